What follows belongs to an exercise in optimizing a design on an open flow for small area; a production flow would make more cautious choices.
In this exercise RTL edits were held to simulation tests only and were not proved equivalent to the original.
Order is by start time. A run may have started before the one above it ended, and the first run may already hold edits.
Not every run is shown, and edits may drop behaviour that the tests do not exercise.
In runs 7 and 8 the design's own scripts or RTL, not TritonCTS, make the clock network.
The clock port is modelled as an ideal driver, which makes a skipped or thinned clock tree look cheaper than it is; a real chip needs a root buffer or a tree.
Power and IR drop assume default switching activity.

$ cat design.v
module stepper_zatvaranje(clk, rst, ir_zatvaranje, motor_zatvaranje1, motor_zatvaranje2);
	input clk;
	input rst;
	input ir_zatvaranje;
	output[3:0] motor_zatvaranje1; 
	output[3:0] motor_zatvaranje2;
	reg[3:0] motor_zatvaranje1;
	reg[3:0] motor_zatvaranje2;
	reg[1:0] step1, step2; 
	reg[31:0] StepCounter;
	parameter	[31:0] step_delay = 32'd200000;	 
	parameter	[31:0] vrijeme_cekanja = 32'd300_000_000;  
	parameter	input_angle = 850; 
	integer angle;
	always @(posedge clk) 
	begin
		if (rst)
		begin 
			step1 <= 3'b0;
			step2 <= 3'b0;
			StepCounter <= 32'b0;
			angle <= 0;
			motor_zatvaranje1 <= 4'b0000;
			motor_zatvaranje2 <= 4'b0000;
		end
		else if ((ir_zatvaranje == 1'b0) && (angle < (2*input_angle)))
		begin
			StepCounter <= StepCounter + 31'b1; 
			if (StepCounter >= step_delay)
			begin
				StepCounter <=32'b0;
				if (angle < input_angle) 
				begin
					step1 <= step1 - 1;
					step2 <= step2 + 1;
					angle <= angle + 1;
					case (step1) 
					0: motor_zatvaranje1 <= 4'b1100;
					1: motor_zatvaranje1 <= 4'b0110;
					2: motor_zatvaranje1 <= 4'b0011;
					3: motor_zatvaranje1 <= 4'b1001;						
					endcase
					case (step2) 
					0: motor_zatvaranje2 <= 4'b1100;
					1: motor_zatvaranje2 <= 4'b0110;
					2: motor_zatvaranje2 <= 4'b0011;
					3: motor_zatvaranje2 <= 4'b1001;						
					endcase 
				end
				else if (angle == input_angle)
				begin
					step1 <= 0;
					step2 <= 0;
					angle <= angle + 1;
				end
				else if ((angle > input_angle) && (angle < (2 * input_angle)))
				begin
					step1 <= step1 + 1;
					step2 <= step2 - 1;
					angle <= angle + 1;
					case (step1) 
					0: motor_zatvaranje1 <= 4'b1100;
					1: motor_zatvaranje1 <= 4'b0110;
					2: motor_zatvaranje1 <= 4'b0011;
					3: motor_zatvaranje1 <= 4'b1001;		
					endcase 
					case (step2) 
					0: motor_zatvaranje2 <= 4'b1100;
					1: motor_zatvaranje2 <= 4'b0110;
					2: motor_zatvaranje2 <= 4'b0011;
					3: motor_zatvaranje2 <= 4'b1001;						
					endcase 
				end
			end
		end
		else if ( angle >= (2 * input_angle))
		begin
			motor_zatvaranje1 <= 4'b0000;
			motor_zatvaranje2 <= 4'b0000;
			StepCounter <= StepCounter + 31'b1;
			if (StepCounter == vrijeme_cekanja)
			begin
				angle <= 0;
				StepCounter <=32'b0;
			end	
		end
	end 
 endmodule
module stepper_traka (clk, rst, ir_zatvaranje, ir_pumpa, motor_traka1, motor_traka2);
	input clk;
	input rst;
	input ir_zatvaranje;
	input ir_pumpa;
	output[3:0] motor_traka1; 
	output[3:0] motor_traka2;
	reg[3:0] motor_traka1; 
	reg[3:0] motor_traka2;
	reg[1:0] step1, step2;
	reg[31:0] StepCounter;
	parameter[31:0] step_delay = 32'd200000;	 
	parameter[31:0] vrijeme_zatvaranja = 32'd227_600_000;  
	parameter[31:0] vrijeme_punjenja = 32'd750_000_000;  
	parameter input_angle = 3000; 
	integer angle;
	integer blokiranje_zatvaranje;
	integer blokiranje_pumpa;
	always @(posedge clk) 
	begin
		if (rst)
		begin 
			step1 <= 3'b0;
			step2 <= 3'b0;
			StepCounter <= 32'b0;
			motor_traka1 <= 4'b0000;
			motor_traka2 <= 4'b0000;
			angle = 0;
			blokiranje_zatvaranje = 0;
			blokiranje_pumpa = 0;
		end
		else if ((ir_zatvaranje == 1'b1) && (ir_pumpa == 1'b1) && (blokiranje_zatvaranje == 0) && (blokiranje_pumpa == 0))
		begin
			StepCounter <= StepCounter + 31'b1; 
			if (StepCounter >= step_delay)
			begin
				StepCounter <= 31'b0;
				step1 <= step1 - 1;
				step2 <= step2 - 1;
				case (step1) 
				0: motor_traka1 <= 4'b1100;
				1: motor_traka1 <= 4'b0110;
				2: motor_traka1 <= 4'b0011;
				3: motor_traka1 <= 4'b1001;						
				endcase 
				case (step2) 
				0: motor_traka2 <= 4'b1100;
				1: motor_traka2 <= 4'b0110;
				2: motor_traka2 <= 4'b0011;
				3: motor_traka2 <= 4'b1001;						
				endcase 
			end
		end
		else if((ir_pumpa == 1'b0) && (StepCounter < vrijeme_punjenja) && (blokiranje_pumpa == 0))
		begin
			StepCounter <= StepCounter + 1'b1;
			motor_traka1 <= 4'b0000;
			motor_traka2 <= 4'b0000;
		end
		else if ((ir_pumpa == 1'b0) && (StepCounter == vrijeme_punjenja) && (blokiranje_pumpa == 0))
		begin
			blokiranje_pumpa = 1;
			StepCounter <= 31'b0;					
		end
		else if(blokiranje_pumpa == 1)
		begin
			StepCounter <= StepCounter + 31'b10;
			if (StepCounter >= step_delay)
			begin
				StepCounter <= 31'b0;
				if (angle < input_angle) 
				begin
					step1 <= step1 - 1;
					step2 <= step2 - 1;
					angle <= angle + 1;
					case (step1) 
					0: motor_traka1 <= 4'b1100;
					1: motor_traka1 <= 4'b0110;
					2: motor_traka1 <= 4'b0011;
					3: motor_traka1 <= 4'b1001;						
					endcase 
					case (step2) 
					0: motor_traka2 <= 4'b1100;
					1: motor_traka2 <= 4'b0110;
					2: motor_traka2 <= 4'b0011;
					3: motor_traka2 <= 4'b1001;						
					endcase 
				end
				else if(angle == input_angle)
				begin
					angle = 0;
					blokiranje_pumpa = 0;
				end
			end
		end
		else if ((ir_zatvaranje == 1'b0) && (StepCounter < vrijeme_zatvaranja) && (blokiranje_zatvaranje == 0))
		begin
			StepCounter <= StepCounter + 31'b1;
			motor_traka1 <= 4'b0000;
			motor_traka2 <= 4'b0000;
		end
		else if ((ir_zatvaranje == 1'b0) && (StepCounter == vrijeme_zatvaranja) && (blokiranje_zatvaranje == 0))
		begin
			blokiranje_zatvaranje = 1;
			StepCounter <= 31'b0;
		end
		else if (blokiranje_zatvaranje == 1)
		begin
			StepCounter <= StepCounter + 31'b10;
			if (StepCounter >= step_delay)
			begin
				StepCounter <= 31'b0;
				if (angle < input_angle) 
				begin
					step1 <= step1 - 1;
					step2 <= step2 - 1;
					angle <= angle + 1;
					case (step1) 
					0: motor_traka1 <= 4'b1100;
					1: motor_traka1 <= 4'b0110;
					2: motor_traka1 <= 4'b0011;
					3: motor_traka1 <= 4'b1001;						
					endcase 
					case (step2) 
					0: motor_traka2 <= 4'b1100;
					1: motor_traka2 <= 4'b0110;
					2: motor_traka2 <= 4'b0011;
					3: motor_traka2 <= 4'b1001;						
					endcase 
				end
				else if(angle == input_angle)
				begin
					angle = 0;
					blokiranje_zatvaranje = 0;
				end
			end
		end
	end
endmodule 
module pumpa (clk, rst, ir_pumpa, pumpa_switch, dioda_punjenje);
	input clk;
	input rst;
	input ir_pumpa;
	output pumpa_switch;
	output dioda_punjenje;
	reg pumpa_switch;
	reg dioda_punjenje;
	reg[35:0] StepCounter;
	parameter[35:0] vrijeme_punjenja = 32'd700_000_000;  
	parameter[35:0] vrijeme_cekanja = 32'd400_000_000;  
	always @(posedge clk) 
	begin
		if (rst)
		begin
			StepCounter <= 32'b0;
			pumpa_switch <= 1'b1;  
			dioda_punjenje <= 1'b1;  
		end
		else if ((ir_pumpa == 1'b0) && (StepCounter < vrijeme_punjenja))
		begin
			pumpa_switch <= 1'b0;  
			dioda_punjenje <= 1'b0;  
			StepCounter <= StepCounter + 1'b1;
		end
		else if((ir_pumpa == 1'b0) && (StepCounter >= vrijeme_punjenja) && (StepCounter < (vrijeme_punjenja + vrijeme_cekanja)))
		begin
			pumpa_switch <= 1'b1;  
			dioda_punjenje <= 1'b1;  
			StepCounter <= StepCounter + 31'b1; 
			if (StepCounter == (vrijeme_cekanja + vrijeme_punjenja - 1))
			begin
				pumpa_switch <= 1'b1;  
				dioda_punjenje <= 1'b1;  
				StepCounter <=32'b0;
			end	
		end
	end
endmodule 
module top(clk,
				rst,
				ir_zatvaranje, 
				ir_pumpa,
				motor_zatvaranje1, 
				motor_zatvaranje2, 
				motor_traka1, 
				motor_traka2,
				pumpa_switch,
				dioda_punjenje
				);
	input clk;
	input rst;
	input ir_zatvaranje;
	input ir_pumpa;
	output [3:0] motor_zatvaranje1; 
	output [3:0] motor_zatvaranje2;
	output [3:0] motor_traka1;
	output [3:0] motor_traka2;
	output pumpa_switch;
	output dioda_punjenje;
	stepper_zatvaranje #(
		.step_delay (32'd20),
		.vrijeme_cekanja (32'd30_000)
		) step_motor_zatvaranje (
		.clk (clk),
		.rst (rst),
		.ir_zatvaranje (ir_zatvaranje),
		.motor_zatvaranje1 (motor_zatvaranje1),
		.motor_zatvaranje2 (motor_zatvaranje2)
		);
	stepper_traka #(
		.step_delay (32'd20),
		.vrijeme_zatvaranja (32'd22_760),
		.vrijeme_punjenja (32'd75_000)
		) step_motor_traka (
		.clk (clk),
		.rst (rst),
		.ir_zatvaranje (ir_zatvaranje),
		.ir_pumpa(ir_pumpa),
		.motor_traka1 (motor_traka1),
		.motor_traka2 (motor_traka2)
		);
	pumpa #(
		.vrijeme_punjenja (36'd70_000),
		.vrijeme_cekanja (36'd40_000)
		) pumpa (
		.clk(clk),
		.rst(rst),
		.ir_pumpa(ir_pumpa),
		.pumpa_switch(pumpa_switch),
		.dioda_punjenje(dioda_punjenje)
		);
endmodule 
$ cat run.sh
#!/bin/bash
# synth_recipe.tcl (not shown) runs the flow's synth.tcl, then flattens the netlist and writes it again
# the make line also repeats each setting of config.mk as NAME=value (left out here)
make -C /OpenROAD-flow-scripts/flow DESIGN_CONFIG=/design/flow/config.mk WORK_HOME=/design/flow/orfs CLKGATE_MAP_FILE= SYNTH_SCRIPT=/design/flow/synth_recipe.tcl finish
$ cat config.mk
export PLATFORM = sky130hd
export DESIGN_NAME = top
export DESIGN_NICKNAME = top
export VERILOG_FILES = /design/flow/design.v
export SDC_FILE = /design/flow/constraint.sdc
export NUM_CORES = 4
export LEC_CHECK = 0
export CAP_MARGIN = 20
export CORE_MARGIN = 2
export CORE_UTILIZATION = 40
export SLEW_MARGIN = 20
$ cat constraint.sdc
create_clock -name core_clock -period 10.0 [get_ports {clk}]
set_input_delay 2.0000 -clock core_clock [delete_from_list [all_inputs] [get_ports {clk}]]
set_output_delay 2.0000 -clock core_clock [all_outputs]
set_load 0.01 [all_outputs]
==> summary.txt, run 1 <==
Timing
  – Period utilization: between 40 and 50%
  – Max Slew Vio Count: 0
  – Final WS setup: roughly 5.5 ns
  – Post-route minimum period: approximately 4.5 ns
  – Least-Margin Pin Slew: between 1 and 1.5 ns
  – TNS Setup: 0 ns
  – Fmax: 0.2240 GHz
  – WHS: between 0.4 and 0.5 ns
  – # setup viols final: 0
  – Clock Skew: 0.01393 ns
  – Headroom to the max-slew limit: between 30% and 40%
  – RSZ-0062 raised after global routing: no
  – Final hold viol count: 0

Critical path
  – Kind of start point of the critical path: primary input
  – WS Path Type: in -> reg
  – Reg2reg start: step_motor_zatvaranje.angle[26]
  – Flop2flop setup slack: 6.65 ns
  – Critical Path Source: ir_zatvaranje
  – CP Capture Type: flip-flop
  – Crit-path max FO: 14
  – Setup crit end: step_motor_traka.motor_traka2[1]
  – WP data arrival: 4.85 ns
  – Reg2Reg Capture Point: step_motor_zatvaranje.motor_zatvaranje2[0]
  – Required @ worst endpoint: 10.38 ns
  – R2R depth: 7

Cells and area
  – P&R area growth vs syn: 10.98%
  – # fillers: ~2300
  – N_diodes: 0
  – Layout Nets: roughly 1200
  – Layout cells sized above 1: a little under 5%
  – Layout Utilization: around 45%

Route
  – Detailed Routing Iterations Pass 1: 5
  – Wire per inst: ~14 um
  – Initial drt markers: between 400 and 500
  – # DRC: 0
  – DR vias: approximately 7900
  – Vias per cell: around 5.4
  – Final WL: between 20000 and 25000 um
  – Detail Route Antenna Nets: 0

Power and ir drop
  – Pleak: 3.614 nW
  – P_sw: between 0.3 and 0.4 mW
  – Clock share of power: 45.5%
  – Internal: roughly 1.1 mW
  – VDD IR max: around 0.11 mV
  – Tot Pwr: ~1.5 mW
  – Pwr/cell area: approximately 140 mW/mm^2
  – Net switching share of the total power: 25.65%
  – Sequential share of power: between 50% and 60%
  – Comb power frac: 3.6%

Floorplan
  – Die Area: between 0.02 and 0.025 mm^2
  – # rows: 56
  – Io pins: 22
  – Core area: roughly 0.023 mm^2
  – Die Height: between 150 and 200 um
  – Horiz. Die Dim: 157.7 um
  – Starting Density: between 40% and 50%

Clocking
  – CTS tree: yes
  – Post-CTS Hold Fix Bufs: 0
  – Worst-skew pair later-pin latency: roughly 0.45 ns
  – CTS Buf Count: 17
  – Post-CTS setup buffers: 0
  – Longest Clk Path Bufs: 2
  – # resized after CTS: 0
  – Sink Count: 191
  – Clock-pin slew on the worst setup and hold paths: 0.07 ns
  – H-tree depth: 4
  – Clk root buf: clkbuf_16

Synthesis
  – Synth warn: 3
  – Average footprint of a synthesized cell: 8.347 um^2
  – Top FF cell, synth: dfxtp_1
  – Post-synthesis sequential element count: ~190
  – Post-synth EDFFs: 0
  – Register area share after synthesis: roughly two fifths
  – Cell variety after synth: 65
  – Async set-or-reset flop fraction in the synthesized netlist: 0%
  – Syn Std Cell Area: ~0.0094 mm^2
  – Syn Inst Count: 1132
  – Syn_nets: roughly 1200

Run
  – Max Cap Violations: 0

Global route
  – Pin count of the biggest net entering global routing: 54
  – Vias in the first global route: approximately 7300
  – First-pass GRT wire length: 36170 um
  – Gr usage total: 17.68%
  – Grt ovf: 0
  – Initial antenna violation count: 0

Status
  – Status: finished clean

Hold path
  – Hold Path Class: reg -> reg

Placed design
  – Detailed-placement wirelength estimate: approximately 14000 um
  – DP Worst Slack: roughly 5.1 ns
  – GPL Wtd Cong: roughly 0.8
  – Number of port buffers: 21
==> through the flow <==
stage          std cells  instance area (um^2)
2_1_floorplan       1132                  9449
3_3_place_gp        1427                  9881
3_5_place_dp        1427                  9881
4_1_cts             1459                 10480
5_1_grt             1459                 10490
6_report            1459                 10490
==> flip-flops by register name (all words and copies together) (netlist names), 2 cells and up <==
name	flops
step_motor_traka.step1	2
step_motor_traka.step2	2
step_motor_traka.motor_traka1	4
step_motor_zatvaranje.motor_zatvaranje1	4
step_motor_traka.StepCounter	32
pumpa.StepCounter	36
step_motor_zatvaranje.step2	2
step_motor_zatvaranje.angle	32
step_motor_zatvaranje.StepCounter	32
step_motor_zatvaranje.step1	2
step_motor_traka.motor_traka2	4
step_motor_traka.angle	32
step_motor_zatvaranje.motor_zatvaranje2	4
==> kinds of logic (layout without fill, tap and decap cells) <==
family	Yosys count	in the layout	share of synthesized area [%]
DFF	191	191	40.47
buffers and inverters	76	84	3.257
muxes	12	12	1.271
AOI/OAI and AO/OA	179	179	12.38
xor gates and xnor gates	74	74	6.859
adders and majority gates	28	28	3.708
and+or+nand+nor	572	572	32.06
==> cell type report <==
| class | instances | area [um^2] | area share, % |
|---|---|---|---|
| inverter | 27 | 101.3 | 0.9665 |
| timing repair buffer | 25 | 235.2 | 2.243 |
| sequential | 191 | 3824 | 36.46 |
| clock inverter | 14 | 155.1 | 1.480 |
| clock buffer | 18 | 439.2 | 4.188 |
| tap | 319 | 399.1 | 3.806 |
| multi-input combinational | 865 | 5333 | 50.85 |
==> placed cells by master (no fill, tap or decap), types with 9 or more instances in the layout <==
cell,n
and3_1,27
clkdlybuf4s50_1,20
nor4_1,48
xnor2_1,49
nor3_1,41
and2_1,45
clkbuf_16,17
or4_1,10
or3_1,17
dfxtp_1,191
o21ai_0,30
ha_1,28
xor2_1,25
nand2_1,99
nor2_1,140
a211oi_1,9
inv_1,27
nand3_1,52
mux2i_1,11
nand4_1,40
a21oi_1,62
o21ai_1,9
==> critical path: stages <==
cell and delay [ns]:
clkdlybuf4s50_1 0.71, nor2_1 0.10, nand2_1 0.10, nor4_1 0.09
nor2_1 0.79, o211ai_1 0.18, a31oi_1 0.67, a32o_1 0.21
==> synthesized netlist by cell type (4+ instances only) <==
cell type / number / area (um^2)
o31ai_1: 7 / 52.55
nand4_1: 40 / 250.2
a21oi_1: 63 / 315.3
and4_1: 7 / 61.31
and3_1: 27 / 168.9
o2bb2ai_1: 6 / 52.55
nor3b_1: 5 / 37.54
nor4_1: 48 / 300.3
xor2_1: 25 / 219.0
inv_1: 27 / 101.4
xnor2_1: 49 / 429.2
or3_1: 17 / 106.4
nor2_1: 140 / 525.5
a311oi_1: 7 / 61.31
dfxtp_1: 191 / 3824
nand3b_1: 7 / 52.55
a21o_1: 5 / 37.54
or4_1: 10 / 75.07
and2_1: 45 / 281.5
o21ai_1: 9 / 45.04
nand3_1: 52 / 260.3
o21ai_0: 30 / 150.1
o2111ai_1: 4 / 35.03
clkbuf_1: 32 / 120.1
nand2b_1: 8 / 50.05
a211oi_1: 9 / 67.56
mux2i_1: 12 / 120.1
o211ai_1: 6 / 45.04
nor4b_1: 7 / 61.31
nor3_1: 42 / 210.2
nor4_4: 4 / 85.08
buf_2: 12 / 60.06
a31oi_1: 7 / 43.79
nand2_1: 100 / 375.4
ha_1: 28 / 350.3
==> per-layer routing <==
| metal | vias up | routed length, um | part of all wire [%] | GRT usage (%) |
|---|---|---|---|---|
| li1 | 4079 | - | - | - |
| met1 | 3682 | 10740 | 51 | 25.07 |
| met2 | 109 | 9212 | 44 | 27.06 |
| met3 | 24 | 669 | 3.2 | 3.449 |
| met4 | 0 | 319 | 1.5 | 5.455 |
| met5 | - | 0 | 0 | 0 |
==> how the worst min path moves through the flow <==
| stage | from | end | slack (ns) | cells past startpoint |
|---|---|---|---|---|
| 2_1_floorplan | pumpa.StepCounter[20] | pumpa.StepCounter[20] | 0.43 | 1 |
| 3_3_place_gp | step_motor_traka.StepCounter[28] | step_motor_traka.StepCounter[28] | 0.44 | 1 |
| 3_5_place_dp | step_motor_traka.motor_traka2[2] | step_motor_traka.motor_traka2[2] | 0.45 | 1 |
| 4_1_cts | step_motor_zatvaranje.motor_zatvaranje2[1] | step_motor_zatvaranje.motor_zatvaranje2[1] | 0.47 | 2 |
| 5_1_grt | pumpa.StepCounter[35] | pumpa.StepCounter[35] | 0.48 | 1 |
| 6_report | step_motor_zatvaranje.motor_zatvaranje2[1] | step_motor_zatvaranje.motor_zatvaranje2[1] | 0.46 | 2 |
==> power by group through the flow <==
stage	combinational, mW	sequential, mW	clock [mW]
global route	0.0616	0.770	0.741
CTS	0.0546	0.769	0.707
floorplan	0.0411	0.785	0
finish	0.0544	0.769	0.688
global placement	0.0540	0.787	0
detailed placement	0.0543	0.787	0
==> run 2: changes to the inputs <==
==> design.v (replaced) <==
module stepper_zatvaranje(clk, rst, ir_zatvaranje, motor_zatvaranje1, motor_zatvaranje2);
	input clk;
	input rst;
	input ir_zatvaranje;
	output [3:0] motor_zatvaranje1;
	output [3:0] motor_zatvaranje2;
	localparam [11:0] H0 = 12'd348;
	localparam [11:0] HREST = H0 + 12'd1700;           
	localparam [11:0] HEND = HREST + 12'd1428;         
	localparam [4:0]  LEND = 5'd12;
	reg [11:0] hi;
	reg [4:0] lo;
	reg f;           
	wire rest = hi[11];
	wire en = rest | ~ir_zatvaranje;
	wire lo_end = lo[4] & lo[2];                                  
	wire rest_end = ((hi & HEND) == HEND) & lo[3] & lo[2];        
	always @(posedge clk)
	begin
		if (rst | rest_end)
		begin
			hi <= H0;
			lo <= 5'd0;
		end
		else if (en)
		begin
			if (lo_end)
			begin
				lo <= 5'd0;
				hi <= hi + 1'b1;
			end
			else
				lo <= lo + 1'b1;
		end
	end
	always @(posedge clk)
		f <= ~rst & (f | rest);
	wire a0 = (hi == H0);
	wire down = (hi > H0) & (hi <= H0 + 12'd850);
	wire a851 = (hi == H0 + 12'd851);
	wire up = (hi >= H0 + 12'd852) & ((hi < HREST) | ((hi == HREST) & (lo == 5'd0)));
	reg [1:0] idx;
	always @(*)
	begin
		if (up)
			idx = hi[1:0] - H0[1:0];
		else if (a851)
			idx = {1'b0, f} + 2'd1 - 2'd2;    
		else
			idx = {1'b0, f} + 2'd1 - (hi[1:0] - H0[1:0]);
	end
	wire on = down | a851 | up;
	wire [3:0] pat = {~(idx[1] ^ idx[0]), ~idx[1], idx[1] ^ idx[0], idx[1]};
	assign motor_zatvaranje1 = on ? pat : 4'b0000;
	assign motor_zatvaranje2 = {motor_zatvaranje1[2], motor_zatvaranje1[3], motor_zatvaranje1[0], motor_zatvaranje1[1]};
endmodule
module stepper_traka (clk, rst, ir_zatvaranje, ir_pumpa, motor_traka1, motor_traka2);
	input clk;
	input rst;
	input ir_zatvaranje;
	input ir_pumpa;
	output [3:0] motor_traka1;
	output [3:0] motor_traka2;
	parameter [16:0] step_delay = 17'd20;
	parameter [16:0] vrijeme_zatvaranja = 17'd22760;
	parameter [16:0] vrijeme_punjenja = 17'd75000;
	parameter [11:0] input_angle = 12'd3000;
	reg [16:0] StepCounter;    
	reg [11:0] angle;          
	reg blok_z, blok_p, on;
	reg [1:0] m;
	wire sc_ge = StepCounter >= step_delay;
	wire sc_fill_end = ((StepCounter & vrijeme_punjenja) == vrijeme_punjenja);
	wire angle_end = ((angle & input_angle) == input_angle);
	wire move = blok_p | (ir_pumpa & blok_z);
	wire [3:0] pat = {~(m[1] ^ m[0]), ~m[1], m[1] ^ m[0], m[1]};
	assign motor_traka1 = on ? pat : 4'b0000;
	assign motor_traka2 = motor_traka1;
	always @(posedge clk)
	begin
		if (rst)
		begin
			StepCounter <= 17'd0;
			angle <= 12'd0;
			blok_z <= 1'b0;
			blok_p <= 1'b0;
			on <= 1'b0;
			m <= 2'd1;
		end
		else if (move)
		begin
			if (sc_ge)
			begin
				StepCounter <= 17'd0;
				if (angle_end)
				begin
					angle <= 12'd0;
					if (blok_p)
						blok_p <= 1'b0;
					else
						blok_z <= 1'b0;
				end
				else
				begin
					angle <= angle + 1'b1;
					m <= m - 1'b1;
					on <= 1'b1;
				end
			end
			else
				StepCounter <= StepCounter + 2'd2;
		end
		else if (!ir_pumpa)
		begin
			if (sc_fill_end)
			begin
				blok_p <= 1'b1;
				StepCounter <= 17'd0;
			end
			else
			begin
				StepCounter <= StepCounter + 1'b1;
				on <= 1'b0;
			end
		end
		else if (ir_zatvaranje)
		begin
			if (sc_ge)
			begin
				StepCounter <= 17'd0;
				m <= m - 1'b1;
				on <= 1'b1;
			end
			else
				StepCounter <= StepCounter + 1'b1;
		end
		else if (StepCounter < vrijeme_zatvaranja)
		begin
			StepCounter <= StepCounter + 1'b1;
			on <= 1'b0;
		end
		else if (StepCounter == vrijeme_zatvaranja)
		begin
			blok_z <= 1'b1;
			StepCounter <= 17'd0;
		end
	end
endmodule
module pumpa (clk, rst, ir_pumpa, pumpa_switch, dioda_punjenje);
	input clk;
	input rst;
	input ir_pumpa;
	output pumpa_switch;
	output dioda_punjenje;
	reg [16:0] D;
	wire last = ((D & 17'd121919) == 17'd121919);
	wire off = D[16] & (D[15] | D[14]);
	assign pumpa_switch = off;
	assign dioda_punjenje = off;
	always @(posedge clk)
	begin
		if (rst)
			D <= 17'd121919;
		else if (!ir_pumpa)
		begin
			if (last)
				D <= 17'd11920;
			else
				D <= D + 1'b1;
		end
	end
endmodule
module top(clk,
				rst,
				ir_zatvaranje,
				ir_pumpa,
				motor_zatvaranje1,
				motor_zatvaranje2,
				motor_traka1,
				motor_traka2,
				pumpa_switch,
				dioda_punjenje
				);
	input clk;
	input rst;
	input ir_zatvaranje;
	input ir_pumpa;
	output [3:0] motor_zatvaranje1;
	output [3:0] motor_zatvaranje2;
	output [3:0] motor_traka1;
	output [3:0] motor_traka2;
	output pumpa_switch;
	output dioda_punjenje;
	stepper_zatvaranje step_motor_zatvaranje (
		.clk (clk),
		.rst (rst),
		.ir_zatvaranje (ir_zatvaranje),
		.motor_zatvaranje1 (motor_zatvaranje1),
		.motor_zatvaranje2 (motor_zatvaranje2)
		);
	stepper_traka step_motor_traka (
		.clk (clk),
		.rst (rst),
		.ir_zatvaranje (ir_zatvaranje),
		.ir_pumpa (ir_pumpa),
		.motor_traka1 (motor_traka1),
		.motor_traka2 (motor_traka2)
		);
	pumpa pumpa (
		.clk (clk),
		.rst (rst),
		.ir_pumpa (ir_pumpa),
		.pumpa_switch (pumpa_switch),
		.dioda_punjenje (dioda_punjenje)
		);
endmodule
==> summary.txt, run 2 <==
Global route
  – Met1 Track Usage GR: 20.75% (-4.3 points)
  – Gr usage total: 17.13% (-0.55 points)
  – Grt ovf: 0 (unchanged)
  – Grt met2 use: 28.99% (+1.9 points)
  – Vias in the first global route: 3335 (-55%)
  – Pin count of the biggest net entering global routing: 25 (-54%)
  – Initial antenna violation count: 0 (unchanged)
  – First-pass GRT wire length: 15550 um (-57%)
  – GR peak layer: met2
  – M3 GR Usage: 4.082% (+0.63 points)

Critical path
  – CP Capture Type: primary output
  – WP data arrival: 2.81 ns (-2.04 ns)
  – R2R depth: 5 (-2)
  – Kind of start point of the critical path: flip-flop
  – WS Path Type: reg -> out
  – Crit-path max FO: 9 (-5)
  – Required @ worst endpoint: 8.00 ns (-2.38 ns)

Synthesis
  – Synth top cells by count: dfxtp_1, nand2_1, nor2_1
  – Leading area contributor after synthesis: dfxtp_1
  – Top FF cell, synth: dfxtp_1
  – Register area share after synthesis: 33.34% (-7.1 points)
  – Top-area cell type share of the netlist area: 33.34% (-7.1 points)
  – Syn Std Cell Area: 0.004143 mm^2 (-56%)
  – Synth top area cells: dfxtp_1, nand2_1, nor2_1
  – Post-synth EDFFs: 0 (unchanged)
  – Syn Inst Count: 513 (-55%)
  – Async set-or-reset flop fraction in the synthesized netlist: 0% (unchanged)
  – Average footprint of a synthesized cell: 8.075 um^2 (-3.3%)
  – Cell variety after synth: 75 (+15%)
  – Post-synthesis sequential element count: 69 (-64%)
  – Syn_nets: 527 (-55%)
  – Most common cell in the netlist: dfxtp_1
  – Synth warn: 3 (unchanged)

Cells and area
  – P&R area growth vs syn: 8.638%
  – Commonest non-fill, non-tap cell in the layout: dfxtp_1
  – Layout Utilization: 44.19% (-0.75 points)
  – Layout cells sized above 1: 7.678% (+2.9 points)
  – Final cell count without fillers: 657 (-55%)
  – Most frequent cells in the layout: dfxtp_1, nand2_1, nor2_1, a21oi_1
  – N_diodes: 0 (unchanged)
  – Largest regs: pumpa.D x17, step_motor_traka.StepCounter x17
  – Layout Nets: 530 (-54%)

Timing
  – TNS Setup: 0 ns (unchanged)
  – Max Slew Vio Count: 0 (unchanged)
  – WHS: 0.5192 ns (+0.06006 ns)
  – Post-route minimum period: 4.805 ns (+0.3406 ns)
  – Fmax: 0.2081 GHz (-7.1%)
  – Clock Skew: 0.01063 ns (-0.003299 ns)
  – Least-Margin Pin Slew: 0.7472 ns (-0.2753 ns)
  – Period utilization: 48.05% (+3.4 points)
  – Final hold viol count: 0 (unchanged)
  – # setup viols final: 0 (unchanged)
  – Headroom to the max-slew limit: 49.89% (+18 points)
  – RSZ-0062 raised after global routing: no

Route
  – Vias per cell: 5.516 (+1.9%)
  – Detailed Routing Iterations Pass 1: 4 (-1)
  – Final WL: 9163 um (-56%)
  – # DRC: 0 (unchanged)
  – Initial drt markers: 245 (-47%)
  – DR vias: 3624 (-54%)
  – Detail Route Antenna Nets: 0 (unchanged)
  – Wire per inst: 13.95 um (-2.8%)

Power and ir drop
  – Pleak: 1.580 nW (-56%)
  – Pwr/cell area: 128.2 mW/mm^2 (-11%)
  – VDD IR max: 0.1204 mV (+6.1%)

Run
  – Max Cap Violations: 0 (unchanged)

Placed design
  – Number of port buffers: 21 (unchanged)
  – Detailed-placement wirelength estimate: 6561 um (-53%)
  – GPL Wtd Cong: 0.8747 (+9.8%)
  – Cell count after placement: 641 (-55%)

Floorplan
  – Core area: 0.01018 mm^2 (-56%)
  – Io pins: 22 (unchanged)
  – # rows: 37 (-34%)
  – Horiz. Die Dim: 105.8 um (-33%)
  – Die Height: 105.8 um (-33%)
  – Starting Density: 40.68% (+0.18 points)
  – Die Area: 0.01119 mm^2 (-55%)

Status
  – Status: finished clean

Clocking
  – CTS tree: yes
  – Clk root buf: clkbuf_8
  – H-tree depth: 3 (-1)
  – Post-CTS Hold Fix Bufs: 0 (unchanged)
  – Worst-skew pair later-pin latency: 0.36 ns (-0.09 ns)
  – Longest Clk Path Bufs: 2 (unchanged)
  – # resized after CTS: 0 (unchanged)
  – Sink Count: 69 (-64%)
  – Clock-pin slew on the worst setup and hold paths: 0.08 ns (about the same)
  – Post-CTS setup buffers: 0 (unchanged)
  – CTS Buf Count: 9 (-8)

Hold path
  – Worst Hold Depth: 2 (unchanged)
  – Hold Path Class: reg -> reg
==> run 2: cell type report <==
cell class	count	area, um^2
clock buffers	10	137.6
well taps	136	170.2
multi-input cells	395	2472
flip-flops and latches	69	1381
fillers	1051	5684
inverters	18	67.56
repair buffers	23	225.2
clock inverters	6	46.29
==> run 2: report_power, final <==
group	leakage (nW)	internal, mW	switching, mW
sequential	0.560	0.288	0.0133
clock	0.0893	0.0983	0.113
combinational	0.931	0.0276	0.0367
==> run 2: logic make-up (layout without fill, tap and decap cells) <==
family	count (synthesis)	after routing	synth area share, %
AO/OA/AOI/OAI	116	116	18.70
XOR/XNOR	36	36	7.611
adder cells (fa/ha/maj)	10	10	3.020
buffers and inverters	49	57	6.977
flip-flops	69	69	33.34
multiplexers	5	5	1.238
AND/OR/NAND/NOR	228	228	29.12
==> run 2: path summary, 6_finish.rpt <==
check	slack [ns]	start	to
worst max-delay path	5.19	step_motor_zatvaranje.hi[4]	motor_zatvaranje2[3]
worst min-delay path	0.52	step_motor_traka.angle[9]	step_motor_traka.angle[9]
worst max register to register	7.81	step_motor_traka.StepCounter[4]	step_motor_traka.on
worst min register to register	0.52	step_motor_traka.angle[9]	step_motor_traka.angle[9]
==> run 2: layer usage <==
layer / wire, um / part of all wire, %
met2: 4362 / 48
met1: 4245 / 46
met3: 340 / 3.7
met4: 214 / 2.3
met5: 0 / 0
==> run 2: worst max-delay path, cell delays in order (launching register included) <==
cell and delay (ns):
dfxtp_1 0.40, nor4_1 0.53, and4b_1 0.28, a32oi_2 0.18, a21oi_1 0.18, a21o_1 0.12
nor2b_1 0.18, clkdlybuf4s50_1 0.57
==> run 2: metrics by stage <==
step	power (mW)	setup slack [ns]	instance area [um^2]
2_1_floorplan	0.3537	6.079	4143
3_3_place_gp	0.3701	5.609	4317
3_5_place_dp	0.3722	5.540	4317
4_1_cts	0.5883	5.226	4501
5_1_grt	0.6114	5.052	4501
6_report	0.5770	5.195	4501
==> run 3: changes to the inputs <==
==> design.v (replaced) <==
module stepper_zatvaranje(clk, rst, ir_zatvaranje, motor_zatvaranje1, motor_zatvaranje2);
	input clk;
	input rst;
	input ir_zatvaranje;
	output [3:0] motor_zatvaranje1;
	output [3:0] motor_zatvaranje2;
	localparam [11:0] H0 = 12'd348;
	localparam [11:0] HEND = H0 + 12'd1700 + 12'd1428;    
	reg [11:0] hi;
	reg [4:0] lo;
	reg f;           
	reg on;          
	function ge12;
		input [11:0] q;
		input [11:0] k;
		integer j;
		begin
			ge12 = 1'b1;
			for (j = 0; j < 12; j = j + 1)
				ge12 = k[j] ? (q[j] & ge12) : (q[j] | ge12);
		end
	endfunction
	wire rest = hi[11];
	wire en = rest | ~ir_zatvaranje;
	wire lo_end = lo[4] & lo[2];                                  
	wire rest_end = ((hi & HEND) == HEND) & lo[3] & lo[2];
	wire clr = rst | rest_end;
	wire hi_inc = en & lo_end;
	wire [5:0] cl;
	wire [12:0] ch;
	assign cl[0] = en;
	assign ch[0] = hi_inc;
	genvar i;
	generate
		for (i = 0; i < 5; i = i + 1)
		begin : lo_c
			assign cl[i + 1] = cl[i] & lo[i];
		end
		for (i = 0; i < 12; i = i + 1)
		begin : hi_c
			assign ch[i + 1] = ch[i] & hi[i];
		end
	endgenerate
	always @(posedge clk)
	begin
		lo <= (clr | hi_inc) ? 5'd0 : lo ^ cl[4:0];
		hi <= clr ? H0 : hi ^ ch[11:0];
		f <= ~rst & (f | rest);
		on <= ~rst & ~rest & (on | (~ir_zatvaranje & lo_end));
	end
	wire up = ge12(hi, H0 + 12'd852);
	wire a851 = ge12(hi, H0 + 12'd851) & ~up;
	wire [1:0] idx = up ? hi[1:0] : a851 ? {1'b0, f} + 2'd3 : {1'b0, f} + 2'd1 - hi[1:0];
	wire [3:0] pat = {~(idx[1] ^ idx[0]), ~idx[1], idx[1] ^ idx[0], idx[1]};
	assign motor_zatvaranje1 = on ? pat : 4'b0000;
	assign motor_zatvaranje2 = {motor_zatvaranje1[2], motor_zatvaranje1[3], motor_zatvaranje1[0], motor_zatvaranje1[1]};
endmodule
module stepper_traka (clk, rst, ir_zatvaranje, ir_pumpa, motor_traka1, motor_traka2);
	input clk;
	input rst;
	input ir_zatvaranje;
	input ir_pumpa;
	output [3:0] motor_traka1;
	output [3:0] motor_traka2;
	localparam [16:0] STEP_DELAY = 17'd20;
	localparam [16:0] T_CAP = 17'd22760;
	localparam [16:0] T_FILL = 17'd75000;
	localparam [11:0] ANGLE = 12'd3000;
	reg [16:0] sc;        
	reg [11:0] angle;     
	reg blok_z, blok_p, on;
	reg [1:0] g;
	function ge17;
		input [16:0] q;
		input [16:0] k;
		integer j;
		begin
			ge17 = 1'b1;
			for (j = 0; j < 17; j = j + 1)
				ge17 = k[j] ? (q[j] & ge17) : (q[j] | ge17);
		end
	endfunction
	wire ge20 = ge17(sc, STEP_DELAY);
	wire fill_end = ((sc & T_FILL) == T_FILL);
	wire angle_end = ((angle & ANGLE) == ANGLE);
	wire le_cap = ~ge17(sc, T_CAP + 17'd1);
	wire eq_cap = le_cap & ((sc & T_CAP) == T_CAP);
	wire lt_cap = le_cap & ~eq_cap;
	wire b_move = blok_p | (ir_pumpa & blok_z);        
	wire b_fill = ~b_move & ~ir_pumpa;                 
	wire b_run = ~b_move & ir_pumpa & ir_zatvaranje;   
	wire b_cap = ~b_move & ir_pumpa & ~ir_zatvaranje;  
	wire move_step = b_move & ge20;
	wire step = (move_step & ~angle_end) | (b_run & ge20);
	wire stop = (b_fill & ~fill_end) | (b_cap & lt_cap);
	wire sc_clr = rst | ((b_move | b_run) & ge20) | (b_fill & fill_end) | (b_cap & eq_cap);
	wire inc2 = b_move;
	wire inc1 = ~b_move & ~(b_cap & ~lt_cap);
	wire [17:0] c;
	assign c[0] = 1'b0;
	assign c[1] = (sc[0] & inc1) | inc2;
	genvar i;
	generate
		for (i = 1; i < 17; i = i + 1)
		begin : sc_inc
			assign c[i + 1] = c[i] & sc[i];
		end
	endgenerate
	wire [16:0] sc_sum = sc ^ {c[16:1], inc1};
	wire [12:0] ca;
	assign ca[0] = move_step;
	generate
		for (i = 0; i < 12; i = i + 1)
		begin : angle_inc
			assign ca[i + 1] = ca[i] & angle[i];
		end
	endgenerate
	wire [3:0] pat = {~g[0], ~g[1], g[0], g[1]};
	assign motor_traka1 = on ? pat : 4'b0000;
	assign motor_traka2 = motor_traka1;
	always @(posedge clk)
	begin
		sc <= sc_clr ? 17'd0 : sc_sum;
		angle <= (rst | (move_step & angle_end)) ? 12'd0 : angle ^ ca[11:0];
		if (rst)
		begin
			blok_z <= 1'b0;
			blok_p <= 1'b0;
			on <= 1'b0;
			g <= 2'b01;
		end
		else
		begin
			if (b_fill & fill_end)
				blok_p <= 1'b1;
			else if (move_step & angle_end & blok_p)
				blok_p <= 1'b0;
			if (b_cap & eq_cap)
				blok_z <= 1'b1;
			else if (move_step & angle_end & ~blok_p)
				blok_z <= 1'b0;
			if (step)
			begin
				g <= {~g[0], g[1]};
				on <= 1'b1;
			end
			else if (stop)
				on <= 1'b0;
		end
	end
endmodule
module pumpa (clk, rst, ir_pumpa, pumpa_switch, dioda_punjenje);
	input clk;
	input rst;
	input ir_pumpa;
	output pumpa_switch;
	output dioda_punjenje;
	localparam [16:0] D_IDLE = 17'd121919;
	localparam [16:0] D_FILL = 17'd11920;
	reg [16:0] D;
	wire last = ((D & D_IDLE) == D_IDLE);
	wire en = ~ir_pumpa;
	wire [17:0] c;
	assign c[0] = en;
	genvar i;
	generate
		for (i = 0; i < 17; i = i + 1)
		begin : inc
			assign c[i + 1] = c[i] & D[i];
		end
	endgenerate
	wire off = D[16] & (D[15] | D[14]);
	assign pumpa_switch = off;
	assign dioda_punjenje = off;
	always @(posedge clk)
	begin
		if (rst)
			D <= D_IDLE;
		else if (en & last)
			D <= D_FILL;
		else
			D <= D ^ c[16:0];
	end
endmodule
module top(clk,
				rst,
				ir_zatvaranje,
				ir_pumpa,
				motor_zatvaranje1,
				motor_zatvaranje2,
				motor_traka1,
				motor_traka2,
				pumpa_switch,
				dioda_punjenje
				);
	input clk;
	input rst;
	input ir_zatvaranje;
	input ir_pumpa;
	output [3:0] motor_zatvaranje1;
	output [3:0] motor_zatvaranje2;
	output [3:0] motor_traka1;
	output [3:0] motor_traka2;
	output pumpa_switch;
	output dioda_punjenje;
	stepper_zatvaranje step_motor_zatvaranje (
		.clk (clk),
		.rst (rst),
		.ir_zatvaranje (ir_zatvaranje),
		.motor_zatvaranje1 (motor_zatvaranje1),
		.motor_zatvaranje2 (motor_zatvaranje2)
		);
	stepper_traka step_motor_traka (
		.clk (clk),
		.rst (rst),
		.ir_zatvaranje (ir_zatvaranje),
		.ir_pumpa (ir_pumpa),
		.motor_traka1 (motor_traka1),
		.motor_traka2 (motor_traka2)
		);
	pumpa pumpa (
		.clk (clk),
		.rst (rst),
		.ir_pumpa (ir_pumpa),
		.pumpa_switch (pumpa_switch),
		.dioda_punjenje (dioda_punjenje)
		);
endmodule
==> summary.txt, run 3 <==
Floorplan
  – Horiz. Die Dim: 95.49 um (-9.7%)
  – # rows: 33 (-11%)
  – Core area: 0.008175 mm^2 (-20%)
  – Io pins: 22 (unchanged)
  – Starting Density: 40.96% (+0.28 points)
  – Die Height: 95.49 um (-9.7%)
  – Die Area: 0.009118 mm^2 (-18%)

Power and ir drop
  – Comb power frac: 11.5% (+0.3 points)
  – Pleak: 1.804 nW (+14%)
  – Clock share of power: 41.9% (+5.2 points)
  – Sequential share of power: 46.6% (-5.6 points)
  – Pwr/cell area: 176.3 mW/mm^2 (+37%)
  – Net switching share of the total power: 22.90% (-5.4 points)
  – VDD IR max: 0.09114 mV (-24%)
  – P_sw: 0.1554 mW (-4.9%)
  – Internal: 0.5232 mW (+27%)

Timing
  – Post-route minimum period: 6.870 ns (+2.065 ns)
  – Fmax: 0.1456 GHz (-30%)
  – RSZ-0062 raised after global routing: no
  – Headroom to the max-slew limit: 32.84% (-17 points)
  – Clock Skew: 0.01258 ns (+0.001952 ns)
  – Final WS setup: 3.130 ns (-2.065 ns)
  – Least-Margin Pin Slew: 0.9944 ns (+0.2472 ns)
  – Final hold viol count: 0 (unchanged)
  – # setup viols final: 0 (unchanged)
  – Period utilization: 68.70% (+21 points)
  – Max Slew Vio Count: 0 (unchanged)
  – TNS Setup: 0 ns (unchanged)

Hold path
  – Hold endpoint: step_motor_traka.g[0]
  – Hold Path Class: reg -> reg
  – Worst Hold Depth: 1 (-1)
  – HP Start: step_motor_traka.g[1]

Synthesis
  – Main combinational cell family by area after synthesis: adder cells
  – Synth warn: 3 (unchanged)
  – Syn Std Cell Area: 0.003348 mm^2 (-19%)
  – Top-area cell type share of the netlist area: 41.85% (+8.5 points)
  – Top FF cell, synth: dfxtp_1
  – Syn_nets: 378 (-28%)
  – Simple-Gate Fraction of Synth Area: 19.62% (-9.5 points)
  – Syn Inst Count: 315 (-39%)
  – Synth Area in Adders: 22.05% (+19 points)
  – Synth top cells by count: dfxtp_1, ha_1, and2_1
  – Synth top area cells: dfxtp_1, ha_1, and2_1
  – Average footprint of a synthesized cell: 10.63 um^2 (+32%)
  – Post-synthesis compound-gate area fraction: 9.454% (-9.2 points)
  – Most common cell in the netlist: dfxtp_1
  – Register area share after synthesis: 41.85% (+8.5 points)
  – Post-synth EDFFs: 0 (unchanged)
  – Mux contribution to synthesized area: 1.196% (-0.042 points)
  – Async set-or-reset flop fraction in the synthesized netlist: 0% (unchanged)
  – Synth Area in XOR/XNOR: 1.308% (-6.3 points)
  – Leading area contributor after synthesis: dfxtp_1
  – Cell variety after synth: 48 (-36%)
  – Post-synthesis sequential element count: 70 (+1.4%)

Cells and area
  – Footprint of the multi-input gates: 0.001795 mm^2 (-27%)
  – # fillers: 795 (-24%)
  – Commonest non-fill, non-tap cell in the layout: dfxtp_1
  – Seq. cell area: 0.001401 mm^2 (+1.4%)
  – P&R area growth vs syn: 14.98%
  – N_diodes: 0 (unchanged)
  – Largest regs: pumpa.D x17, step_motor_traka.sc x17
  – Layout Nets: 395 (-25%)
  – Most frequent cells in the layout: dfxtp_1, ha_1, and2_1, clkdlybuf4s50_1, nor2_1
  – Layout cells sized above 1: 8.012% (+0.33 points)

Placed design
  – Detailed-placement wirelength estimate: 4087 um (-38%)
  – DP Worst Slack: 2.762 ns (-2.778 ns)
  – GPL Wtd Cong: 0.7636 (-13%)
  – Number of port buffers: 21 (unchanged)

Route
  – Wire per inst: 12.14 um (-13%)
  – DR vias: 2205 (-39%)
  – Vias per cell: 4.989 (-9.6%)
  – Initial drt markers: 69 (-72%)
  – Final WL: 5366 um (-41%)
  – Detail Route Antenna Nets: 0 (unchanged)
  – Detailed Routing Iterations Pass 1: 4 (unchanged)
  – # DRC: 0 (unchanged)

Global route
  – Initial antenna violation count: 0 (unchanged)
  – First-pass GRT wire length: 9397 um (-40%)
  – Vias in the first global route: 2066 (-38%)
  – Gr usage total: 13.34% (-3.8 points)
  – Pin count of the biggest net entering global routing: 24 (-4.0%)
  – Grt ovf: 0 (unchanged)

Critical path
  – WP data arrival: 7.10 ns (+4.29 ns)
  – Reg2Reg Capture Point: step_motor_traka.sc[16]
  – Reg2reg start: step_motor_traka.sc[5]
  – R2R depth: 24 (+19)
  – WS Path Type: in -> reg
  – Flop2flop setup slack: 4.94 ns (-2.87 ns)
  – Crit-path max FO: 5 (-4)
  – Required @ worst endpoint: 10.23 ns (+2.23 ns)
  – CP Capture Type: flip-flop
  – Kind of start point of the critical path: primary input

Clocking
  – # resized after CTS: 0 (unchanged)
  – CTS tree: yes
  – Clk root buf: clkbuf_8
  – Longest Clk Path Bufs: 2 (unchanged)
  – Worst-skew pair later-pin latency: 0.34 ns (-0.02 ns)
  – CTS Buf Count: 9 (unchanged)
  – Post-CTS Hold Fix Bufs: 0 (unchanged)
  – Sink Count: 70 (+1.4%)
  – Post-CTS setup buffers: 0 (unchanged)
  – H-tree depth: 3 (unchanged)
  – Clock-pin slew on the worst setup and hold paths: 0.07 ns (about the same)

Status
  – Status: finished clean

Run
  – Max Cap Violations: 0 (unchanged)
run 3: cell count changes after synthesis, moves of 11 or more:
cell / delta
nand2_1: -58
and2_1: +43
nand3_1: -21
ha_1: +49
xnor2_1: -16
o21ai_0: -22
a21oi_1: -28
nor2_1: -34
and3_1: -11
xor2_1: -15
run 3: worst max-delay path: stages:
cell and delay (ns):
clkdlybuf4s50_1 0.55, inv_2 0.09, or4_4 0.50, o21a_1 0.21
ha_1 0.18, or3_1 0.35, ha_1 0.21, ha_1 0.20
ha_1 0.19, ha_1 0.20, ha_1 0.20, ha_1 0.19
ha_1 0.20, ha_1 0.19, ha_1 0.20, ha_1 0.20
ha_1 0.19, ha_1 0.19, ha_1 0.19, ha_1 0.19
ha_1 0.20, xor2_1 0.13, and2_1 0.15
run 3: area by class of cell:
cell class                 instances  area share (%)
clock buffer                      11           3.932
clock inverter                     5           2.697
inverter                          13           1.267
multi-input combinational        216           46.64
sequential                        70           36.40
tap                              105           3.412
timing repair buffer              22           5.655
run 3: metal layers:
layer  global-route usage [%]  routed length [um]  vias to the layer above
li1                         -                   -                     1133
met5                        0                   0                        -
met1                    17.75                2659                     1033
met4                    3.929                  55                        0
met2                    20.36                2431                       34
met3                    4.743                 220                        5
run 3: worst max path at each step:
stage | startpoint | end | slack [ns] | cells past startpoint
2_1_floorplan | ir_pumpa | step_motor_traka.sc[16] | 3.55 | 22
3_3_place_gp | ir_pumpa | step_motor_traka.sc[16] | 2.84 | 23
5_1_grt | ir_pumpa | step_motor_traka.sc[16] | 2.92 | 23
4_1_cts | ir_pumpa | step_motor_traka.sc[16] | 3.14 | 23
6_report | ir_pumpa | step_motor_traka.sc[16] | 3.13 | 23
3_5_place_dp | ir_pumpa | step_motor_traka.sc[16] | 2.76 | 23
run 3: cell families after synthesis:
kind of cell             Yosys count
AND/OR/NAND/NOR                  107
flip-flops                        70
adder cells (fa/ha/maj)           59
AO/OA/AOI/OAI                     41
buffers and inverters             29
XOR/XNOR                           5
multiplexers                       4
run 3: power groups by stage:
stage	Clock (mW)	Combinational, mW	Sequential, mW
after global placement	0	0.0785	0.322
after floorplan	0	0.0603	0.319
after global routing	0.303	0.0940	0.319
final	0.285	0.0779	0.316
after detailed placement	0	0.0792	0.323
after CTS	0.294	0.0801	0.316
run 3: metrics by stage:
| step | hold WS, ns | utilization (%) | instance area [um^2] | total power, mW | cells |
|---|---|---|---|---|---|
| after floorplan | 0.4724 | - | 3348 | 0.3792 | 315 |
| after global placement | 0.4907 | 43.97 | 3595 | 0.4009 | 426 |
| after detailed placement | 0.4965 | 43.97 | 3595 | 0.4020 | 426 |
| after CTS | 0.5126 | 47.09 | 3850 | 0.6902 | 442 |
| after global routing | 0.5373 | 47.09 | 3850 | 0.7160 | 442 |
| final | 0.5114 | 47.09 | 3850 | 0.6786 | 442 |
==> run 4: changes to the inputs <==
==> flow/run.sh (new file) <==
#!/bin/bash
# Standard layout, unchanged.
set -e
bash standard.sh finish > standard.log 2>&1
==> standard.sh (new file) <==
#!/bin/bash
# synth_recipe.tcl (not shown) runs the flow's synth.tcl, then flattens the netlist and writes it again
# the make line also repeats each setting of config.mk as NAME=value (left out here)
make -C /OpenROAD-flow-scripts/flow DESIGN_CONFIG=/design/flow/config.mk WORK_HOME=/design/flow/orfs CLKGATE_MAP_FILE= SYNTH_SCRIPT=/design/flow/synth_recipe.tcl "${@:-finish}"
removed: run.sh
==> summary.txt, run 4 <==
Placed design
  – Area after DPL: 0.003595 mm^2 (unchanged)
  – Number of port buffers: 21 (unchanged)
  – Detailed-placement wirelength estimate: 4087 um (unchanged)
  – GPL Wtd Cong: 0.7636 (unchanged)

Cells and area
  – Layout Nets: 395 (unchanged)
  – N_diodes: 0 (unchanged)
  – Most frequent cells in the layout: dfxtp_1, ha_1, and2_1, clkdlybuf4s50_1, nor2_1
  – Final Instance Area: 0.003850 mm^2 (unchanged)
  – Largest regs: pumpa.D x17, step_motor_traka.sc x17
  – Layout cells sized above 1: 8.012% (unchanged)
  – # fillers: 795 (unchanged)
  – P&R area growth vs syn: 14.98% (unchanged)
  – Commonest non-fill, non-tap cell in the layout: dfxtp_1

Global route
  – Pin count of the biggest net entering global routing: 24 (unchanged)
  – First-pass GRT wire length: 9397 um (unchanged)
  – Grt ovf: 0 (unchanged)
  – Vias in the first global route: 2066 (unchanged)
  – Initial antenna violation count: 0 (unchanged)
  – Gr usage total: 13.34% (unchanged)

Synthesis
  – Synth top cells by count: dfxtp_1, ha_1, and2_1
  – Register area share after synthesis: 41.85% (unchanged)
  – Top-area cell type share of the netlist area: 41.85% (unchanged)
  – Synth Area in Adders: 22.05% (unchanged)
  – Cell variety after synth: 48 (unchanged)
  – Post-synthesis sequential element count: 70 (unchanged)
  – Synth Area in XOR/XNOR: 1.308% (unchanged)
  – Most common cell in the netlist: dfxtp_1
  – Async set-or-reset flop fraction in the synthesized netlist: 0% (unchanged)
  – Syn_nets: 378 (unchanged)
  – Mux contribution to synthesized area: 1.196% (unchanged)
  – Post-synth EDFFs: 0 (unchanged)
  – Leading area contributor after synthesis: dfxtp_1
  – Top FF cell, synth: dfxtp_1
  – Syn Std Cell Area: 0.003348 mm^2 (unchanged)
  – Simple-Gate Fraction of Synth Area: 19.62% (unchanged)
  – Average footprint of a synthesized cell: 10.63 um^2 (unchanged)
  – Synth warn: 3 (unchanged)
  – Post-synthesis compound-gate area fraction: 9.454% (unchanged)
  – Syn Inst Count: 315 (unchanged)
  – Synth top area cells: dfxtp_1, ha_1, and2_1
  – Main combinational cell family by area after synthesis: adder cells

Timing
  – TNS Setup: 0 ns (unchanged)
  – Headroom to the max-slew limit: 32.84% (unchanged)
  – Max Slew Vio Count: 0 (unchanged)
  – # setup viols final: 0 (unchanged)
  – Least-Margin Pin Slew: 0.9944 ns (unchanged)
  – Post-route minimum period: 6.870 ns (unchanged)
  – Fmax: 0.1456 GHz (unchanged)
  – Clock Skew: 0.01258 ns (unchanged)
  – RSZ-0062 raised after global routing: no
  – Final hold viol count: 0 (unchanged)
  – Period utilization: 68.70% (unchanged)

Route
  – Final WL: 5366 um (unchanged)
  – # DRC: 0 (unchanged)
  – Wire per inst: 12.14 um (unchanged)
  – DR vias: 2205 (unchanged)
  – Vias per cell: 4.989 (unchanged)
  – Detailed Routing Iterations Pass 1: 4 (unchanged)
  – Initial drt markers: 69 (unchanged)
  – Detail Route Antenna Nets: 0 (unchanged)

Critical path
  – Kind of start point of the critical path: primary input
  – WS Path Type: in -> reg
  – CP Capture Type: flip-flop
  – Flop2flop setup slack: 4.94 ns (about the same)
  – Required @ worst endpoint: 10.23 ns (about the same)
  – WP data arrival: 7.10 ns (about the same)
  – Crit-path max FO: 5 (unchanged)

Floorplan
  – Die Height: 95.49 um (unchanged)
  – # rows: 33 (unchanged)
  – Core area: 0.008175 mm^2 (unchanged)
  – Io pins: 22 (unchanged)
  – Die Area: 0.009118 mm^2 (unchanged)
  – Starting Density: 40.96% (unchanged)
  – Horiz. Die Dim: 95.49 um (unchanged)

Clocking
  – Post-CTS setup buffers: 0 (unchanged)
  – # resized after CTS: 0 (unchanged)
  – Worst-skew pair later-pin latency: 0.34 ns (about the same)
  – Clock-pin slew on the worst setup and hold paths: 0.07 ns (about the same)
  – H-tree depth: 3 (unchanged)
  – Clk root buf: clkbuf_8
  – Longest Clk Path Bufs: 2 (unchanged)
  – Sink Count: 70 (unchanged)
  – Post-CTS Hold Fix Bufs: 0 (unchanged)
  – CTS tree: yes
  – CTS Buf Count: 9 (unchanged)

Power and ir drop
  – Pwr/cell area: 176.3 mW/mm^2 (unchanged)
  – Pleak: 1.804 nW (unchanged)
  – VDD IR max: 0.09114 mV (unchanged)

Hold path
  – Hold Path Class: reg -> reg

Status
  – Status: finished clean

Run
  – Max Cap Violations: 0 (unchanged)
-- run 4: layout make-up --
class	count	area [um^2]	area share, %
tap	105	131.4	3.412
clock inverter	5	103.9	2.697
multi-input combinational	216	1795	46.64
timing repair buffer	22	217.7	5.655
clock buffer	11	151.4	3.932
sequential	70	1401	36.40
inverter	13	48.80	1.267
-- run 4: path summary, 6_finish.rpt --
kind / cells past startpoint / to / startpoint
worst max register to register: 24 / step_motor_traka.sc[16] / step_motor_traka.sc[5]
worst max-delay path: 23 / step_motor_traka.sc[16] / ir_pumpa
worst min register to register: 1 / step_motor_traka.g[0] / step_motor_traka.g[1]
worst min-delay path: 1 / step_motor_traka.g[0] / step_motor_traka.g[1]
-- run 4: where the power goes --
part           internal, mW  switching (mW)
Sequential            0.303          0.0126
Combinational        0.0399          0.0380
Clock                 0.180           0.105
-- run 4: kinds of logic after synthesis --
family,count (synthesis)
AO/OA/AOI/OAI,41
adder cells (fa/ha/maj),59
AND/OR/NAND/NOR,107
XOR/XNOR,5
flip-flops,70
buffers and inverters,29
multiplexers,4
-- run 4: per-stage QoR --
step	hold slack, ns	power [mW]	std cells	setup slack, ns	utilization, %
5_1_grt	0.5373	0.7160	442	2.923	47.09
6_report	0.5114	0.6786	442	3.130	47.09
2_1_floorplan	0.4724	0.3792	315	3.555	-
3_5_place_dp	0.4965	0.4020	426	2.762	43.97
4_1_cts	0.5126	0.6902	442	3.136	47.09
3_3_place_gp	0.4907	0.4009	426	2.835	43.97
-- run 4: routing by layer --
layer	up-vias	track usage [%]	wire, um
li1	1133	-	-
met1	1033	17.75	2659
met2	34	20.36	2431
met3	5	4.743	220
met4	0	3.929	55
met5	-	0	0
-- run 4: worst max-delay path, cell delays in order --
cell and delay (ns):
clkdlybuf4s50_1 0.55, inv_2 0.09, or4_4 0.50, o21a_1 0.21
ha_1 0.18, or3_1 0.35, ha_1 0.21, ha_1 0.20
ha_1 0.19, ha_1 0.20, ha_1 0.20, ha_1 0.19
ha_1 0.20, ha_1 0.19, ha_1 0.20, ha_1 0.20
ha_1 0.19, ha_1 0.19, ha_1 0.19, ha_1 0.19
ha_1 0.20, xor2_1 0.13, and2_1 0.15
==> run 5: changes to the inputs <==
==> flow/run.sh (replaced) <==
#!/bin/bash
# Standard layout with single-drive-strength port buffers and a small clock tree.
set -e
bash standard.sh BUFFER_PORTS_ARGS="-buffer_cell sky130_fd_sc_hd__buf_1" \
  CTS_ARGS="-sink_clustering_enable -repair_clock_nets -dont_use_dummy_load -buf_list sky130_fd_sc_hd__clkbuf_8 -root_buf sky130_fd_sc_hd__clkbuf_8 -sink_clustering_size 70" \
  finish > standard.log 2>&1
==> summary.txt, run 5 <==
Status
  – Status: finished clean

Timing
  – Fmax: 0.1545 GHz (+6.1%)
  – Least-Margin Pin Slew: 0.8977 ns (-0.09670 ns)
  – TNS Setup: 0 ns (unchanged)
  – Clock Skew: 0.02369 ns (+0.01111 ns)
  – Final WS setup: 3.527 ns (+0.3969 ns)
  – # setup viols final: 0 (unchanged)
  – Final hold viol count: 0 (unchanged)
  – Max Slew Vio Count: 0 (unchanged)
  – RSZ-0062 raised after global routing: no
  – Period utilization: 64.73% (-4.0 points)
  – Post-route minimum period: 6.473 ns (-0.3968 ns)
  – Headroom to the max-slew limit: 39.37% (+6.5 points)

Floorplan
  – Horiz. Die Dim: 95.49 um (unchanged)
  – Die Height: 95.49 um (unchanged)
  – # rows: 33 (unchanged)
  – Io pins: 22 (unchanged)
  – Starting Density: 40.96% (unchanged)
  – Core area: 0.008175 mm^2 (unchanged)
  – Die Area: 0.009118 mm^2 (unchanged)

Critical path
  – R2R depth: 24 (unchanged)
  – Critical-path cell list: buf_1 -> inv_2 -> or4_4 -> o21a_1 -> ha_1 -> or3_1 -> ha_1 -> ha_1 -> ha_1 -> ha_1 -> ha_1 -> ha_1 -> ha_1 -> ha_1 -> ha_1 -> ha_1 -> ha_1 -> ha_1 -> ha_1 -> ha_1 -> ha_1 -> xor2_1 -> and2_1
  – Number of buffers and inverters on the critical path: 2 (unchanged)
  – Kind of start point of the critical path: primary input
  – Most used cell, CP: ha_1
  – CP Depth: 23 (unchanged)
  – WS Path Type: in -> reg
  – Reg2reg start: step_motor_traka.sc[7]
  – WP data arrival: 6.71 ns (-0.39 ns)
  – CP Capture Type: flip-flop
  – Required @ worst endpoint: 10.23 ns (about the same)
  – Reg2Reg Capture Point: step_motor_traka.sc[16]
  – Crit-path max FO: 5 (unchanged)
  – Slowest stage delay, CP: 0.50 ns (-0.05 ns)
  – CP delay by family, top: adder cells
  – CP max-delay cell: or4_4
  – Flop2flop setup slack: 4.96 ns (+0.02 ns)

Power and ir drop
  – Tot Pwr: 0.5610 mW (-17%)
  – VDD IR max: 0.1004 mV (+10%)
  – Pwr/cell area: 156.4 mW/mm^2 (-11%)
  – Pleak: 1.689 nW (-6.4%)

Cells and area
  – Layout cells sized above 1: 6.061% (-2.0 points)
  – P&R area growth vs syn: 7.138%
  – N_diodes: 0 (unchanged)
  – Seq. cell area: 0.001401 mm^2 (unchanged)
  – Layout Nets: 395 (unchanged)
  – # fillers: 815 (+2.5%)
  – Commonest non-fill, non-tap cell in the layout: dfxtp_1
  – Final cell count without fillers: 435 (-1.6%)
  – Footprint of the multi-input gates: 0.001795 mm^2 (unchanged)
  – Most frequent cells in the layout: dfxtp_1, ha_1, and2_1, buf_1, nor2_1
  – Largest regs: pumpa.D x17, step_motor_traka.sc x17

Synthesis
  – Post-synthesis sequential element count: 70 (unchanged)
  – Mux contribution to synthesized area: 1.196% (unchanged)
  – Leading area contributor after synthesis: dfxtp_1
  – Synth Area in Adders: 22.05% (unchanged)
  – Syn Std Cell Area: 0.003348 mm^2 (unchanged)
  – Synth warn: 3 (unchanged)
  – Most common cell in the netlist: dfxtp_1
  – Cell variety after synth: 48 (unchanged)
  – Average footprint of a synthesized cell: 10.63 um^2 (unchanged)
  – Top-area cell type share of the netlist area: 41.85% (unchanged)
  – Post-synth EDFFs: 0 (unchanged)
  – Synth top cells by count: dfxtp_1, ha_1, and2_1
  – Syn_nets: 378 (unchanged)
  – Synth top area cells: dfxtp_1, ha_1, and2_1
  – Syn Inst Count: 315 (unchanged)
  – Top FF cell, synth: dfxtp_1
  – Async set-or-reset flop fraction in the synthesized netlist: 0% (unchanged)
  – Synth Area in XOR/XNOR: 1.308% (unchanged)
  – Post-synthesis compound-gate area fraction: 9.454% (unchanged)
  – Register area share after synthesis: 41.85% (unchanged)
  – Simple-Gate Fraction of Synth Area: 19.62% (unchanged)
  – Main combinational cell family by area after synthesis: adder cells

Clocking
  – Post-CTS setup buffers: 0 (unchanged)
  – Longest Clk Path Bufs: 2 (unchanged)
  – Worst-skew pair later-pin latency: 0.34 ns (about the same)
  – Sink Count: 70 (unchanged)
  – CTS Buf Count: 9 (unchanged)
  – Post-CTS Hold Fix Bufs: 0 (unchanged)
  – CTS tree: yes
  – Clock-pin slew on the worst setup and hold paths: 0.06 ns (about the same)
  – # resized after CTS: 0 (unchanged)
  – Clk root buf: clkbuf_8
  – H-tree depth: 3 (unchanged)

Placed design
  – Cell count after placement: 426 (unchanged)
  – Detailed-placement wirelength estimate: 3989 um (-2.4%)
  – DP Worst Slack: 3.145 ns (+0.3834 ns)
  – Number of port buffers: 21 (unchanged)
  – GPL Wtd Cong: 0.7700 (+0.84%)

Route
  – DR vias: 2164 (-1.9%)
  – Wire per inst: 12.22 um (+0.64%)
  – Final WL: 5315 um (-0.95%)
  – Initial drt markers: 58 (-16%)
  – Vias per cell: 4.975 (-0.28%)
  – Detail Route Antenna Nets: 0 (unchanged)
  – # DRC: 0 (unchanged)
  – Detailed Routing Iterations Pass 1: 4 (unchanged)

Global route
  – Vias in the first global route: 2033 (-1.6%)
  – Pin count of the biggest net entering global routing: 24 (unchanged)
  – First-pass GRT wire length: 9246 um (-1.6%)
  – Grt ovf: 0 (unchanged)
  – Gr usage total: 13.39% (+0.051 points)
  – Initial antenna violation count: 0 (unchanged)

Run
  – Max Cap Violations: 0 (unchanged)

Hold path
  – Hold endpoint: step_motor_zatvaranje.f
  – Worst Hold Depth: 2 (+1)
  – HP Start: step_motor_zatvaranje.f
  – Hold Path Class: reg -> reg
-- run 5: final cells by class --
class / count / area share [%]
inverters: 13 / 1.360
well taps: 105 / 3.662
flip-flops and latches: 70 / 39.07
multi-input cells: 216 / 50.05
repair buffers: 22 / 2.407
clock buffers: 9 / 3.453
-- run 5: logic make-up after synthesis --
group           count (synthesis)
xor+xnor                        5
simple gates                  107
mux                             4
flops                          70
compound gates                 41
buf+inv                        29
fa+ha+maj                      59
-- run 5: worst max-delay path by stage --
stage | startpoint | endpoint | slack [ns]
floorplan | ir_pumpa | step_motor_traka.sc[16] | 3.55
global placement | ir_pumpa | step_motor_traka.sc[16] | 3.21
detailed placement | ir_pumpa | step_motor_traka.sc[16] | 3.15
CTS | ir_pumpa | step_motor_traka.sc[16] | 3.51
global route | ir_pumpa | step_motor_traka.sc[16] | 3.23
finish | ir_pumpa | step_motor_traka.sc[16] | 3.53
-- run 5: worst min-delay path, delay by kind of cell, from the launching register on --
kind | cells | cell delay (ns)
flops | 1 | 0.33
simple gates | 2 | 0.13
-- run 5: where the power goes --
part | leakage [nW] | total, mW | switching [mW] | internal (mW)
clock | 0.0647 | 0.172 | 0.0917 | 0.0802
combinational | 1.06 | 0.0730 | 0.0381 | 0.0349
sequential | 0.568 | 0.316 | 0.0125 | 0.304
total | 1.69 | 0.561 | 0.142 | 0.419
-- run 5: per-layer routing --
layer  global-route usage [%]  share of wire [%]  up-vias
met1                    17.48                 51      996
met3                    5.138                4.3        9
met5                        0                  0        -
met4                    5.357                1.5        0
met2                    19.89                 43       32
li1                         -                  -     1127
-- run 5: stage by stage --
stage	instance area [um^2]	hold slack (ns)	utilization, %
after floorplan	3348	0.4724	-
after CTS	3587	0.5046	43.88
after global routing	3587	0.5377	43.88
final	3587	0.5001	43.88
after detailed placement	3463	0.4939	42.36
after global placement	3463	0.4904	42.36
==> run 6: changes to the inputs <==
==> flow/run.sh (replaced) <==
#!/bin/bash
# Standard layout with single-drive-strength port buffers and a small clock tree.
set -e
bash standard.sh BUFFER_PORTS_ARGS="-buffer_cell sky130_fd_sc_hd__buf_1" \
  CTS_ARGS="-sink_clustering_enable -repair_clock_nets -dont_use_dummy_load -buf_list sky130_fd_sc_hd__clkbuf_4 -root_buf sky130_fd_sc_hd__clkbuf_4 -sink_clustering_size 35" \
  finish > standard.log 2>&1
==> summary.txt, run 6 <==
Critical path
  – Flop2flop setup slack: 4.95 ns (about the same)
  – Number of buffers and inverters on the critical path: 2 (unchanged)
  – WS Path Type: in -> reg
  – Crit-path max FO: 5 (unchanged)
  – CP Capture Type: flip-flop
  – Most used cell, CP: ha_1
  – CP max-delay cell: or4_4
  – Kind of start point of the critical path: primary input
  – WP data arrival: 6.70 ns (about the same)
  – Slowest stage delay, CP: 0.50 ns (about the same)
  – CP delay by family, top: adder cells
  – Required @ worst endpoint: 10.30 ns (+0.07 ns)
  – Critical-path cell list: buf_1 -> inv_2 -> or4_4 -> o21a_1 -> ha_1 -> or3_1 -> ha_1 -> ha_1 -> ha_1 -> ha_1 -> ha_1 -> ha_1 -> ha_1 -> ha_1 -> ha_1 -> ha_1 -> ha_1 -> ha_1 -> ha_1 -> ha_1 -> ha_1 -> xor2_1 -> and2_1

Global route
  – Grt ovf: 0 (unchanged)
  – Pin count of the biggest net entering global routing: 24 (unchanged)
  – Vias in the first global route: 2031 (-0.098%)
  – Initial antenna violation count: 0 (unchanged)
  – Gr usage total: 13.26% (-0.13 points)
  – First-pass GRT wire length: 9197 um (-0.53%)

Clocking
  – Post-CTS setup buffers: 0 (unchanged)
  – CTS tree: yes
  – # resized after CTS: 0 (unchanged)
  – CTS Buf Count: 9 (unchanged)
  – Longest Clk Path Bufs: 2 (unchanged)
  – Clk root buf: clkbuf_4
  – Clock-pin slew on the worst setup and hold paths: 0.09 ns (+0.03 ns)
  – H-tree depth: 3 (unchanged)
  – Sink Count: 70 (unchanged)
  – Post-CTS Hold Fix Bufs: 0 (unchanged)
  – Worst-skew pair later-pin latency: 0.41 ns (+0.07 ns)

Placed design
  – GPL Wtd Cong: 0.7700 (unchanged)
  – Number of port buffers: 21 (unchanged)
  – Detailed-placement wirelength estimate: 3989 um (unchanged)

Synthesis
  – Register area share after synthesis: 41.85% (unchanged)
  – Top-area cell type share of the netlist area: 41.85% (unchanged)
  – Leading area contributor after synthesis: dfxtp_1
  – Most common cell in the netlist: dfxtp_1
  – Post-synthesis sequential element count: 70 (unchanged)
  – Async set-or-reset flop fraction in the synthesized netlist: 0% (unchanged)
  – Synth top area cells: dfxtp_1, ha_1, and2_1
  – Syn_nets: 378 (unchanged)
  – Average footprint of a synthesized cell: 10.63 um^2 (unchanged)
  – Post-synth EDFFs: 0 (unchanged)
  – Synth top cells by count: dfxtp_1, ha_1, and2_1
  – Synth warn: 3 (unchanged)
  – Syn Std Cell Area: 0.003348 mm^2 (unchanged)
  – Top FF cell, synth: dfxtp_1
  – Syn Inst Count: 315 (unchanged)
  – Cell variety after synth: 48 (unchanged)

Timing
  – Max Slew Vio Count: 0 (unchanged)
  – Final hold viol count: 0 (unchanged)
  – TNS Setup: 0 ns (unchanged)
  – RSZ-0062 raised after global routing: no
  – Headroom to the max-slew limit: 38.64% (-0.73 points)
  – Fmax: 0.1562 GHz (+1.1%)
  – Clock Skew: 0.03677 ns (+0.01308 ns)
  – # setup viols final: 0 (unchanged)
  – Least-Margin Pin Slew: 0.9085 ns (+0.01084 ns)
  – Post-route minimum period: 6.401 ns (-0.07292 ns)
  – WHS: 0.5072 ns (+0.007090 ns)
  – Period utilization: 64.01% (-0.73 points)

Floorplan
  – Io pins: 22 (unchanged)
  – Starting Density: 40.96% (unchanged)
  – # rows: 33 (unchanged)
  – Core area: 0.008175 mm^2 (unchanged)
  – Die Height: 95.49 um (unchanged)
  – Die Area: 0.009118 mm^2 (unchanged)
  – Horiz. Die Dim: 95.49 um (unchanged)

Power and ir drop
  – Comb power frac: 14.1% (+1.1 points)
  – Net switching share of the total power: 26.53% (+1.2 points)
  – Pleak: 1.666 nW (-1.4%)
  – Pwr/cell area: 146.5 mW/mm^2 (-6.3%)
  – P_sw: 0.1372 mW (-3.5%)
  – Clock share of power: 24.8% (-5.8 points)
  – VDD IR max: 0.1008 mV (+0.43%)
  – Sequential share of power: 61.1% (+4.7 points)
  – Internal: 0.3801 mW (-9.2%)

Cells and area
  – P&R area growth vs syn: 5.456%
  – Most frequent cells in the layout: dfxtp_1, ha_1, and2_1, buf_1, nor2_1
  – Commonest non-fill, non-tap cell in the layout: dfxtp_1
  – Footprint of the multi-input gates: 0.001795 mm^2 (unchanged)
  – Layout Nets: 395 (unchanged)
  – Layout cells sized above 1: 6.061% (unchanged)
  – Largest regs: pumpa.D x17, step_motor_traka.sc x17
  – Seq. cell area: 0.001401 mm^2 (unchanged)
  – # fillers: 827 (+1.5%)
  – N_diodes: 0 (unchanged)

Route
  – Final WL: 5255 um (-1.1%)
  – Top Metal Used: met4
  – Routed wl met3: 227 um (-0.87%)
  – Detailed Routing Iterations Pass 1: 4 (unchanged)
  – Detail Route Antenna Nets: 0 (unchanged)
  – Vias per cell: 4.982 (+0.14%)
  – M1 wire length: 2666 um (-2.1%)
  – Wire per inst: 12.08 um (-1.1%)
  – # DRC: 0 (unchanged)
  – DR vias: 2167 (+0.14%)
  – Initial drt markers: 60 (+3.4%)
  – Met2 wire length: 2258 um (-0.96%)

Status
  – Status: finished clean

Hold path
  – Hold Path Class: reg -> reg

Run
  – Max Cap Violations: 0 (unchanged)
run 6: cell counts after synthesis:
Identical to the previous run, type by type.
run 6: path summary, 6_finish.rpt:
path                             endpoint  cells after the start               startpoint
setup reg to reg  step_motor_traka.sc[16]                     24   step_motor_traka.sc[7]
setup / recovery  step_motor_traka.sc[16]                     23                 ir_pumpa
hold / removal    step_motor_zatvaranje.f                      2  step_motor_zatvaranje.f
hold reg to reg   step_motor_zatvaranje.f                      2  step_motor_zatvaranje.f
run 6: final cells by class:
type                       count  area share (%)
sequential                    70           39.69
inverter                      13           1.382
multi-input combinational    216           50.85
clock buffer                   9           1.914
tap                          105           3.721
timing repair buffer          22           2.445
run 6: power by group through the flow:
stage          Clock [mW]  Sequential [mW]  Combinational (mW)
2_1_floorplan           0            0.319              0.0603
3_3_place_gp            0            0.322              0.0733
3_5_place_dp            0            0.322              0.0747
4_1_cts             0.136            0.316              0.0750
5_1_grt             0.148            0.319              0.0878
6_report            0.128            0.316              0.0732
run 6: worst register-to-register path, cell delays in order, from the launching register on:
cell and delay, ns:
dfxtp_1 0.39, nand4_1 0.17, or2_2 0.34, nand2_1 0.09, nor2_1 0.04, o21a_1 0.17
ha_1 0.18, or3_1 0.34, ha_1 0.21, ha_1 0.19, ha_1 0.19, ha_1 0.19
ha_1 0.19, ha_1 0.19, ha_1 0.20, ha_1 0.19, ha_1 0.20, ha_1 0.19
ha_1 0.20, ha_1 0.20, ha_1 0.20, ha_1 0.20, ha_1 0.20, xor2_1 0.13
and2_1 0.15
run 6: logic make-up after synthesis:
family / count (synthesis) / share of synthesized area [%]
xor+xnor: 5 / 1.308
buf+inv: 29 / 4.521
fa+ha+maj: 59 / 22.05
mux: 4 / 1.196
simple gates: 107 / 19.62
flops: 70 / 41.85
compound gates: 41 / 9.455
run 6: stage by stage:
stage               power, mW  area, um^2  setup WS (ns)  cells  utilization (%)
floorplan              0.3792        3348          3.555    315                -
detailed placement     0.3969        3463          3.145    426            42.36
finish                 0.5174        3531          3.600    435            43.19
global route           0.5548        3531          3.330    435            43.19
CTS                    0.5265        3531          3.582    435            43.19
global placement       0.3955        3463          3.205    426            42.36
run 6: per-layer routing:
metal  up-vias  global-route usage (%)
li1       1130                       -
met1       987                   17.29
met2        41                   19.78
met3         9                   4.743
met4         0                   5.714
met5         -                       0
==> run 7: changes to the inputs <==
==> flow/run.sh (replaced) <==
#!/bin/bash
# Standard layout, except: single-strength port buffers and a hand-built
# one-level clock tree (flow/cts_manual.tcl) in place of TritonCTS.
set -e
here=$(pwd)
args=(BUFFER_PORTS_ARGS="-buffer_cell sky130_fd_sc_hd__buf_1")
bash standard.sh "${args[@]}" place > place.log 2>&1
MY_CLKBUF=sky130_fd_sc_hd__clkbuf_8 MY_CLKBUF_N=4 \
  bash standard.sh "${args[@]}" run RUN_SCRIPT=$here/flow/cts_manual.tcl RUN_LOG_NAME_STEM=4_1_cts > cts.log 2>&1
bash standard.sh "${args[@]}" finish > finish.log 2>&1
==> flow/cts_manual.tcl (new file) <==
# Clock tree step in place of ORFS's cts.tcl: the design is small, so the
# clock port drives a few clock buffers directly and each buffer drives a
# group of registers (split by x position).  The rest follows cts.tcl.
utl::set_metrics_stage "cts__{}"
source $::env(SCRIPTS_DIR)/load.tcl
erase_non_stage_variables cts
load_design 3_place.odb 3_place.sdc

set buf_cell $::env(MY_CLKBUF)
set nbuf $::env(MY_CLKBUF_N)

set db [ord::get_db]
set block [ord::get_db_block]
set clk_net [$block findNet clk]
set master [$db findMaster $buf_cell]

set sinks {}
foreach it [$clk_net getITerms] {
  set inst [$it getInst]
  set bb [$inst getBBox]
  set x [expr {([$bb xMin] + [$bb xMax]) / 2}]
  set y [expr {([$bb yMin] + [$bb yMax]) / 2}]
  lappend sinks [list $x $y $it]
}
# split the sinks into nbuf groups: halves by x, then each half by y
proc split_sinks {sinks parts axis} {
  if {$parts <= 1} { return [list $sinks] }
  set sinks [lsort -integer -index $axis $sinks]
  set n [llength $sinks]
  set h [expr {$n / 2}]
  set p [expr {$parts / 2}]
  set next [expr {1 - $axis}]
  return [concat [split_sinks [lrange $sinks 0 [expr {$h - 1}]] $p $next] \
                 [split_sinks [lrange $sinks $h end] [expr {$parts - $p}] $next]]
}
set groups [split_sinks $sinks $nbuf 0]
puts "manual cts: [llength $sinks] sinks, $nbuf x $buf_cell"

set b 0
foreach group $groups {
  set net [odb::dbNet_create $block clknet_${b}_clk]
  $net setSigType CLOCK
  set inst [odb::dbInst_create $block $master clkbuf_${b}_clk]
  set sx 0
  set sy 0
  foreach s $group {
    set it [lindex $s 2]
    $it disconnect
    $it connect $net
    set sx [expr {$sx + [lindex $s 0]}]
    set sy [expr {$sy + [lindex $s 1]}]
  }
  set cnt [llength $group]
  [$inst findITerm A] connect $clk_net
  [$inst findITerm X] connect $net
  $inst setLocation [expr {$sx / $cnt}] [expr {$sy / $cnt}]
  $inst setPlacementStatus PLACED
  puts "manual cts: buffer $b drives $cnt sinks"
  incr b
}

set_propagated_clock [all_clocks]
estimate_parasitics -placement

set_placement_padding -global \
  -left $::env(CELL_PAD_IN_SITES_DETAIL_PLACEMENT) \
  -right $::env(CELL_PAD_IN_SITES_DETAIL_PLACEMENT)
detailed_placement
estimate_parasitics -placement
repair_timing_helper
detailed_placement
check_placement -verbose

report_metrics 4 "cts final"
orfs_write_db $::env(RESULTS_DIR)/4_1_cts.odb
orfs_write_sdc $::env(RESULTS_DIR)/4_cts.sdc
--- a/config.mk
+++ b/config.mk
@@ -7,5 +7,5 @@
 export LEC_CHECK = 0
 export CAP_MARGIN = 20
 export CORE_MARGIN = 2
-export CORE_UTILIZATION = 40
+export CORE_UTILIZATION = 65
 export SLEW_MARGIN = 20
==> summary.txt, run 7 <==
Power and ir drop
  – Sequential share of power: 64.0% (+2.9 points)
  – Pleak: 1.653 nW (-0.76%)
  – Pwr/cell area: 142.3 mW/mm^2 (-2.9%)
  – P_sw: 0.1188 mW (-13%)
  – VDD IR max: 0.1199 mV (+19%)
  – Comb power frac: 14.6% (+0.5 points)
  – Internal: 0.3755 mW (-1.2%)
  – Clock share of power: 21.4% (-3.4 points)
  – Net switching share of the total power: 24.03% (-2.5 points)

Synthesis
  – Synth warn: 3 (unchanged)
  – Most common cell in the netlist: dfxtp_1
  – Syn_nets: 378 (unchanged)
  – Post-synthesis sequential element count: 70 (unchanged)
  – Post-synth EDFFs: 0 (unchanged)
  – Register area share after synthesis: 41.85% (unchanged)
  – Top FF cell, synth: dfxtp_1
  – Synth top area cells: dfxtp_1, ha_1, and2_1
  – Leading area contributor after synthesis: dfxtp_1
  – Synth top cells by count: dfxtp_1, ha_1, and2_1
  – Average footprint of a synthesized cell: 10.63 um^2 (unchanged)
  – Async set-or-reset flop fraction in the synthesized netlist: 0% (unchanged)
  – Cell variety after synth: 48 (unchanged)
  – Top-area cell type share of the netlist area: 41.85% (unchanged)
  – Syn Std Cell Area: 0.003348 mm^2 (unchanged)
  – Syn Inst Count: 315 (unchanged)

Global route
  – Vias in the first global route: 2066 (+1.7%)
  – First-pass GRT wire length: 8790 um (-4.4%)
  – GR peak layer: met2
  – Grt met2 use: 34.20% (+14 points)
  – Pin count of the biggest net entering global routing: 24 (unchanged)
  – Met1 Track Usage GR: 25.27% (+8.0 points)
  – Initial antenna violation count: 0 (unchanged)
  – Gr usage total: 18.78% (+5.5 points)
  – Grt ovf: 0 (unchanged)
  – M3 GR Usage: 1.058% (-3.7 points)

Floorplan
  – Io pins: 22 (unchanged)
  – Horiz. Die Dim: 75.77 um (-21%)
  – Die Area: 0.005741 mm^2 (-37%)
  – Starting Density: 66.40% (+25 points)
  – Core area: 0.005042 mm^2 (-38%)
  – # rows: 26 (-21%)
  – Die Height: 75.77 um (-21%)

Timing
  – Clock Skew: 0.01035 ns (-0.02642 ns)
  – Max Slew Vio Count: 0 (unchanged)
  – Period utilization: 66.78% (+2.8 points)
  – Least-Margin Pin Slew: 0.9168 ns (+0.008267 ns)
  – Fmax: 0.1497 GHz (-4.2%)
  – RSZ-0062 raised after global routing: no
  – Final hold viol count: 0 (unchanged)
  – Post-route minimum period: 6.678 ns (+0.2779 ns)
  – Headroom to the max-slew limit: 38.08% (-0.56 points)
  – TNS Setup: 0 ns (unchanged)
  – # setup viols final: 0 (unchanged)

Cells and area
  – Most frequent cells in the layout: dfxtp_1, ha_1, and2_1, buf_1, nor2_1
  – Commonest non-fill, non-tap cell in the layout: dfxtp_1
  – P&R area growth vs syn: 3.774%
  – Layout Nets: 390 (-1.3%)
  – Largest regs: pumpa.D x17, step_motor_traka.sc x17
  – N_diodes: 0 (unchanged)
  – Layout cells sized above 1: 4.615% (-1.4 points)
  – Final Instance Area: 0.003475 mm^2 (-1.6%)

Route
  – Detailed Routing Iterations Pass 1: 5 (+1)
  – Vias per cell: 5.387 (+8.1%)
  – Initial drt markers: 71 (+18%)
  – Wire per inst: 12.75 um (+5.6%)
  – Detail Route Antenna Nets: 0 (unchanged)
  – DR vias: 2128 (-1.8%)
  – # DRC: 0 (unchanged)
  – Final WL: 5037 um (-4.1%)

Critical path
  – WP data arrival: 6.74 ns (+0.04 ns)
  – Kind of start point of the critical path: primary input
  – Crit-path max FO: 5 (unchanged)
  – WS Path Type: in -> reg
  – CP Capture Type: flip-flop
  – Flop2flop setup slack: 4.93 ns (-0.02 ns)
  – Required @ worst endpoint: 10.06 ns (-0.24 ns)

Clocking
  – Clock-pin slew on the worst setup and hold paths: 0.11 ns (+0.02 ns)
  – Worst-skew pair later-pin latency: 0.16 ns (-0.25 ns)
  – Post-CTS setup buffers: 0 (unchanged)
  – # resized after CTS: 0 (unchanged)
  – Post-CTS Hold Fix Bufs: 0 (unchanged)

Placed design
  – Number of port buffers: 21 (unchanged)
  – Area after DPL: 0.003420 mm^2 (-1.3%)
  – GPL Wtd Cong: 0.7880 (+2.3%)
  – Detailed-placement wirelength estimate: 3791 um (-5.0%)

Status
  – Status: finished clean

Run
  – Max Cap Violations: 0 (unchanged)

Hold path
  – Hold Path Class: reg -> reg
==> run 7: changes by cell type in the layout (fill, tap and decap cells not counted), sizes merged <==
cell / delta
clkbuf: -5
==> run 7: final timing paths <==
| check | cells past startpoint | from | to |
|---|---|---|---|
| min reg2reg | 1 | step_motor_traka.g[1] | step_motor_traka.g[0] |
| min | 1 | step_motor_traka.g[1] | step_motor_traka.g[0] |
| max reg2reg | 24 | step_motor_traka.sc[7] | step_motor_traka.sc[16] |
| max | 23 | ir_pumpa | step_motor_traka.sc[16] |
==> run 7: power groups by stage <==
stage	Clock [mW]	Combinational [mW]	Sequential, mW
6_report	0.106	0.0724	0.316
5_1_grt	0.118	0.0862	0.319
4_1_cts	0.111	0.0739	0.316
3_5_place_dp	0	0.0731	0.323
3_3_place_gp	0	0.0714	0.322
2_1_floorplan	0	0.0603	0.319
==> run 7: layer usage <==
layer,share of wire [%],wire length [um]
met4,1.4,68
met2,46,2312
met1,50,2524
met5,0,0
met3,2.6,132
==> run 7: cell type report <==
type / instances / area (um^2)
Multi-Input combinational cell: 216 / 1795
Inverter: 13 / 48.80
Sequential cell: 70 / 1401
Buffer: 4 / 55.05
Timing Repair Buffer: 22 / 86.33
Fill cell: 427 / 1568
Tap cell: 70 / 87.58
==> run 7: logic make-up after synthesis <==
group / after synthesis / share of synthesized area (%)
flip-flops: 70 / 41.85
multiplexers: 4 / 1.196
AND/OR/NAND/NOR: 107 / 19.62
adder cells (fa/ha/maj): 59 / 22.05
AO/OA/AOI/OAI: 41 / 9.455
XOR/XNOR: 5 / 1.308
buffers and inverters: 29 / 4.521
==> run 7: critical path, cell delays in order <==
cell    delay (ns)
buf_1         0.18
inv_2         0.10
or4_4         0.51
o21a_1        0.20
ha_1          0.18
or3_1         0.34
ha_1          0.21
ha_1          0.19
ha_1          0.19
ha_1          0.19
ha_1          0.20
ha_1          0.19
ha_1          0.20
ha_1          0.20
ha_1          0.20
ha_1          0.20
ha_1          0.19
ha_1          0.19
ha_1          0.20
ha_1          0.19
ha_1          0.20
xor2_1        0.13
and2_1        0.16
==> run 7: metrics by stage <==
stage	power, mW	util, %	hold WS (ns)	std cells	setup WS [ns]
global placement	0.3932	67.82	0.4898	391	3.217
detailed placement	0.3957	67.82	0.5076	391	3.111
floorplan	0.3792	-	0.4724	315	3.555
finish	0.4943	68.91	0.5458	395	3.322
global route	0.5227	68.91	0.5609	395	3.072
==> run 8: changes to the inputs <==
--- a/flow/run.sh
+++ b/flow/run.sh
@@ -5,6 +5,6 @@
 here=$(pwd)
 args=(BUFFER_PORTS_ARGS="-buffer_cell sky130_fd_sc_hd__buf_1")
 bash standard.sh "${args[@]}" place > place.log 2>&1
-MY_CLKBUF=sky130_fd_sc_hd__clkbuf_8 MY_CLKBUF_N=4 \
+MY_CLKBUF=sky130_fd_sc_hd__buf_8 MY_CLKBUF_N=4 \
   bash standard.sh "${args[@]}" run RUN_SCRIPT=$here/flow/cts_manual.tcl RUN_LOG_NAME_STEM=4_1_cts > cts.log 2>&1
 bash standard.sh "${args[@]}" finish > finish.log 2>&1
==> summary.txt, run 8 <==
Status
  – Status: finished clean

Cells and area
  – Largest regs: pumpa.D x17, step_motor_traka.sc x17
  – Most frequent cells in the layout: dfxtp_1, ha_1, and2_1, buf_1, nor2_1
  – Layout Utilization: 69.01% (+0.099 points)
  – N_diodes: 0 (unchanged)
  – Commonest non-fill, non-tap cell in the layout: dfxtp_1
  – P&R area growth vs syn: 3.924%
  – Layout Nets: 390 (unchanged)
  – # fillers: 429 (+0.47%)
  – Layout cells sized above 1: 4.615% (unchanged)

Synthesis
  – Syn_nets: 378 (unchanged)
  – Top-area cell type share of the netlist area: 41.85% (unchanged)
  – Async set-or-reset flop fraction in the synthesized netlist: 0% (unchanged)
  – Simple-Gate Fraction of Synth Area: 19.62% (unchanged)
  – Most common cell in the netlist: dfxtp_1
  – Main combinational cell family by area after synthesis: adder cells
  – Top FF cell, synth: dfxtp_1
  – Synth Area in Adders: 22.05% (unchanged)
  – Synth top area cells: dfxtp_1, ha_1, and2_1
  – Syn Std Cell Area: 0.003348 mm^2 (unchanged)
  – Leading area contributor after synthesis: dfxtp_1
  – Syn Inst Count: 315 (unchanged)
  – Average footprint of a synthesized cell: 10.63 um^2 (unchanged)
  – Synth warn: 3 (unchanged)
  – Mux contribution to synthesized area: 1.196% (unchanged)
  – Synth top cells by count: dfxtp_1, ha_1, and2_1
  – Synth Area in XOR/XNOR: 1.308% (unchanged)
  – Post-synthesis sequential element count: 70 (unchanged)
  – Post-synthesis compound-gate area fraction: 9.454% (unchanged)
  – Post-synth EDFFs: 0 (unchanged)
  – Register area share after synthesis: 41.85% (unchanged)
  – Cell variety after synth: 48 (unchanged)

Hold path
  – Hold Path Class: reg -> reg

Global route
  – Pin count of the biggest net entering global routing: 24 (unchanged)
  – M3 GR Usage: 1.058% (unchanged)
  – GR peak layer: met2
  – Grt ovf: 0 (unchanged)
  – Vias in the first global route: 2078 (+0.58%)
  – Initial antenna violation count: 0 (unchanged)
  – Met1 Track Usage GR: 25.27% (unchanged)
  – First-pass GRT wire length: 8818 um (+0.32%)
  – Gr usage total: 18.84% (+0.055 points)
  – Grt met2 use: 34.48% (+0.29 points)

Placed design
  – Detailed-placement wirelength estimate: 3791 um (unchanged)
  – Number of port buffers: 21 (unchanged)
  – GPL Wtd Cong: 0.7880 (unchanged)

Route
  – Detail Route Antenna Nets: 0 (unchanged)
  – DR vias: 2125 (-0.14%)
  – Wire per inst: 12.63 um (-0.93%)
  – Vias per cell: 5.380 (-0.14%)
  – Final WL: 4990 um (-0.93%)
  – # DRC: 0 (unchanged)
  – Initial drt markers: 64 (-9.9%)
  – Detailed Routing Iterations Pass 1: 4 (-1)

Critical path
  – Most used cell, CP: ha_1
  – CP max-delay cell: or4_4
  – WS Path Type: in -> reg
  – Number of buffers and inverters on the critical path: 2 (unchanged)
  – CP delay by family, top: adder cells
  – CP Capture Type: flip-flop
  – Flop2flop setup slack: 4.95 ns (+0.02 ns)
  – Required @ worst endpoint: 10.02 ns (-0.04 ns)
  – Critical-path cell list: buf_1 -> inv_2 -> or4_4 -> o21a_1 -> ha_1 -> or3_1 -> ha_1 -> ha_1 -> ha_1 -> ha_1 -> ha_1 -> ha_1 -> ha_1 -> ha_1 -> ha_1 -> ha_1 -> ha_1 -> ha_1 -> ha_1 -> ha_1 -> ha_1 -> xor2_1 -> and2_1
  – Kind of start point of the critical path: primary input
  – Slowest stage delay, CP: 0.50 ns (about the same)
  – Crit-path max FO: 5 (unchanged)
  – WP data arrival: 6.74 ns (about the same)

Timing
  – Final hold viol count: 0 (unchanged)
  – WHS: 0.5306 ns (-0.01525 ns)
  – Headroom to the max-slew limit: 38.08% (about the same)
  – Max Slew Vio Count: 0 (unchanged)
  – RSZ-0062 raised after global routing: no
  – Post-route minimum period: 6.713 ns (+0.03436 ns)
  – TNS Setup: 0 ns (unchanged)
  – Clock Skew: 0.01029 ns (-0.00006200 ns)
  – Least-Margin Pin Slew: 0.9167 ns (-0.00006062 ns)
  – Fmax: 0.1490 GHz (-0.51%)
  – Period utilization: 67.13% (+0.34 points)
  – # setup viols final: 0 (unchanged)

Floorplan
  – # rows: 26 (unchanged)
  – Core area: 0.005042 mm^2 (unchanged)
  – Starting Density: 66.40% (unchanged)
  – Die Area: 0.005741 mm^2 (unchanged)
  – Die Height: 75.77 um (unchanged)
  – Horiz. Die Dim: 75.77 um (unchanged)
  – Io pins: 22 (unchanged)

Power and ir drop
  – Tot Pwr: 0.5021 mW (+1.6%)
  – Pleak: 1.654 nW (about the same)
  – VDD IR max: 0.1236 mV (+3.1%)
  – Pwr/cell area: 144.3 mW/mm^2 (+1.4%)

Clocking
  – # resized after CTS: 0 (unchanged)
  – Worst-skew pair later-pin latency: 0.13 ns (-0.03 ns)
  – Clock-pin slew on the worst setup and hold paths: 0.10 ns (about the same)
  – Post-CTS Hold Fix Bufs: 0 (unchanged)
  – Post-CTS setup buffers: 0 (unchanged)

Run
  – Max Cap Violations: 0 (unchanged)
## run 8: cell counts after synthesis
No cell type changed its count.
## run 8: path summary, 6_finish.rpt
| check | start | to | cells after the start |
|---|---|---|---|
| worst max-delay path | ir_pumpa | step_motor_traka.sc[16] | 23 |
| worst min-delay path | step_motor_traka.g[1] | step_motor_traka.g[0] | 1 |
| worst max register to register | step_motor_traka.sc[7] | step_motor_traka.sc[16] | 24 |
| worst min register to register | step_motor_traka.g[1] | step_motor_traka.g[0] | 1 |
## run 8: through the flow
step | setup slack (ns) | cells | cell area [um^2]
2_1_floorplan | 3.555 | 315 | 3348
5_1_grt | 3.024 | 395 | 3480
3_5_place_dp | 3.111 | 391 | 3420
3_3_place_gp | 3.217 | 391 | 3420
6_report | 3.287 | 395 | 3480
## run 8: logic make-up after synthesis
| family | count (synthesis) |
|---|---|
| and+or+nand+nor | 107 |
| muxes | 4 |
| xor gates and xnor gates | 5 |
| DFF | 70 |
| adders and majority gates | 59 |
| buffers and inverters | 29 |
| AOI/OAI and AO/OA | 41 |
## run 8: routing by layer
layer | vias to the layer above | share of wire [%]
li1 | 1120 | -
met2 | 41 | 46
met5 | - | 0
met4 | 0 | 1.2
met1 | 958 | 50
met3 | 6 | 2.7
## run 8: area by class of cell
cell class              instances  area [um^2]  share of cell area [%]
inverters                      13        48.80                   1.402
plain buffers                   4        60.06                   1.726
well taps                      70        87.58                   2.517
flip-flops and latches         70         1401                   40.27
repair buffers                 22        86.33                   2.481
multi-input cells             216         1795                   51.60
## run 8: power by group
| part | switching (mW) | internal [mW] | total [mW] | leakage (nW) |
|---|---|---|---|---|
| sequential | 0.0129 | 0.303 | 0.316 | 0.568 |
| combinational | 0.0375 | 0.0349 | 0.0724 | 1.06 |
| clock | 0.0674 | 0.0459 | 0.113 | 0.0297 |

==> what the ideal ports hide <==
The results above use ideal ports. As a check the final layouts listed here were re-extracted and re-timed, cells and wires unchanged.
Step 1 (the two cells are an assumption about what drives the block):
set clk [get_ports {clk}]
set_driving_cell -lib_cell sky130_fd_sc_hd__clkbuf_16 $clk
set_driving_cell -lib_cell sky130_fd_sc_hd__buf_2 [delete_from_list [all_inputs] $clk]
Step 2, shift: input delay + t, output delay - t, t = (earliest + latest rising clock arrival at the registers) / 2. This alone moves slack from input paths to output paths.
Three values: ideal ports, drivers, drivers and shift; two values: the first two.
| run | t (ns) | setup WS [ns] | latest minus earliest clock arrival (ns) |
|---|---|---|---|
| run 1 | 0.488 | 5.535 / 5.560 / 5.071 | 0.014 / 0.013 |
| run 2 | 0.385 | 5.195 / 5.162 / 5.526 | 0.010 / 0.010 |
| run 3 | 0.358 | 3.130 / 3.133 / 2.775 | 0.012 / 0.013 |
| run 4 | 0.358 | 3.130 / 3.133 / 2.775 | 0.012 / 0.013 |
| run 5 | 0.360 | 3.527 / 3.528 / 3.168 | 0.023 / 0.024 |
| run 6 | 0.419 | 3.599 / 3.599 / 3.179 | 0.037 / 0.037 |
| run 7 | 0.215 | 3.322 / 3.356 / 3.141 | 0.012 / 0.013 |
| run 8 | 0.191 | 3.287 / 3.334 / 3.143 | 0.012 / 0.012 |
After both steps setup and hold are still met in every run listed. For run 1, which loses most, drivers alone change the setup slack by +0.025 ns; drivers and shift together by -0.464 ns.
